Source: an optimization exercise on an open RTL-to-GDS flow (aim: a short achievable clock period and few clock cycles). Production flows keep margins and buffers that such runs may drop.
RTL that was checked went through simulation tests only; none was proved equivalent to the original.
The runs stand in the order in which they began. Some may have run side by side, so a run need not build on the results above it, and the first need not be the original design.
Not every run is shown, and edits may drop behaviour that the tests do not exercise.
For runs 2 and 3, only the layout was checked, not whether the RTL still works.
No activity file was given, so power comes from the tool's default toggle rates.

## flow/config.mk

```make
export PLATFORM = sky130hd
export DESIGN_NAME = Processador
export DESIGN_NICKNAME = Processador
export VERILOG_FILES = /design/flow/design.v
export SDC_FILE = /design/flow/constraint.sdc
export NUM_CORES = 4
export LEC_CHECK = 0
export CAP_MARGIN = 20
export CORE_MARGIN = 2
export CORE_UTILIZATION = 40
export SLEW_MARGIN = 20
```

## flow/constraint.sdc

```tcl
create_clock -name core_clock -period 10.5 [get_ports {clock}]
set_input_delay 2.1000 -clock core_clock [delete_from_list [all_inputs] [get_ports {clock}]]
set_output_delay 2.1000 -clock core_clock [all_outputs]
set_load 0.01 [all_outputs]
```

## flow/design.v

```verilog
module mux(
    input [31:0] valor1,
    input [31:0] valor2,
    input sinal_mux,
    output [31:0] endereco_saida
);
    assign endereco_saida = (sinal_mux == 0) ? valor1 : valor2;
endmodule
module PC(
    input clock,
    input reset,
    input wire [31:0] endereco_pc,  
    output reg [31:0] endereco_saida  
);
always @(posedge clock) begin
    if (reset) begin
        endereco_saida <= 32'b0;
    end
    else begin
        endereco_saida <= endereco_pc;
    end
end
endmodule
module BRegistradores(
    input clock,                   
    input reg_escrita,              
    input [4:0] endereco_regd,      
    input [4:0] endereco_reg1,      
    input [4:0] endereco_reg2,      
    input [31:0] dado_escrita,      
    output reg [31:0] valor_reg1,   
    output reg [31:0] valor_reg2    
);
    reg [31:0] registradores[1:31];  
    always @(posedge clock) begin
        if (reg_escrita && endereco_regd != 0) begin  
            registradores[endereco_regd] <= dado_escrita;
        end
    end
    always @(*) begin
        if (endereco_reg1 == 5'd0) valor_reg1 = 32'b0;
        else valor_reg1 = registradores[endereco_reg1];
    end
    always @(*) begin
        if (endereco_reg2 == 5'd0) valor_reg2 = 32'b0;
        else valor_reg2 = registradores[endereco_reg2];
    end
endmodule
module ImmGen (
    input [31:0] instrucao, 
    input [6:0] opcode,
    output reg [31:0] imm_estendido
);
    always @(*) begin
        case(opcode)
            7'b0010011:  
                imm_estendido = {{20{instrucao[31]}}, instrucao[31:20]}; 
            7'b0000011:   
                imm_estendido = {{20{instrucao[31]}}, instrucao[31:20]}; 
            7'b0100011:   
                imm_estendido = {{20{instrucao[31]}}, instrucao[31:25], instrucao[11:7]}; 
            7'b1100011:   
                imm_estendido = {{19{instrucao[31]}}, instrucao[31], instrucao[7], instrucao[30:25], instrucao[11:8], 1'b0}; 
            default:     imm_estendido = 32'b0;  
        endcase
    end
endmodule
module ALU (
    input wire [3:0] resultado_alu_control,
    input wire [31:0] valor1,
    input wire [31:0] valor2,
    output reg [31:0] resultado_alu,
    output reg resultado_desvio  
);
    always @(*) begin
        resultado_desvio = 1'b0;
        case(resultado_alu_control)
            4'b0000: resultado_alu = valor1 & valor2;  
            4'b0001: resultado_alu = valor1 | valor2;  
            4'b0010: resultado_alu = valor1 + valor2;  
            4'b0011: resultado_alu = valor1 << valor2[4:0];  
            4'b0110: begin
                resultado_alu = valor1 - valor2;  
                resultado_desvio = (resultado_alu != 32'b0);  
            end
            default: resultado_alu = 32'b0;
        endcase
    end
endmodule
module ALUControl (
    input wire [1:0] ALUop,  
    input wire [2:0] funct3,  
    output reg [3:0] operacao_selecionada  
);
always @(*) begin 
    case (ALUop)
        2'b00: operacao_selecionada = 4'b0010;  
        2'b01: operacao_selecionada = 4'b0110;  
        2'b10: begin
            case(funct3)
                3'b110:operacao_selecionada = 4'b0001;  
                3'b000:operacao_selecionada = 4'b0010;  
                3'b001:operacao_selecionada = 4'b0011;  
                default:operacao_selecionada = 4'b1111;  
            endcase
        end
        2'b11: operacao_selecionada = 4'b0000;  
        default: operacao_selecionada = 4'b1111;  
    endcase
end
endmodule
module Controle (
    input wire [6:0] opcode,         
    input wire [6:0] funct7,          
    input wire [2:0] funct3,          
    output reg [1:0] ALUop,            
    output reg sinal_leitura,          
    output reg sinal_escrita,          
    output reg reg_escrita,            
    output reg ALUSrc,                 
    output reg branch,                 
    output reg MemToReg                
);
    always @(*) begin
        case (opcode)
            7'b0000011: begin  
                ALUop = 2'b00;    
                sinal_leitura = 1;
                sinal_escrita = 0;
                reg_escrita = 1;
                ALUSrc = 1;
                branch = 0;
                MemToReg = 1;
            end
            7'b0100011: begin  
                ALUop = 2'b00;    
                sinal_leitura = 0;
                sinal_escrita = 1;
                reg_escrita = 0;
                ALUSrc = 1;
                branch = 0;
                MemToReg = 0;
            end
            7'b0110011: begin  
                ALUop = 2'b10;    
                sinal_leitura = 0;
                sinal_escrita = 0;
                reg_escrita = 1;
                ALUSrc = 0;
                branch = 0;
                MemToReg = 0;
            end
            7'b0010011: begin  
                ALUop = 2'b11;  
                sinal_leitura = 0;
                sinal_escrita = 0;
                reg_escrita = 1;
                ALUSrc = 1;
                branch = 0;
                MemToReg = 0;
            end
            7'b1100011: begin  
                ALUop = 2'b01;    
                sinal_leitura = 0;
                sinal_escrita = 0;
                reg_escrita = 0;
                ALUSrc = 0;
                branch = 1;
                MemToReg = 0;
            end
            default: begin  
                ALUop = 2'b00;
                sinal_leitura = 0;
                sinal_escrita = 0;
                reg_escrita = 0;
                ALUSrc = 0;
                branch = 0;
                MemToReg = 0;
            end
        endcase
    end
endmodule
module Processador(
    input clock,
    input reset,
    output [31:0] imem_endereco,
    input  [31:0] imem_instrucao,
    output [31:0] dmem_endereco,
    output [15:0] dmem_dado_escrita,
    output        dmem_escrita,
    input  [15:0] dmem_dado_leitura
);
    wire [31:0] endereco_pc;
    wire [31:0] endereco_soma4;
    wire [31:0] endereco_desvio;
    wire [31:0] valor_reg1;
    wire [31:0] valor_reg2;
    wire [31:0] valor2;
    wire [31:0] resultado_alu;
    wire [31:0] dado_saida;
    wire [31:0] imm_estendido;
    wire [31:0] dado_escrita;
    wire [31:0] endereco_saida;
    wire [31:0] instrucao_saida;
    wire [3:0] operacao_selecionada;
    wire [4:0] endereco_reg1;
    wire [4:0] endereco_reg2;
    wire [4:0] endereco_regd;
    wire [6:0] opcode;
    wire [2:0] funct3;
    wire [6:0] funct7;
    wire [1:0] ALUop;
    wire sinal_leitura;
    wire branch;
    wire sinal_escrita;
    wire reg_escrita;
    wire ALUSrc;
    wire resultado_desvio;
    wire MemToReg;
    wire sinal_mux;
    assign instrucao_saida = imem_instrucao;
    assign opcode        = instrucao_saida[6:0];
    assign funct3        = instrucao_saida[14:12];
    assign funct7        = instrucao_saida[31:25];
    assign endereco_reg1 = instrucao_saida[19:15];
    assign endereco_reg2 = instrucao_saida[24:20];
    assign endereco_regd = instrucao_saida[11:7];
    assign imem_endereco = endereco_saida;
    assign dmem_endereco     = resultado_alu;
    assign dmem_dado_escrita = valor_reg2[15:0];
    assign dmem_escrita      = sinal_escrita & ~reset;
    assign dado_saida        = {{16{dmem_dado_leitura[15]}}, dmem_dado_leitura};
    assign sinal_mux = resultado_desvio & branch;
    assign endereco_desvio = endereco_saida + imm_estendido;
    assign endereco_soma4 = endereco_saida + 32'h4;
    PC pc_inst (
        .clock(clock),
        .reset(reset),
        .endereco_pc(endereco_pc),
        .endereco_saida(endereco_saida)
    );
    BRegistradores reg_inst (
        .clock(clock),
        .reg_escrita(reg_escrita & ~reset),
        .endereco_regd(endereco_regd),
        .endereco_reg1(endereco_reg1),
        .endereco_reg2(endereco_reg2),
        .dado_escrita(dado_escrita),
        .valor_reg1(valor_reg1),
        .valor_reg2(valor_reg2)
    );
    ImmGen immgen_inst (
        .instrucao(instrucao_saida),
        .opcode(opcode),
        .imm_estendido(imm_estendido)
    );
    ALU alu_inst (
        .resultado_alu_control(operacao_selecionada),
        .valor1(valor_reg1),
        .valor2(valor2),
        .resultado_alu(resultado_alu),
        .resultado_desvio(resultado_desvio)
    );
    ALUControl alucontrol_inst (
        .ALUop(ALUop),
        .funct3(funct3),
        .operacao_selecionada(operacao_selecionada)
    );
    Controle controle_inst (
        .opcode(opcode),
        .funct7(funct7),
        .funct3(funct3),
        .ALUop(ALUop),
        .sinal_leitura(sinal_leitura),
        .sinal_escrita(sinal_escrita),
        .reg_escrita(reg_escrita),
        .ALUSrc(ALUSrc),
        .branch(branch),
        .MemToReg(MemToReg)
    );
    mux muxpc_inst (
        .valor1(endereco_soma4),
        .valor2(endereco_desvio),
        .sinal_mux(sinal_mux),
        .endereco_saida(endereco_pc)
    );
    mux muxalu_inst (
        .valor1(valor_reg2),
        .valor2(imm_estendido),
        .sinal_mux(ALUSrc),
        .endereco_saida(valor2)
    );
    mux muxmemreg_inst (
        .valor1(resultado_alu),
        .valor2(dado_saida),
        .sinal_mux(MemToReg),
        .endereco_saida(dado_escrita)
    );
endmodule
```

## flow/run.sh

```bash
#!/bin/bash
# synth_recipe.tcl (not shown) runs the flow's synth.tcl, then flattens the netlist and writes it again
# the make line also repeats each setting of config.mk as NAME=value (left out here)
make -C /OpenROAD-flow-scripts/flow DESIGN_CONFIG=/design/flow/config.mk WORK_HOME=/design/flow/orfs CLKGATE_MAP_FILE= SYNTH_SCRIPT=/design/flow/synth_recipe.tcl finish
```

==> run notes, run 1 <==
The run finished with no timing, DRC or antenna violations. The final hold violation count came out at 0. The via density per instance came out at approximately 6.5. The number of enable flip-flop cells after synthesis is 992. The worst path uses 97.8% of the clock period. For this design the ratio of total power to cell area is 177 mW/mm2. The number of CTS-inserted buffers came out at 107. The number of different library cells used by synthesis comes to 96. Prior to clock tree synthesis, the placed netlist has a worst setup slack of -218 ps. After synthesis, the mean cell area works out to 14.0 um2. The critical path capture point type is a primary output. The area taken by flip-flops and latches came out at a little over 0.03 mm2.

The later pin in the worst-skew pair is clocked with a latency of 730 ps. The overall die width came out at 382 um. Synthesis handed over a netlist of 4088 instances. The number of design rule violations left after detail routing is 0. Internal power comes to 0.00826 W. The number of nets in the layout came out at 4604.

The total length of routed wires came out at 208 mm. Derived from the worst setup path, the maximum achievable clock frequency is 0.0974 GHz. The floorplan core area came out at 0.142 mm2.

The final antenna-violating net count is 0. For this design, the CTS-stage hold fixing added 0 buffers. Input and output buffers added on the ports amount to 130. The final setup violation count is 0. The area added between synthesis and finish came out at 16.8%. The number of max-cap violations is 0.

The max-slew violation count is 0. The cell that appears most often on the critical path is sky130_fd_sc_hd__buf_4. Setup repair after global routing left no endpoint under its margin. The arrival time at the worst endpoint came out at 8170 ps. The worst-case headroom to the max-slew limit came out at 19.8%. The maximum single-stage delay on the critical path came out at between 500 and 600 ps. The worst setup path is launched from a primary input. The signal on the critical path passes through buf_12, buf_4, mux4_2, a22o_1, a31oi_1, a31oi_1, nor2_1, ha_1, or4_1, nand3_1, a41oi_1, buf_4, o41ai_1, buf_4, a21boi_0, o21bai_1, xnor2_1, a211oi_1, o21ai_0, clkdlybuf4s50_1. The placer's final routability congestion estimate came out at 0.992. The met3 track utilization from global routing came out at under 10%.

The routed length per placed instance is 32.4 um. The H-tree was split into 3 levels. The number of synthesized register bits is 1024. The initial antenna violation count is 7. The leakage power figure came out at 23.1 nW. The portion of total power attributed to combinational logic is 24.8%. The total overflow left after global routing is 0. Of the total power, registers draw 42.6%. The number of warning messages in the yosys log is 6. For this run, global-route usage on met1 was measured as 36.1%.

The initial core utilization is between 40 and 50%. For this block, the via count after detailed routing is 41400. The filler cell count is 12500.

The die covers 0.146 mm2. The worst vdd rail ir drop came out at 0.123 mV. The slack of the critical path is 233 ps. The combined area of all synthesized cells came out at about 0.057 mm2. The number of nets in the synthesized netlist came out at approximately 4300. Entering global routing, the biggest net connects 65 pins.

In this run switching power makes up 30.1% of total power. Pin placement for this block handled 131 I/O pins. The most used flip-flop cell after synthesis is sky130_fd_sc_hd__edfxtp_1.

The power spent charging and discharging nets came out at between 0.003 and 0.004 W. The global-route wire length before repair came out at 293 mm. The total global routing track utilization is 27.9%.

The number of clock sinks seen by CTS came out at 1024. The slowest stage of the critical path is the sky130_fd_sc_hd__or4_1 cell. The largest driver fanout on the critical path came out at 51.

Broken down by cell family, the worst path's largest delay share belongs to compound AO/OA/AOI/OAI gates. For the pin with the worst max-slew slack, the measured transition is 1200 ps. The proportion of layout cells with a drive suffix above 1 came out at 25.6%. The count of buffering cells on the critical path with inverters included is 5.

The sequential cell area fraction in the yosys report came out at 53.3%. The total iterations of the first detailed-routing run came out at 6. Counting along the longest clock path gives a buffer depth of 3.

The final critical delay including setup and external delays is between 10000 and 15000 ps. The via count of the first global-routing pass came to 40100. Power comes to ~0.012 W. The vertical die dimension is 382 um. The initialized floorplan defines roughly 140 standard-cell rows. The layer flagged by global routing as most heavily used is met2. The worst clock skew came out at between 40 and 50 ps.

The root buffer cell chosen for the clock tree is sky130_fd_sc_hd__clkbuf_16. The final HPWL from detailed placement is 138 mm. The worst setup path is of the in -> out kind.

The proportion of power drawn by the clock network is 32.6%. Of all flip-flops after synthesis, the portion carrying an async set or reset was 0%. The area of the multi-input gates is ~0.025 mm2. The count of routing violations after the opening detailed-route iteration is 5502. The worst endpoint required time came out at 8400 ps. The worst hold path belongs to the class reg -> reg. The post-CTS clock slew at the launch and capture registers of the worst setup and hold paths is 50 ps.

The TritonCTS clock tree is built. The global routing usage on met2 is 46.3%.
[worst min-delay path, cell delays in order (launching register included)]
cell and delay [ps]:
sky130_fd_sc_hd__dfxtp_1 320, sky130_fd_sc_hd__nand4b_1 90, sky130_fd_sc_hd__nand2_1 50
[metal layers]
| layer | vias up | share of wire (%) |
|---|---|---|
| li1 | 17200 | - |
| met4 | 2 | 4.5 |
| met2 | 2385 | 48 |
| met3 | 442 | 9.3 |
| met1 | 21400 | 38 |
| met5 | - | 0.0038 |
[final cells by class]
cell class | count | share of cell area, %
timing repair buffer | 535 | 6.91
multi-input combinational | 2666 | 38.0
antenna | 1 | 0.00375
tap | 1890 | 3.55
inverter | 108 | 0.608
clock inverter | 75 | 1.04
clock buffer | 125 | 4.27
sequential | 1024 | 45.6
[kinds of logic after synthesis]
family	count (synthesis)	share of synthesized area (%)
flops	1024	53.3
simple gates	855	7.33
compound gates	850	10.1
mux	799	23.0
buf+inv	398	3.03
fa+ha+maj	112	2.49
xor+xnor	50	0.767
[path summary, 6_finish.rpt]
kind | startpoint | end | slack (ps) | depth (start not counted)
min reg2reg | pc_inst.endereco_saida[31]$_SDFF_PP0_ | pc_inst.endereco_saida[31]$_SDFF_PP0_ | 510 | 2
min | pc_inst.endereco_saida[31]$_SDFF_PP0_ | pc_inst.endereco_saida[31]$_SDFF_PP0_ | 510 | 2
max | imem_instrucao[20] | dmem_endereco[23] | 230 | 20
max reg2reg | reg_inst.registradores[10][14]$_DFFE_PP_ | pc_inst.endereco_saida[28]$_SDFF_PP0_ | 3610 | 22
[synth_stat cells, drive strengths merged (82+ instances only)]
cell type  count  area (um2)
ha           109        1360
clkbuf       144         541
mux4         404        9100
buf          146         783
o21ai        165         826
a211oi        82         621
a21oi        177         890
edfxtp       992       29800
nor2         309        1180
inv          107         402
mux2i        323        3230
nand2        164         618
[cell usage in the layout, fill, tap and decap left out, types with 105 or more instances in the layout]
| cell type | count |
|---|---|
| sky130_fd_sc_hd__clkdlybuf4s50_1 | 119 |
| sky130_fd_sc_hd__mux4_2 | 404 |
| sky130_fd_sc_hd__nand2_1 | 163 |
| sky130_fd_sc_hd__mux2i_1 | 322 |
| sky130_fd_sc_hd__o21ai_0 | 163 |
| sky130_fd_sc_hd__clkbuf_16 | 112 |
| sky130_fd_sc_hd__inv_1 | 105 |
| sky130_fd_sc_hd__nor2_1 | 270 |
| sky130_fd_sc_hd__edfxtp_1 | 992 |
| sky130_fd_sc_hd__ha_1 | 109 |
| sky130_fd_sc_hd__a21oi_1 | 176 |
| sky130_fd_sc_hd__buf_4 | 385 |
[power groups by stage]
stage / Clock, W / Sequential (W) / Combinational, W
final: 0.00385 / 0.00503 / 0.00293
after global routing: 0.00405 / 0.00503 / 0.00310
after CTS: 0.00389 / 0.00504 / 0.00287
after detailed placement: 0 / 0.00512 / 0.00286
after global placement: 0 / 0.00512 / 0.00284
after floorplan: 0 / 0.00512 / 0.00153
[sequential cells by signal, summed over array words and instances (netlist names)]
signal and cells:
reg_inst.registradores 992, pc_inst.endereco_saida 32
[what timing repair did]
action,in CTS,in global routing
resized for setup,2,10
setup buffers,0,0
setup endpoints to repair,3,7
pin swaps,0,0
[per-stage QoR]
| stage | cells | instance area [um2] | utilization, % | setup TNS (ps) | hold WS [ps] |
|---|---|---|---|---|---|
| 2_1_floorplan | 4088 | 57100 | - | 0 | 496 |
| 4_1_cts | 6423 | 66600 | 47.1 | 0 | 512 |
| 5_1_grt | 6424 | 66700 | 47.1 | 0 | 542 |
| 3_3_place_gp | 6221 | 63100 | 44.5 | -295 | 480 |
| 3_5_place_dp | 6223 | 63100 | 44.6 | -376 | 503 |
| 6_report | 6424 | 66700 | 47.1 | 0 | 508 |
Testbench counts, summed over its fixed seeds: cycles 14,273.
==> run 2, diff against run 1 <==
--- a/flow/design.v
+++ b/flow/design.v
@@ -192,108 +192,126 @@
 );
-    wire [31:0] endereco_pc;
-    wire [31:0] endereco_soma4;
-    wire [31:0] endereco_desvio;
-    wire [31:0] valor_reg1;
-    wire [31:0] valor_reg2;
-    wire [31:0] valor2;
-    wire [31:0] resultado_alu;
-    wire [31:0] dado_saida;
-    wire [31:0] imm_estendido;
-    wire [31:0] dado_escrita;
-    wire [31:0] endereco_saida;
-    wire [31:0] instrucao_saida;
-    wire [3:0] operacao_selecionada;
-    wire [4:0] endereco_reg1;
-    wire [4:0] endereco_reg2;
-    wire [4:0] endereco_regd;
-    wire [6:0] opcode;
-    wire [2:0] funct3;
-    wire [6:0] funct7;
-    wire [1:0] ALUop;
-    wire sinal_leitura;
-    wire branch;
-    wire sinal_escrita;
-    wire reg_escrita;
-    wire ALUSrc;
-    wire resultado_desvio;
-    wire MemToReg;
-    wire sinal_mux;
-    assign instrucao_saida = imem_instrucao;
-    assign opcode        = instrucao_saida[6:0];
-    assign funct3        = instrucao_saida[14:12];
-    assign funct7        = instrucao_saida[31:25];
-    assign endereco_reg1 = instrucao_saida[19:15];
-    assign endereco_reg2 = instrucao_saida[24:20];
-    assign endereco_regd = instrucao_saida[11:7];
-    assign imem_endereco = endereco_saida;
-    assign dmem_endereco     = resultado_alu;
-    assign dmem_dado_escrita = valor_reg2[15:0];
-    assign dmem_escrita      = sinal_escrita & ~reset;
-    assign dado_saida        = {{16{dmem_dado_leitura[15]}}, dmem_dado_leitura};
-    assign sinal_mux = resultado_desvio & branch;
-    assign endereco_desvio = endereco_saida + imm_estendido;
-    assign endereco_soma4 = endereco_saida + 32'h4;
-    PC pc_inst (
-        .clock(clock),
-        .reset(reset),
-        .endereco_pc(endereco_pc),
-        .endereco_saida(endereco_saida)
-    );
-    BRegistradores reg_inst (
-        .clock(clock),
-        .reg_escrita(reg_escrita & ~reset),
-        .endereco_regd(endereco_regd),
-        .endereco_reg1(endereco_reg1),
-        .endereco_reg2(endereco_reg2),
-        .dado_escrita(dado_escrita),
-        .valor_reg1(valor_reg1),
-        .valor_reg2(valor_reg2)
-    );
-    ImmGen immgen_inst (
-        .instrucao(instrucao_saida),
-        .opcode(opcode),
-        .imm_estendido(imm_estendido)
-    );
-    ALU alu_inst (
-        .resultado_alu_control(operacao_selecionada),
-        .valor1(valor_reg1),
-        .valor2(valor2),
-        .resultado_alu(resultado_alu),
-        .resultado_desvio(resultado_desvio)
-    );
-    ALUControl alucontrol_inst (
-        .ALUop(ALUop),
-        .funct3(funct3),
-        .operacao_selecionada(operacao_selecionada)
-    );
-    Controle controle_inst (
-        .opcode(opcode),
-        .funct7(funct7),
-        .funct3(funct3),
-        .ALUop(ALUop),
-        .sinal_leitura(sinal_leitura),
-        .sinal_escrita(sinal_escrita),
-        .reg_escrita(reg_escrita),
-        .ALUSrc(ALUSrc),
-        .branch(branch),
-        .MemToReg(MemToReg)
-    );
-    mux muxpc_inst (
-        .valor1(endereco_soma4),
-        .valor2(endereco_desvio),
-        .sinal_mux(sinal_mux),
-        .endereco_saida(endereco_pc)
-    );
-    mux muxalu_inst (
-        .valor1(valor_reg2),
-        .valor2(imm_estendido),
-        .sinal_mux(ALUSrc),
-        .endereco_saida(valor2)
-    );
-    mux muxmemreg_inst (
-        .valor1(resultado_alu),
-        .valor2(dado_saida),
-        .sinal_mux(MemToReg),
-        .endereco_saida(dado_escrita)
-    );
+    reg [31:0] pc_f;
+    reg        id_valid;
+    reg [31:0] id_pc;
+    reg [31:0] id_ir;
+    reg        ex_valid;
+    reg [31:0] ex_fall;       
+    reg [4:0]  ex_rd;
+    reg        ex_wr;         
+    reg        ex_load;
+    reg        ex_store;
+    reg        ex_branch;
+    reg        ex_use_imm;
+    reg        ex_op_add, ex_op_or, ex_op_and, ex_op_sll;
+    reg [31:0] ex_a, ex_b, ex_imm;
+    reg        ex_fa_mem, ex_fa_wb, ex_fb_mem, ex_fb_wb;
+    reg [31:0] mem_res;       
+    reg [15:0] mem_sd;
+    reg        mem_we;
+    reg        mem_load;
+    reg        mem_wr;
+    reg [4:0]  mem_rd;
+    reg [31:0] wb_val;
+    reg        wb_wr;
+    reg [4:0]  wb_rd;
+    reg [31:0] regs [1:31];
+    assign imem_endereco     = pc_f;
+    assign dmem_endereco     = mem_res;
+    assign dmem_dado_escrita = mem_sd;
+    assign dmem_escrita      = mem_we;
+    wire [6:0] opc = id_ir[6:0];
+    wire [4:0] rs1 = id_ir[19:15];
+    wire [4:0] rs2 = id_ir[24:20];
+    wire [4:0] rd  = id_ir[11:7];
+    wire [2:0] f3  = id_ir[14:12];
+    wire d_r      = (opc == 7'b0110011);
+    wire d_andi   = (opc == 7'b0010011);
+    wire d_load   = (opc == 7'b0000011);
+    wire d_store  = (opc == 7'b0100011);
+    wire d_branch = (opc == 7'b1100011);
+    wire d_use2   = d_r | d_store | d_branch;
+    wire d_wr     = (d_r | d_andi | d_load) & (rd != 5'd0);
+    wire [31:0] imm_i = {{20{id_ir[31]}}, id_ir[31:20]};
+    wire [31:0] imm_s = {{20{id_ir[31]}}, id_ir[31:25], id_ir[11:7]};
+    wire [31:0] imm_b = {{19{id_ir[31]}}, id_ir[31], id_ir[7], id_ir[30:25], id_ir[11:8], 1'b0};
+    wire [31:0] rf1 = (rs1 == 5'd0) ? 32'd0 : (wb_wr && wb_rd == rs1) ? wb_val : regs[rs1];
+    wire [31:0] rf2 = (rs2 == 5'd0) ? 32'd0 : (wb_wr && wb_rd == rs2) ? wb_val : regs[rs2];
+    wire ex_wr_v  = ex_valid & ex_wr;
+    wire fa_mem   = ex_wr_v && ex_rd == rs1;
+    wire fb_mem   = ex_wr_v && ex_rd == rs2;
+    wire fa_wb    = mem_wr && mem_rd == rs1;
+    wire fb_wb    = mem_wr && mem_rd == rs2;
+    wire stall = id_valid & ex_valid & ex_load & ex_wr &
+                 ((ex_rd == rs1) | (d_use2 & (ex_rd == rs2)));
+    wire id_go    = id_valid & ~stall;
+    wire id_redir = id_go & d_branch;
+    wire [31:0] id_target = id_pc + imm_b;
+    wire [31:0] a  = ex_fa_mem ? mem_res : ex_fa_wb ? wb_val : ex_a;
+    wire [31:0] b  = ex_fb_mem ? mem_res : ex_fb_wb ? wb_val : ex_b;
+    wire [31:0] b2 = ex_use_imm ? ex_imm : b;
+    wire [31:0] sum = a + b2;
+    wire [31:0] res = ex_op_add ? sum :
+                      ex_op_or  ? (a | b2) :
+                      ex_op_and ? (a & b2) :
+                                  (a << b2[4:0]);
+    wire ex_mispred = ex_valid & ex_branch & (a == b);
+    always @(posedge clock) begin
+        if (reset) begin
+            pc_f     <= 32'd0;
+            id_valid <= 1'b0;
+            ex_valid <= 1'b0;
+            mem_we   <= 1'b0;
+            mem_wr   <= 1'b0;
+            mem_load <= 1'b0;
+            wb_wr    <= 1'b0;
+        end else begin
+            if (ex_mispred) begin
+                pc_f     <= ex_fall;
+                id_valid <= 1'b0;
+            end else if (id_redir) begin
+                pc_f     <= id_target;
+                id_valid <= 1'b0;
+            end else if (!stall) begin
+                pc_f     <= pc_f + 32'd4;
+                id_valid <= 1'b1;
+            end
+            ex_valid <= id_go & ~ex_mispred;
+            mem_we   <= ex_valid & ex_store;
+            mem_wr   <= ex_valid & ex_wr;
+            mem_load <= ex_load;
+            wb_wr    <= mem_wr;
+        end
+    end
+    always @(posedge clock) begin
+        if (!stall && !ex_mispred) begin
+            id_pc <= pc_f;
+            id_ir <= imem_instrucao;
+        end
+        if (!stall) begin
+            ex_fall    <= id_pc + 32'd4;
+            ex_rd      <= rd;
+            ex_wr      <= d_wr;
+            ex_load    <= d_load;
+            ex_store   <= d_store;
+            ex_branch  <= d_branch;
+            ex_use_imm <= d_andi | d_load | d_store;
+            ex_op_add  <= d_load | d_store | (d_r & f3 == 3'b000);
+            ex_op_or   <= d_r & f3 == 3'b110;
+            ex_op_and  <= d_andi;
+            ex_op_sll  <= d_r & f3 == 3'b001;
+            ex_a       <= rf1;
+            ex_b       <= rf2;
+            ex_imm     <= d_store ? imm_s : imm_i;
+            ex_fa_mem  <= fa_mem;
+            ex_fa_wb   <= fa_wb;
+            ex_fb_mem  <= fb_mem;
+            ex_fb_wb   <= fb_wb;
+        end
+        mem_res <= res;
+        mem_sd  <= b[15:0];
+        mem_rd  <= ex_rd;
+        wb_val  <= mem_load ? {{16{dmem_dado_leitura[15]}}, dmem_dado_leitura} : mem_res;
+        wb_rd   <= mem_rd;
+        if (wb_wr) regs[wb_rd] <= wb_val;
+    end
 endmodule
==> run 2 against run 1 <==
- cell count grew 7.3%
- register-to-register slack better by 1400 ps
- worst setup slack better by 4800 ps
- critical endpoint is now mem_res[28]$_DFF_P_
- area after synthesis up 15%
- via count rose by 4.9%
- non-clock buffer count is 284 lower
- total power grew 9.1%
- core utilization down 1.5 points
- clock skew is 5.7 ps lower
- critical path depth down 7
==> run notes, run 2 <==
The depth of the most critical reg-to-reg path came to 13 (was 22). The number of rows created at floorplan is 148 (was 138). The total length of routed wires came to 213 mm (was 208 mm). The final HPWL from detailed placement was 124 mm (was 138 mm). The proportion of register bits with asynchronous set or reset after synthesis was 0% (unchanged).

The number of clock sinks seen by CTS came out at 1309 (was 1024). The total global routing track utilization came out at 25.0% (was 27.9%). Biggest area contributors in the synthesized netlist: sky130_fd_sc_hd__edfxtp_1, sky130_fd_sc_hd__mux4_2, sky130_fd_sc_hd__mux2i_1, sky130_fd_sc_hd__dfxtp_1, sky130_fd_sc_hd__a21oi_1 (was sky130_fd_sc_hd__edfxtp_1, sky130_fd_sc_hd__mux4_2, sky130_fd_sc_hd__mux2i_1, sky130_fd_sc_hd__ha_1, sky130_fd_sc_hd__nor2_1). The post-CTS clock slew at the launch and capture registers of the worst setup and hold paths is 60 ps (was 50 ps). The portion of synthesized cell area occupied by the leading cell type is 53.8% (was 52.1%). The number of flip-flops under the largest register name is 992 (unchanged). The arrival time at the worst endpoint was 6130 ps (was 8170 ps). The post-CTS setup buffer count came out at 0 (unchanged). The combined area of all synthesized cells is 0.0659 mm2 (was 0.0571 mm2).

The H-tree depth came out at 4 (was 3). Leading cell types in the layout, fill and taps excluded: sky130_fd_sc_hd__edfxtp_1, sky130_fd_sc_hd__mux4_2, sky130_fd_sc_hd__mux2i_1, sky130_fd_sc_hd__a21oi_1, sky130_fd_sc_hd__nor2_1 (was sky130_fd_sc_hd__edfxtp_1, sky130_fd_sc_hd__mux4_2, sky130_fd_sc_hd__buf_4). The total iterations of the first detailed-routing run is 5 (was 6). The routed length per placed instance was 31.0 um (was 32.4 um).

The count of routing violations after the opening detailed-route iteration came out at 5666 (was 5502). The most frequent standard cell in the layout excluding fill and tap cells is sky130_fd_sc_hd__edfxtp_1 (unchanged). The clock latency on the worst-skew pair is 780 ps (was 730 ps). The number of non-filler instances in the completed layout is 6891 (was 6424). The power per standard cell area came out at 173 mW/mm2 (was 177 mW/mm2). The placer's final routability congestion estimate is 0.902 (was 0.992). The TritonCTS clock tree is built (unchanged). The register ranked first by flip-flop count was regs (was reg_inst.registradores). The top-level port count came out at 131 (unchanged). The number of synthesized register bits came to 1309 (was 1024). The number of nets in the synthesized netlist is 4676 (was 4250). The proportion of layout cells with a drive suffix above 1 is 20.3% (was 25.6%). The number of placed instances, taps included came out at 6634 (was 6223).

The max-slew violation count was 0 (unchanged). The worst endpoint required time came out at 11140 ps (was 8400 ps). The post-cts hold buffer count was 0 (unchanged).

The via count of the first global-routing pass is 43400 (was 40100). The number of max-cap violations came out at 0 (unchanged). The count of cell types in the netlist is 90 (was 96). The transition time at the pin with the least slew margin was 1110 ps (was 1200 ps). The launching element of the worst setup path is wb_val[0]$_DFF_P_ (was imem_instrucao[20]).

The final critical delay including setup and external delays is 5490 ps (was 10270 ps). The largest driver fanout on the critical path was 35 (was 51). The maximum clock path buffer count is 3 (unchanged).

The critical path capture point type is a flip-flop (was primary output). The number of nets in the layout is 4748 (was 4604). The initial core utilization is 40.4% (was 40.3%).

The die area is 0.168 mm2 (was 0.146 mm2). The leakage power figure came to 25.2 nW (was 23.1 nW). The most numerous cell in the Yosys netlist was sky130_fd_sc_hd__edfxtp_1 (unchanged).

The number of warning messages in the yosys log is 1 (was 6). The per-instance average area after synthesis is 14.5 um2 (was 14.0 um2). The startpoint type of the worst setup path is a flip-flop (was primary input).

The number of antenna cells inserted is 0 (was 1). The largest net degree at the start of global routing is 97 (was 65). The overall die width is 410 um (was 382 um). The floorplan core area is 0.163 mm2 (was 0.142 mm2). The worst-case headroom to the max-slew limit is 25.7% (was 19.8%). The vertical die dimension was 410 um (was 382 um).

The global-route wire length before repair came out at 306 mm (was 293 mm). The count of cells along the worst hold path is 0 (was 2). The final hold violation count is 0 (unchanged). The number of instances in the synthesized netlist is 4531 (was 4088).

The worst clock skew came out at 36.4 ps (was 42.0 ps). The final setup violation count came out at 0 (unchanged). The number of buffers inserted by port buffering came out at 130 (unchanged). The number of gates resized after CTS is 0 (was 2). The number of enable flip-flop cells after synthesis came out at 1181 (was 992). The total via count after detailed routing came out at 43500 (was 41400). The endpoint of the worst setup timing path was mem_res[28]$_DFF_P_ (was dmem_endereco[23]). The register-to-register setup slack came to 5010 ps (was 3610 ps). The buffer cell driving the clock tree root is sky130_fd_sc_hd__clkbuf_16 (unchanged). The leading register cell type out of synthesis is sky130_fd_sc_hd__edfxtp_1 (unchanged). The via density per instance is 6.31 (was 6.45).

The beginning of the worst register-to-register path is wb_val[0]$_DFF_P_ (was reg_inst.registradores[10][14]$_DFFE_PP_). The initial antenna violation count is 2 (was 7). Setup repair after global routing missed its margin: no (unchanged). Result of the run: no timing/DRC/antenna violations (unchanged). The area added between synthesis and finish came out at 12.8% (was 16.8%).

The worst vdd rail ir drop came out at 0.153 mV (was 0.123 mV). The total congestion overflow after global routing is 0 (unchanged). The type of the worst setup path is reg -> reg (was in -> out). The path type of the worst min-delay path is reg -> reg (unchanged).

Commonest cells in the netlist: sky130_fd_sc_hd__edfxtp_1, sky130_fd_sc_hd__mux4_2, sky130_fd_sc_hd__a21oi_1, sky130_fd_sc_hd__mux2i_1, sky130_fd_sc_hd__nor2_1 (was sky130_fd_sc_hd__edfxtp_1, sky130_fd_sc_hd__mux4_2, sky130_fd_sc_hd__mux2i_1, sky130_fd_sc_hd__nor2_1, sky130_fd_sc_hd__a21oi_1). The share of the clock period used by the worst path came to 52.3% (was 97.8%). The end of the worst register-to-register path is mem_res[28]$_DFF_P_ (was pc_inst.endereco_saida[28]$_SDFF_PP0_). The highest attainable clock frequency is 0.182 GHz (was 0.0974 GHz). The final antenna-violating net count is 0 (unchanged). The number of design rule violations left after detail routing came to 0 (unchanged). The number of CTS-inserted buffers is 142 (was 107). The sequential cell area fraction in the yosys report is 57.7% (was 53.3%).

The biggest area consumer among synthesized cells is sky130_fd_sc_hd__edfxtp_1 (unchanged). The setup TNS was 0 ps (unchanged).
run 2: changes by cell type in the layout (fill, tap and decap cells not counted), moves of 61 or more:
cell / delta
sky130_fd_sc_hd__a21oi_1: +130
sky130_fd_sc_hd__mux2_2: +61
sky130_fd_sc_hd__a211oi_1: -62
sky130_fd_sc_hd__buf_4: -272
sky130_fd_sc_hd__a221oi_1: +69
sky130_fd_sc_hd__edfxtp_1: +189
sky130_fd_sc_hd__dfxtp_1: +81
run 2: critical path, stage by stage, from the launching register on:
cell and delay [ps]:
sky130_fd_sc_hd__dfxtp_1 1050, sky130_fd_sc_hd__mux2i_1 230, sky130_fd_sc_hd__a221o_1 720, sky130_fd_sc_hd__inv_2 610
sky130_fd_sc_hd__ha_1 310, sky130_fd_sc_hd__inv_1 80, sky130_fd_sc_hd__fa_1 490, sky130_fd_sc_hd__maj3_1 420
sky130_fd_sc_hd__a2111oi_2 410, sky130_fd_sc_hd__nand4b_1 200, sky130_fd_sc_hd__a31oi_1 120, sky130_fd_sc_hd__o21ai_2 210
sky130_fd_sc_hd__a41oi_1 180, sky130_fd_sc_hd__o311a_1 320
run 2: layer usage:
metal | vias up | wire length, um | global-route usage [%]
li1 | 18200 | - | -
met1 | 22500 | 85800 | 34.0
met2 | 2307 | 101000 | 39.9
met3 | 438 | 18300 | 4.29
met4 | 0 | 8840 | 9.97
met5 | - | 0 | 0
run 2: final cells by class:
cell class,count,area [um2]
clock buffers,185,3760
multi-input cells,2775,26400
flip-flops and latches,1309,38000
well taps,2175,2720
clock inverters,72,671
fillers,14300,88800
repair buffers,251,2310
inverters,124,473
run 2: how the worst min path moves through the flow:
stage | from | to | slack [ps]
after CTS | mem_rd[3]$_DFF_P_ | wb_rd[3]$_DFF_P_ | 400
final | mem_rd[4]$_DFF_P_ | wb_rd[4]$_DFF_P_ | 400
after floorplan | mem_rd[0]$_DFF_P_ | wb_rd[0]$_DFF_P_ | 370
after detailed placement | mem_rd[3]$_DFF_P_ | wb_rd[3]$_DFF_P_ | 390
after global routing | mem_rd[4]$_DFF_P_ | wb_rd[4]$_DFF_P_ | 410
after global placement | mem_rd[3]$_DFF_P_ | wb_rd[3]$_DFF_P_ | 390
run 2: cells by family after synthesis:
group | share of synthesized area [%]
and+or+nand+nor | 5.36
buffers and inverters | 2.75
muxes | 21.7
adders and majority gates | 1.86
AOI/OAI and AO/OA | 8.79
xor gates and xnor gates | 1.81
DFF | 57.7
run 2: power by group:
part,total (W),internal (W),switching [W]
Combinational,0.00177,0.000677,0.00110
Sequential,0.00630,0.00604,0.000262
Clock,0.00483,0.00270,0.00213
run 2: per-stage QoR:
step                      total power [W]  setup WS (ps)  util, %  instance area (um2)  hold slack, ps
after floorplan                   0.00738           4740        -                65900             373
after global placement            0.00815           5170     42.9                69900             394
after detailed placement          0.00815           5090     42.9                69900             391
after CTS                          0.0129           5070     45.6                74400             403
after global routing               0.0133           4640     45.6                74400             412
final                              0.0129           5010     45.6                74400             401
==> run 3, diff against run 2 <==
--- a/flow/design.v
+++ b/flow/design.v
@@ -196,2 +196,3 @@
     reg [31:0] id_ir;
+    reg        stall_r;       
     reg        ex_valid;
@@ -203,6 +204,5 @@
     reg        ex_branch;
-    reg        ex_use_imm;
-    reg        ex_op_add, ex_op_or, ex_op_and, ex_op_sll;
-    reg [31:0] ex_a, ex_b, ex_imm;
-    reg        ex_fa_mem, ex_fa_wb, ex_fb_mem, ex_fb_wb;
+    reg        ex_op_add, ex_op_or, ex_op_and;
+    reg [31:0] ex_a, ex_b, ex_b2;    
+    reg        ex_fa_mem, ex_fa_wb, ex_fb_mem, ex_fb_wb, ex_fc_mem, ex_fc_wb;
     reg [31:0] mem_res;       
@@ -231,3 +231,3 @@
     wire d_branch = (opc == 7'b1100011);
-    wire d_use2   = d_r | d_store | d_branch;
+    wire d_imm    = d_andi | d_load | d_store;
     wire d_wr     = (d_r | d_andi | d_load) & (rd != 5'd0);
@@ -235,3 +235,2 @@
     wire [31:0] imm_s = {{20{id_ir[31]}}, id_ir[31:25], id_ir[11:7]};
-    wire [31:0] imm_b = {{19{id_ir[31]}}, id_ir[31], id_ir[7], id_ir[30:25], id_ir[11:8], 1'b0};
     wire [31:0] rf1 = (rs1 == 5'd0) ? 32'd0 : (wb_wr && wb_rd == rs1) ? wb_val : regs[rs1];
@@ -243,15 +242,18 @@
     wire fb_wb    = mem_wr && mem_rd == rs2;
-    wire stall = id_valid & ex_valid & ex_load & ex_wr &
-                 ((ex_rd == rs1) | (d_use2 & (ex_rd == rs2)));
+    wire stall    = stall_r & id_valid;
     wire id_go    = id_valid & ~stall;
-    wire id_redir = id_go & d_branch;
-    wire [31:0] id_target = id_pc + imm_b;
+    wire [31:0] fi    = imem_instrucao;
+    wire        f_bne = (fi[6:0] == 7'b1100011);
+    wire [31:0] f_immb = {{19{fi[31]}}, fi[31], fi[7], fi[30:25], fi[11:8], 1'b0};
+    wire [31:0] f_target = pc_f + f_immb;
+    wire        f_use2 = (fi[6:0] == 7'b0110011) | (fi[6:0] == 7'b0100011) | f_bne;
+    wire        f_dep  = (fi[19:15] == rd) | (f_use2 & (fi[24:20] == rd));
     wire [31:0] a  = ex_fa_mem ? mem_res : ex_fa_wb ? wb_val : ex_a;
     wire [31:0] b  = ex_fb_mem ? mem_res : ex_fb_wb ? wb_val : ex_b;
-    wire [31:0] b2 = ex_use_imm ? ex_imm : b;
+    wire [31:0] b2 = ex_fc_mem ? mem_res : ex_fc_wb ? wb_val : ex_b2;
     wire [31:0] sum = a + b2;
     wire [31:0] res = ex_op_add ? sum :
-                      ex_op_or  ? (a | b2) :
-                      ex_op_and ? (a & b2) :
-                                  (a << b2[4:0]);
+                      ex_op_or  ? (a | b) :
+                      ex_op_and ? (a & ex_b2) :
+                                  (a << b[4:0]);
     wire ex_mispred = ex_valid & ex_branch & (a == b);
@@ -260,2 +262,3 @@
             pc_f     <= 32'd0;
+            stall_r  <= 1'b0;
             id_valid <= 1'b0;
@@ -270,9 +273,7 @@
                 id_valid <= 1'b0;
-            end else if (id_redir) begin
-                pc_f     <= id_target;
-                id_valid <= 1'b0;
             end else if (!stall) begin
-                pc_f     <= pc_f + 32'd4;
+                pc_f     <= f_bne ? f_target : pc_f + 32'd4;
                 id_valid <= 1'b1;
             end
+            stall_r  <= id_go & d_load & d_wr & f_dep;
             ex_valid <= id_go & ~ex_mispred;
@@ -285,7 +286,5 @@
     always @(posedge clock) begin
-        if (!stall && !ex_mispred) begin
+        if (!stall) begin
             id_pc <= pc_f;
             id_ir <= imem_instrucao;
-        end
-        if (!stall) begin
             ex_fall    <= id_pc + 32'd4;
@@ -296,3 +295,2 @@
             ex_branch  <= d_branch;
-            ex_use_imm <= d_andi | d_load | d_store;
             ex_op_add  <= d_load | d_store | (d_r & f3 == 3'b000);
@@ -300,6 +298,5 @@
             ex_op_and  <= d_andi;
-            ex_op_sll  <= d_r & f3 == 3'b001;
             ex_a       <= rf1;
             ex_b       <= rf2;
-            ex_imm     <= d_store ? imm_s : imm_i;
+            ex_b2      <= d_imm ? (d_store ? imm_s : imm_i) : rf2;
             ex_fa_mem  <= fa_mem;
@@ -308,2 +305,4 @@
             ex_fb_wb   <= fb_wb;
+            ex_fc_mem  <= fb_mem & ~d_imm;
+            ex_fc_wb   <= fb_wb & ~d_imm;
         end
==> flow/flow/run.sh (new file) <==
#!/bin/bash
set -euo pipefail
bash standard.sh SETUP_SLACK_MARGIN=${MARGIN:-8} finish > standard_flow.log 2>&1
==> flow/standard.sh (new file) <==
#!/bin/bash
# synth_recipe.tcl (not shown) runs the flow's synth.tcl, then flattens the netlist and writes it again
# the make line also repeats each setting of config.mk as NAME=value (left out here)
make -C /OpenROAD-flow-scripts/flow DESIGN_CONFIG=/design/flow/config.mk WORK_HOME=/design/flow/orfs CLKGATE_MAP_FILE= SYNTH_SCRIPT=/design/flow/synth_recipe.tcl "${@:-finish}"
removed: flow/run.sh
==> run 3 against run 2 <==
- clock power increased by 4%
- largest power group unchanged
- sequential share of layout area decreased by 6.7 points
- flip-flop and latch count increased by 27
- global-route usage increased by 2.9 points
- first-iteration DRC count increased by 27%
- clock-buffer cell count decreased by 2
- die area increased by 2.0%
- combinational power increased by 57%
- area after synthesis increased by 2.0%
- core utilization increased by 7.1 points
- worst setup slack improved by 1800 ps
- still clean on timing, DRC and antenna
==> run notes, run 3 <==
The highest attainable clock frequency is 0.270 GHz (was 0.182 GHz). The sequential cell area fraction in the yosys report came out at 57.6% (was 57.7%). The worst vdd rail ir drop came to 0.146 mV (was 0.153 mV). The most frequent standard cell in the layout excluding fill and tap cells is sky130_fd_sc_hd__edfxtp_1 (unchanged). The register-to-register setup slack is 6940 ps (was 5010 ps).

The worst endpoint required time came out at 11180 ps (was 11140 ps). The total via count after detailed routing is 48200 (was 43500). The register ranked first by flip-flop count is regs (unchanged). The number of flip-flops under the largest register name came out at 992 (unchanged). The number of enable flip-flop cells after synthesis is 1202 (was 1181). The TritonCTS clock tree is built (unchanged). The initial antenna violation count was 5 (was 2). The total global routing track utilization is 27.9% (was 25.0%).

The largest driver fanout on the critical path is 3 (was 35). The number of buffers inserted by port buffering came out at 130 (unchanged). The total iterations of the first detailed-routing run is 6 (was 5). The number of synthesized register bits came out at 1336 (was 1309). The share of the clock period used by the worst path is 35.3% (was 52.3%).

The area taken by flip-flops and latches came out at 0.0391 mm2 (was 0.0380 mm2). The arrival time at the worst endpoint is 4380 ps (was 6130 ps). The final critical delay including setup and external delays is 3700 ps (was 5490 ps). The clock latency on the worst-skew pair came to 800 ps (was 780 ps). The area added between synthesis and finish came out at 30.8% (was 12.8%). The leading register cell type out of synthesis is sky130_fd_sc_hd__edfxtp_1 (unchanged). The count of cell types in the netlist is 87 (was 90). The per-instance average area after synthesis came out at 14.7 um2 (was 14.5 um2). The floorplan core area is 0.167 mm2 (was 0.163 mm2).

The global routing usage on met2 came to 42.7% (was 39.9%). The path type of the worst min-delay path was reg -> reg (unchanged). The max-slew violation count came out at 0 (unchanged). The type of the worst setup path was in -> reg (was reg -> reg). The number of rows created at floorplan was 150 (was 148). The most numerous cell in the Yosys netlist is sky130_fd_sc_hd__edfxtp_1 (unchanged).

The number of design rule violations left after detail routing came out at 0 (unchanged). The final setup violation count came out at 0 (unchanged). The number of clock sinks seen by CTS was 1336 (was 1309).

The most heavily used metal layer in global routing is met2 (unchanged). The transition time at the pin with the least slew margin came out at 1130 ps (was 1110 ps). The overall die width is 414 um (was 410 um). The portion of synthesized cell area occupied by the leading cell type came out at 53.7% (was 53.8%).

The number of antenna cells inserted is 0 (unchanged). The area of the multi-input gates is 0.0309 mm2 (was 0.0264 mm2). The maximum clock path buffer count is 3 (unchanged). Leading cell types in the layout, fill and taps excluded: sky130_fd_sc_hd__edfxtp_1, sky130_fd_sc_hd__mux4_2, sky130_fd_sc_hd__buf_4 (was sky130_fd_sc_hd__edfxtp_1, sky130_fd_sc_hd__mux4_2, sky130_fd_sc_hd__mux2i_1, sky130_fd_sc_hd__a21oi_1, sky130_fd_sc_hd__nor2_1). The proportion of register bits with asynchronous set or reset after synthesis is 0% (unchanged).

The global-route wire length before repair is 345 mm (was 306 mm). The proportion of layout cells with a drive suffix above 1 is 42.3% (was 20.3%). The startpoint type of the worst setup path is a primary input (was flip-flop). The largest net degree at the start of global routing came out at 97 (unchanged). The post-route core utilization was 52.7% (was 45.6%). The top-level port count came to 131 (unchanged). The leakage power figure is 30.8 nW (was 25.2 nW). The sum of internal, switching and leakage power is 0.0141 W (was 0.0129 W). The final hold violation count is 0 (unchanged). The power per standard cell area came out at 160 mW/mm2 (was 173 mW/mm2). The final antenna-violating net count was 0 (unchanged). The vertical die dimension was 414 um (was 410 um). The biggest area consumer among synthesized cells is sky130_fd_sc_hd__edfxtp_1 (unchanged). The worst slack after detailed placement came out at 5010 ps (was 5090 ps). The count of routing violations after the opening detailed-route iteration is 7194 (was 5666).

Setup repair after global routing missed its margin: yes (was no). The final HPWL from detailed placement is 130 mm (was 124 mm). The H-tree depth came out at 4 (unchanged). The routed length per placed instance came out at 33.0 um (was 31.0 um).

The setup TNS came out at 0 ps (unchanged). The total congestion overflow after global routing came to 0 (unchanged). The post-cts hold buffer count came out at 0 (unchanged).

The die area is 0.171 mm2 (was 0.168 mm2). The critical path capture point type is a flip-flop (unchanged). The initial core utilization is 40.3% (was 40.4%). The worst hold slack is 388 ps (was 401 ps).

Commonest cells in the netlist: sky130_fd_sc_hd__edfxtp_1, sky130_fd_sc_hd__mux4_2, sky130_fd_sc_hd__nand2_1, sky130_fd_sc_hd__mux2i_1, sky130_fd_sc_hd__a21oi_1 (was sky130_fd_sc_hd__edfxtp_1, sky130_fd_sc_hd__mux4_2, sky130_fd_sc_hd__a21oi_1, sky130_fd_sc_hd__mux2i_1, sky130_fd_sc_hd__nor2_1). The worst-case headroom to the max-slew limit came to 24.7% (was 25.7%). The met3 track utilization from global routing was 5.99% (was 4.29%). The met1 track demand over resource in global routing was 38.9% (was 34.0%). The worst clock skew is 32.8 ps (was 36.4 ps). Biggest area contributors in the synthesized netlist: sky130_fd_sc_hd__edfxtp_1, sky130_fd_sc_hd__mux4_2, sky130_fd_sc_hd__mux2i_1, sky130_fd_sc_hd__dfxtp_1, sky130_fd_sc_hd__a21oi_1 (unchanged). The total length of routed wires came out at 248 mm (was 213 mm). The number of warning messages in the yosys log is 1 (unchanged). The buffer cell driving the clock tree root is sky130_fd_sc_hd__clkbuf_16 (unchanged). The number of nets in the synthesized netlist is 4710 (was 4676). Result of the run: no timing/DRC/antenna violations (unchanged). The combined area of all synthesized cells is 0.0673 mm2 (was 0.0659 mm2). The filler cell count is 13500 (was 14300).

The number of max-cap violations came to 0 (unchanged). The number of instances in the synthesized netlist came to 4562 (was 4531). The placer's final routability congestion estimate came to 0.946 (was 0.902). The number of nets in the layout is 5345 (was 4748). The via density per instance came out at 6.41 (was 6.31).

The post-CTS clock slew at the launch and capture registers of the worst setup and hold paths came to 60 ps (about the same). The via count of the first global-routing pass came to 47100 (was 43400). The slack of the critical path came out at 6800 ps (was 5010 ps).

The number of CTS-inserted buffers came out at 141 (was 142).
## run 3: changes by cell type after synthesis, moves of 36 or more
cell                       before  now
sky130_fd_sc_hd__a21oi_1      306  260
sky130_fd_sc_hd__mux4_2       433  505
sky130_fd_sc_hd__nor3_1        96   60
sky130_fd_sc_hd__mux2_2       130   80
sky130_fd_sc_hd__a221oi_1     105   65
sky130_fd_sc_hd__nand2_1      194  296
## run 3: kinds of logic (layout without fill, tap and decap cells)
logic type | count (synthesis) | count (layout) | share of synthesized area [%]
simple gates | 844 | 845 | 5.70
fa+ha+maj | 98 | 98 | 1.85
compound gates | 846 | 846 | 7.91
buf+inv | 439 | 1189 | 2.67
flops | 1336 | 1336 | 57.6
mux | 884 | 884 | 22.7
xor+xnor | 115 | 115 | 1.50
## run 3: power breakdown
part / switching [W] / leakage (nW) / internal, W
Sequential: 0.000145 / 12.6 / 0.00619
Combinational: 0.00159 / 16.0 / 0.00119
Clock: 0.00220 / 2.21 / 0.00281
## run 3: timing repair
item | CTS | global route
cloned | 59 | 15
gates resized for setup | 1370 | 373
setup buffers | 354 | 135
pin swaps | 166 | 166
endpoints found under the setup margin | 1027 | 565
## run 3: cell type report
class                           count  share of cell area, %
Clock buffer                      183                   4.35
Clock inverter                     76                  0.795
Inverter                          112                  0.519
Multi-Input combinational cell   2788                   35.2
Sequential cell                  1336                   44.4
Tap cell                         2204                   3.13
Timing Repair Buffer              818                   11.6
## run 3: final timing paths
path | start | end | cells past startpoint
max | imem_instrucao[8] | pc_f[31]$_SDFFE_PP0P_ | 12
min | mem_rd[2]$_DFF_P_ | wb_rd[2]$_DFF_P_ | 0
max reg2reg | ex_fa_wb$_DFFE_PN_ | mem_res[30]$_DFF_P_ | 14
min reg2reg | mem_rd[2]$_DFF_P_ | wb_rd[2]$_DFF_P_ | 0
## run 3: metrics by stage
stage	instances	cell area, um2
after floorplan	4562	68000
after global placement	6695	71700
after detailed placement	6695	71700
after CTS	7367	84800
after global routing	7517	88000
final	7517	88000
## run 3: worst max-delay path, cell delays in order
cell	delay, ps
sky130_fd_sc_hd__buf_8	80
sky130_fd_sc_hd__ha_4	150
sky130_fd_sc_hd__inv_2	40
sky130_fd_sc_hd__fa_2	330
sky130_fd_sc_hd__nand2b_4	150
sky130_fd_sc_hd__a21o_1	180
sky130_fd_sc_hd__a211o_1	360
sky130_fd_sc_hd__a31oi_4	240
sky130_fd_sc_hd__a31oi_4	140
sky130_fd_sc_hd__o31a_1	280
sky130_fd_sc_hd__a31o_1	190
sky130_fd_sc_hd__o2111a_1	120
## run 3: routing by layer
layer | routed length, um | up-vias
met5 | 52 | -
met4 | 11400 | 8
met3 | 29300 | 553
met2 | 112000 | 3134
met1 | 95800 | 24900
li1 | - | 19700
==> run 4, diff against run 3 <==
--- a/flow/design.v
+++ b/flow/design.v
@@ -67,23 +67,26 @@
 endmodule
-module ALU (
-    input wire [3:0] resultado_alu_control,
-    input wire [31:0] valor1,
-    input wire [31:0] valor2,
-    output reg [31:0] resultado_alu,
-    output reg resultado_desvio  
+module ALU #(parameter W = 32, parameter L = 5) (
+    input  [W-1:0] a,
+    input  [W-1:0] b,
+    output [W-1:0] s
 );
-    always @(*) begin
-        resultado_desvio = 1'b0;
-        case(resultado_alu_control)
-            4'b0000: resultado_alu = valor1 & valor2;  
-            4'b0001: resultado_alu = valor1 | valor2;  
-            4'b0010: resultado_alu = valor1 + valor2;  
-            4'b0011: resultado_alu = valor1 << valor2[4:0];  
-            4'b0110: begin
-                resultado_alu = valor1 - valor2;  
-                resultado_desvio = (resultado_alu != 32'b0);  
+    wire [W-1:0] g [0:L];
+    wire [W-1:0] p [0:L];
+    assign g[0] = a & b;
+    assign p[0] = a ^ b;
+    genvar k, i;
+    generate
+        for (k = 0; k < L; k = k + 1) begin : lvl
+            for (i = 0; i < W; i = i + 1) begin : bit_
+                if (i >= (1 << k)) begin : comb
+                    assign g[k+1][i] = g[k][i] | (p[k][i] & g[k][i-(1<<k)]);
+                    assign p[k+1][i] = p[k][i] & p[k][i-(1<<k)];
+                end else begin : pass
+                    assign g[k+1][i] = g[k][i];
+                    assign p[k+1][i] = p[k][i];
+                end
             end
-            default: resultado_alu = 32'b0;
-        endcase
-    end
+        end
+    endgenerate
+    assign s = p[0] ^ {g[L][W-2:0], 1'b0};
 endmodule
@@ -203,6 +206,5 @@
     reg        ex_store;
-    reg        ex_branch;
+    reg        ex_branch;     
     reg        ex_op_add, ex_op_or, ex_op_and;
     reg [31:0] ex_a, ex_b, ex_b2;    
-    reg        ex_fa_mem, ex_fa_wb, ex_fb_mem, ex_fb_wb, ex_fc_mem, ex_fc_wb;
     reg [31:0] mem_res;       
@@ -238,6 +240,7 @@
     wire ex_wr_v  = ex_valid & ex_wr;
-    wire fa_mem   = ex_wr_v && ex_rd == rs1;
-    wire fb_mem   = ex_wr_v && ex_rd == rs2;
-    wire fa_wb    = mem_wr && mem_rd == rs1;
-    wire fb_wb    = mem_wr && mem_rd == rs2;
+    wire fa_ex    = ex_wr_v && ex_rd == rs1;
+    wire fb_ex    = ex_wr_v && ex_rd == rs2;
+    wire fa_mem   = mem_wr && mem_rd == rs1;
+    wire fb_mem   = mem_wr && mem_rd == rs2;
+    wire [31:0] mem_val = mem_load ? {{16{dmem_dado_leitura[15]}}, dmem_dado_leitura} : mem_res;
     wire stall    = stall_r & id_valid;
@@ -246,10 +249,19 @@
     wire        f_bne = (fi[6:0] == 7'b1100011);
+    wire        f_jmp = f_bne & (fi[19:15] != fi[24:20]);
     wire [31:0] f_immb = {{19{fi[31]}}, fi[31], fi[7], fi[30:25], fi[11:8], 1'b0};
-    wire [31:0] f_target = pc_f + f_immb;
+    wire [12:0] f_lo;
+    wire        f_c13;
+    ALU #(.W(14), .L(4)) add_tgt (.a({1'b0, pc_f[12:0]}), .b({1'b0, f_immb[12:0]}), .s({f_c13, f_lo}));
+    wire [18:0] pc_hi   = pc_f[31:13];
+    wire [18:0] pc_hi_p = pc_hi + 19'd1;
+    wire [18:0] pc_hi_m = pc_hi - 19'd1;
+    wire [18:0] f_hi    = (fi[31] == f_c13) ? pc_hi : fi[31] ? pc_hi_m : pc_hi_p;
+    wire [31:0] f_target = {f_hi, f_lo};
     wire        f_use2 = (fi[6:0] == 7'b0110011) | (fi[6:0] == 7'b0100011) | f_bne;
     wire        f_dep  = (fi[19:15] == rd) | (f_use2 & (fi[24:20] == rd));
-    wire [31:0] a  = ex_fa_mem ? mem_res : ex_fa_wb ? wb_val : ex_a;
-    wire [31:0] b  = ex_fb_mem ? mem_res : ex_fb_wb ? wb_val : ex_b;
-    wire [31:0] b2 = ex_fc_mem ? mem_res : ex_fc_wb ? wb_val : ex_b2;
-    wire [31:0] sum = a + b2;
+    wire [31:0] a  = ex_a;
+    wire [31:0] b  = ex_b;
+    wire [31:0] b2 = ex_b2;
+    wire [31:0] sum;
+    ALU add_ex (.a(a), .b(b2), .s(sum));
     wire [31:0] res = ex_op_add ? sum :
@@ -259,2 +271,4 @@
     wire ex_mispred = ex_valid & ex_branch & (a == b);
+    wire [31:0] op1 = fa_ex ? res : fa_mem ? mem_val : rf1;
+    wire [31:0] op2 = fb_ex ? res : fb_mem ? mem_val : rf2;
     always @(posedge clock) begin
@@ -274,3 +288,3 @@
             end else if (!stall) begin
-                pc_f     <= f_bne ? f_target : pc_f + 32'd4;
+                pc_f     <= f_jmp ? f_target : pc_f + 32'd4;
                 id_valid <= 1'b1;
@@ -294,3 +308,3 @@
             ex_store   <= d_store;
-            ex_branch  <= d_branch;
+            ex_branch  <= d_branch & (rs1 != rs2);
             ex_op_add  <= d_load | d_store | (d_r & f3 == 3'b000);
@@ -298,11 +312,5 @@
             ex_op_and  <= d_andi;
-            ex_a       <= rf1;
-            ex_b       <= rf2;
-            ex_b2      <= d_imm ? (d_store ? imm_s : imm_i) : rf2;
-            ex_fa_mem  <= fa_mem;
-            ex_fa_wb   <= fa_wb;
-            ex_fb_mem  <= fb_mem;
-            ex_fb_wb   <= fb_wb;
-            ex_fc_mem  <= fb_mem & ~d_imm;
-            ex_fc_wb   <= fb_wb & ~d_imm;
+            ex_a       <= op1;
+            ex_b       <= op2;
+            ex_b2      <= d_imm ? (d_store ? imm_s : imm_i) : op2;
         end
@@ -311,3 +319,3 @@
         mem_rd  <= ex_rd;
-        wb_val  <= mem_load ? {{16{dmem_dado_leitura[15]}}, dmem_dado_leitura} : mem_res;
+        wb_val  <= mem_val;
         wb_rd   <= mem_rd;
==> run 4 against run 3 <==
- still clean on timing, DRC and antenna
- via count down 0.65%
- total power up 0.28%
- sequential share of layout area up 0.20 points
- critical path type unchanged
- highest routed layer unchanged
==> run notes, run 4 <==
The final HPWL from detailed placement came out at 131 mm (was 130 mm). The worst vdd rail ir drop was 0.186 mV (was 0.146 mV). The combined area of all synthesized cells is 0.0668 mm2 (was 0.0673 mm2). The worst slack after detailed placement came to 4900 ps (was 5010 ps). The worst-case headroom to the max-slew limit is 23.4% (was 24.7%).

The via count of the first global-routing pass came out at 46800 (was 47100). Result of the run: no timing/DRC/antenna violations (unchanged). The depth of the most critical reg-to-reg path came to 12 (was 14).

The leakage power figure came out at 30.8 nW (about the same). The top-level port count is 131 (unchanged). The start point of the worst min-delay path was ex_b[8]$_DFFE_PN_ (was mem_rd[2]$_DFF_P_).

The initial antenna violation count is 3 (was 5). The count of routing violations after the opening detailed-route iteration is 7450 (was 7194). The number of max-cap violations came to 0 (unchanged).

The startpoint type of the worst setup path is a primary input (unchanged). The total via count after detailed routing is 47900 (was 48200). The power per standard cell area is 162 mW/mm2 (was 160 mW/mm2). The number of CTS-inserted buffers is 142 (was 141). The via density per instance is 6.53 (was 6.41).

The number of nets in the layout is 5184 (was 5345). The final antenna-violating net count came out at 0 (unchanged). The global-route wire length before repair is 347 mm (was 345 mm). Commonest cells in the netlist: sky130_fd_sc_hd__edfxtp_1, sky130_fd_sc_hd__mux4_2, sky130_fd_sc_hd__nor2_1, sky130_fd_sc_hd__a21oi_1, sky130_fd_sc_hd__nand2_1 (was sky130_fd_sc_hd__edfxtp_1, sky130_fd_sc_hd__mux4_2, sky130_fd_sc_hd__nand2_1, sky130_fd_sc_hd__mux2i_1, sky130_fd_sc_hd__a21oi_1). The maximum clock path buffer count came out at 3 (unchanged). The clock latency on the worst-skew pair came to 810 ps (was 800 ps). The total global routing track utilization was 28.7% (was 27.9%). The path type of the worst min-delay path is reg -> reg (unchanged). The number of instances in the synthesized netlist is 4358 (was 4562). The overall die width came out at 413 um (was 414 um). The number of flip-flops under the largest register name came out at 992 (unchanged).

The worst endpoint required time came out at 11130 ps (was 11180 ps). The routed length per placed instance came out at 33.8 um (was 33.0 um). The post-cts hold buffer count is 0 (unchanged).

Biggest area contributors in the synthesized netlist: sky130_fd_sc_hd__edfxtp_1, sky130_fd_sc_hd__mux4_2, sky130_fd_sc_hd__dfxtp_1, sky130_fd_sc_hd__mux2i_1, sky130_fd_sc_hd__a211oi_1 (was sky130_fd_sc_hd__edfxtp_1, sky130_fd_sc_hd__mux4_2, sky130_fd_sc_hd__mux2i_1, sky130_fd_sc_hd__dfxtp_1, sky130_fd_sc_hd__a21oi_1). The largest net degree at the start of global routing is 106 (was 97). The worst clock skew is 35.3 ps (was 32.8 ps). The highest attainable clock frequency came out at 0.260 GHz (was 0.270 GHz).

The final setup violation count is 0 (unchanged). The biggest area consumer among synthesized cells is sky130_fd_sc_hd__edfxtp_1 (unchanged). The die area is 0.170 mm2 (was 0.171 mm2). The H-tree depth came out at 4 (unchanged). The share of the clock period used by the worst path came out at 36.6% (was 35.3%). The total length of routed wires is 248 mm (about the same).

The type of the worst setup path is in -> reg (unchanged). The floorplan core area is 0.165 mm2 (was 0.167 mm2). The number of design rule violations left after detail routing is 0 (unchanged). The final hold violation count came out at 0 (unchanged). The leading register cell type out of synthesis is sky130_fd_sc_hd__edfxtp_1 (unchanged). Setup repair after global routing missed its margin: yes (unchanged). The register-to-register setup slack is 7140 ps (was 6940 ps). The arrival time at the worst endpoint came out at 4480 ps (was 4380 ps).

The setup TNS came out at 0 ps (unchanged). The number of nets in the synthesized netlist came out at 4507 (was 4710). The per-instance average area after synthesis was 15.3 um2 (was 14.7 um2). The post-CTS clock slew at the launch and capture registers of the worst setup and hold paths is 60 ps (about the same). The total iterations of the first detailed-routing run is 9 (was 6). The proportion of register bits with asynchronous set or reset after synthesis is 0% (unchanged). The most numerous cell in the Yosys netlist is sky130_fd_sc_hd__edfxtp_1 (unchanged). The transition time at the pin with the least slew margin is 1150 ps (was 1130 ps). The most frequent standard cell in the layout excluding fill and tap cells is sky130_fd_sc_hd__edfxtp_1 (unchanged). The largest driver fanout on the critical path came to 5 (was 3).

The number of rows created at floorplan came out at 149 (was 150). The count of cells along the worst hold path is 0 (unchanged). The proportion of layout cells with a drive suffix above 1 is 44.5% (was 42.3%).

The number of enable flip-flop cells after synthesis is 1196 (was 1202). The register ranked first by flip-flop count is regs (unchanged). The number of warning messages in the yosys log came to 3 (was 1). The max-slew violation count is 0 (unchanged). The total congestion overflow after global routing came out at 0 (unchanged). Leading cell types in the layout, fill and taps excluded: sky130_fd_sc_hd__edfxtp_1, sky130_fd_sc_hd__mux4_2, sky130_fd_sc_hd__buf_4 (unchanged). The number of buffers inserted by port buffering is 130 (unchanged).

The buffer cell driving the clock tree root is sky130_fd_sc_hd__clkbuf_16 (unchanged). The initial core utilization came out at 40.4% (was 40.3%). The final critical delay including setup and external delays is 3850 ps (was 3700 ps). The critical path capture point type is a flip-flop (unchanged). The TritonCTS clock tree is built (unchanged). The vertical die dimension is 413 um (was 414 um). The count of cell types in the netlist came to 86 (was 87). The portion of synthesized cell area occupied by the leading cell type is 53.8% (was 53.7%).

The capture endpoint of the worst hold path is mem_sd[8]$_DFF_P_ (was wb_rd[2]$_DFF_P_). The number of antenna cells inserted came to 0 (unchanged). The end of the worst register-to-register path is ex_b2[6]$_DFFE_PN_ (was mem_res[30]$_DFF_P_). The placer's final routability congestion estimate is 0.936 (was 0.946). The sequential cell area fraction in the yosys report is 58.0% (was 57.6%). The slack of the critical path came out at 6650 ps (was 6800 ps). The number of synthesized register bits is 1335 (was 1336). The area added between synthesis and finish is 30.9% (was 30.8%). The number of clock sinks seen by CTS is 1335 (was 1336).
run 4: cell count changes after synthesis, moves of 23 or more:
| cell | change |
|---|---|
| sky130_fd_sc_hd__o21ai_0 | -130 |
| sky130_fd_sc_hd__mux2i_1 | -124 |
| sky130_fd_sc_hd__a211oi_1 | +121 |
| sky130_fd_sc_hd__nand2_1 | -82 |
| sky130_fd_sc_hd__mux2_2 | -54 |
| sky130_fd_sc_hd__mux4_2 | +54 |
| sky130_fd_sc_hd__nor2_1 | +45 |
| sky130_fd_sc_hd__clkbuf_1 | -40 |
| sky130_fd_sc_hd__a221oi_1 | -35 |
| sky130_fd_sc_hd__nor3_1 | -25 |
| sky130_fd_sc_hd__a21oi_1 | -23 |
run 4: power breakdown:
group	internal [W]	total (W)	leakage (nW)	switching [W]
registers	0.00617	0.00654	12.5	0.000366
clock network	0.00287	0.00507	2.22	0.00220
logic	0.00123	0.00255	16.1	0.00133
run 4: worst max-delay path by stage:
stage                            from               endpoint  slack, ps
floorplan           imem_instrucao[8]  pc_f[28]$_SDFFE_PP0P_       6190
global placement    imem_instrucao[8]  pc_f[31]$_SDFFE_PP0P_       5010
detailed placement  imem_instrucao[8]  pc_f[28]$_SDFFE_PP0P_       4900
CTS                 imem_instrucao[8]  pc_f[31]$_SDFFE_PP0P_       6630
global route        imem_instrucao[8]  pc_f[31]$_SDFFE_PP0P_       6610
finish              imem_instrucao[8]  pc_f[13]$_SDFFE_PP0P_       6650
run 4: critical path, cell delays in order:
cell and delay [ps]:
sky130_fd_sc_hd__buf_8 100, sky130_fd_sc_hd__ha_4 150, sky130_fd_sc_hd__fa_2 370, sky130_fd_sc_hd__a211oi_4 270
sky130_fd_sc_hd__o21a_1 160, sky130_fd_sc_hd__o211ai_1 140, sky130_fd_sc_hd__nor4bb_1 170, sky130_fd_sc_hd__or3_4 430
sky130_fd_sc_hd__buf_6 160, sky130_fd_sc_hd__buf_6 120, sky130_fd_sc_hd__a21oi_4 110, sky130_fd_sc_hd__xnor2_1 120
sky130_fd_sc_hd__a211oi_1 80
run 4: layer usage:
| metal | GRT usage (%) | routed length (um) | up-vias |
|---|---|---|---|
| li1 | - | - | 19200 |
| met1 | 38.8 | 92600 | 24800 |
| met2 | 43.8 | 113000 | 3333 |
| met3 | 7.39 | 29600 | 635 |
| met4 | 12.4 | 12600 | 6 |
| met5 | 0 | 34 | - |
run 4: layout make-up:
cell class	instances	area, um2
Clock buffer	177	3800
Multi-Input combinational cell	2607	30400
Clock inverter	79	785
Timing Repair Buffer	832	10200
Inverter	117	517
Fill cell	13100	78000
Sequential cell	1335	39000
Tap cell	2189	2740
run 4: cell families (layout without fill, tap and decap cells):
group | Yosys count | in the layout | share of synthesized area (%)
AOI/OAI and AO/OA | 837 | 837 | 8.49
and+or+nand+nor | 777 | 785 | 5.28
DFF | 1335 | 1335 | 58.0
muxes | 755 | 755 | 21.9
adders and majority gates | 99 | 99 | 1.89
xor gates and xnor gates | 131 | 131 | 1.72
buffers and inverters | 424 | 1205 | 2.82
run 4: repair_timing:
item	CTS	global route
cloned	69	9
endpoints found under the setup margin	934	410
pin swaps	212	186
resized for setup	1348	306
buffers inserted	379	156
run 4: stage by stage:
stage,utilization [%],area [um2],power [W],hold WS [ps],instances
2_1_floorplan,-,67400,0.00755,343,4358
3_3_place_gp,42.9,70900,0.00826,356,6465
3_5_place_dp,42.9,70900,0.00827,353,6467
4_1_cts,51.0,84300,0.0139,374,7171
5_1_grt,52.9,87400,0.0145,382,7336
6_report,52.9,87400,0.0142,374,7336
Testbench counts for the RTL of run 4, summed over its fixed seeds: cycles 15,042.
==> run 5, diff against run 4 <==
--- a/flow/design.v
+++ b/flow/design.v
@@ -247,2 +247,3 @@
     wire id_go    = id_valid & ~stall;
+    wire [31:0] id_fall = id_pc + 32'd4;
     wire [31:0] fi    = imem_instrucao;
@@ -271,2 +272,6 @@
     wire ex_mispred = ex_valid & ex_branch & (a == b);
+    wire ex_sum_zero = ((a ^ b2) == {a[30:0] | b2[30:0], 1'b0});
+    wire id_bpt      = d_branch & (rs1 != rs2);
+    wire id_nt       = id_go & id_bpt & ex_op_add & ex_sum_zero &
+                       ((fa_ex & (rs2 == 5'd0)) | (fb_ex & (rs1 == 5'd0)));
     wire [31:0] op1 = fa_ex ? res : fa_mem ? mem_val : rf1;
@@ -287,2 +292,5 @@
                 id_valid <= 1'b0;
+            end else if (id_nt) begin
+                pc_f     <= id_fall;
+                id_valid <= 1'b0;
             end else if (!stall) begin
@@ -303,3 +311,5 @@
             id_ir <= imem_instrucao;
-            ex_fall    <= id_pc + 32'd4;
+        end
+        begin
+            ex_fall    <= id_fall;
             ex_rd      <= rd;
@@ -308,3 +318,3 @@
             ex_store   <= d_store;
-            ex_branch  <= d_branch & (rs1 != rs2);
+            ex_branch  <= id_bpt & ~id_nt;
             ex_op_add  <= d_load | d_store | (d_r & f3 == 3'b000);
==> run 5 against run 4 <==
- flip-flop and latch count unchanged
- via count is 0.26% lower
- still clean
- worst setup slack better by 69 ps
- clock-buffer cell count is 15 higher
==> run notes, run 5 <==
The global-route wire length before repair is 346 mm (was 347 mm). The switching fraction of total power came to 28.0% (was 27.5%). The overall die width is 413 um (about the same). The total global routing track utilization came out at 28.6% (was 28.7%). The transition time at the pin with the least slew margin came out at 1320 ps (was 1150 ps). The post-CTS clock slew at the launch and capture registers of the worst setup and hold paths is 60 ps (about the same). The number of synthesized register bits is 1335 (unchanged).

The count of cell types in the netlist came out at 94 (was 86). The arrival time at the worst endpoint came out at 4490 ps (was 4480 ps). The highest attainable clock frequency is 0.265 GHz (was 0.260 GHz).

Biggest area contributors in the synthesized netlist: sky130_fd_sc_hd__edfxtp_1, sky130_fd_sc_hd__mux4_2, sky130_fd_sc_hd__dfxtp_1, sky130_fd_sc_hd__mux2i_1, sky130_fd_sc_hd__ha_1 (was sky130_fd_sc_hd__edfxtp_1, sky130_fd_sc_hd__mux4_2, sky130_fd_sc_hd__dfxtp_1, sky130_fd_sc_hd__mux2i_1, sky130_fd_sc_hd__a211oi_1). The number of instances in the synthesized netlist is 4540 (was 4358). The worst-case headroom to the max-slew limit is 11.8% (was 23.4%).

The portion of total power attributed to combinational logic came out at 18.5% (was 18.0%). The area taken by flip-flops and latches came to 0.0377 mm2 (was 0.0390 mm2). The combined area of all synthesized cells is 0.0669 mm2 (was 0.0668 mm2). The number of max-cap violations came to 0 (unchanged).

The placer's final routability congestion estimate came out at 0.990 (was 0.936). The register-to-register setup slack came out at 7010 ps (was 7140 ps). The final setup violation count is 0 (unchanged). The worst vdd rail ir drop was 0.195 mV (was 0.186 mV). The max-slew violation count came out at 0 (unchanged). The largest driver fanout on the critical path is 7 (was 5). Leading cell types in the layout, fill and taps excluded: sky130_fd_sc_hd__edfxtp_1, sky130_fd_sc_hd__mux4_2, sky130_fd_sc_hd__buf_4 (unchanged). The master of the slowest instance on the critical path is sky130_fd_sc_hd__a2111o_1 (was sky130_fd_sc_hd__or3_4). The initial antenna violation count is 2 (was 3). Result of the run: no timing/DRC/antenna violations (unchanged). The number of design rule violations left after detail routing came out at 0 (unchanged). The worst endpoint required time came to 11210 ps (was 11130 ps). The vertical die dimension came out at 413 um (about the same). The most numerous cell in the Yosys netlist is sky130_fd_sc_hd__edfxtp_1 (unchanged). The via count of the first global-routing pass came out at 47300 (was 46800). The TritonCTS clock tree is built (unchanged). The path type of the worst min-delay path was reg -> reg (unchanged).

The largest net degree at the start of global routing is 72 (was 106). The power spent charging and discharging nets is 0.00399 W (was 0.00389 W). The clock latency on the worst-skew pair came out at 810 ps (about the same). The maximum clock path buffer count came out at 3 (unchanged). The worst clock skew is 31.3 ps (was 35.3 ps). The per-instance average area after synthesis came out at 14.7 um2 (was 15.3 um2).

The buffer cell driving the clock tree root is sky130_fd_sc_hd__clkbuf_16 (unchanged). The total length of routed wires was 248 mm (about the same). The proportion of layout cells with a drive suffix above 1 was 43.6% (was 44.5%). The final critical delay including setup and external delays was 3780 ps (was 3850 ps). The count of buffering cells on the critical path with inverters included is 3 (unchanged). The number of clock sinks seen by CTS came out at 1335 (unchanged). The proportion of register bits with asynchronous set or reset after synthesis is 0% (unchanged). The power per standard cell area was 164 mW/mm2 (was 162 mW/mm2). The area added between synthesis and finish came to 29.9% (was 30.9%). The most frequent standard cell in the layout excluding fill and tap cells is sky130_fd_sc_hd__edfxtp_1 (unchanged). The area of the multi-input gates came out at 0.0317 mm2 (was 0.0304 mm2). The via density per instance came out at 6.42 (was 6.53).

The number of nets in the layout is 5298 (was 5184). The startpoint type of the worst setup path is a primary input (unchanged). The biggest area consumer among synthesized cells is sky130_fd_sc_hd__edfxtp_1 (unchanged). The total via count after detailed routing came out at 47800 (was 47900). The critical path capture point type is a flip-flop (unchanged).

The top-level port count came out at 131 (unchanged). The number of rows created at floorplan is 150 (was 149). The fraction of power consumed by sequential logic came out at 45.8% (was 46.2%). Commonest cells in the netlist: sky130_fd_sc_hd__edfxtp_1, sky130_fd_sc_hd__mux4_2, sky130_fd_sc_hd__dfxtp_1, sky130_fd_sc_hd__nor2_1, sky130_fd_sc_hd__a21oi_1 (was sky130_fd_sc_hd__edfxtp_1, sky130_fd_sc_hd__mux4_2, sky130_fd_sc_hd__nor2_1, sky130_fd_sc_hd__a21oi_1, sky130_fd_sc_hd__nand2_1). The type of the worst setup path is in -> reg (unchanged). Setup repair after global routing missed its margin: yes (unchanged). The total iterations of the first detailed-routing run is 6 (was 9).

The floorplan core area was 0.167 mm2 (was 0.165 mm2). The proportion of power drawn by the clock network came out at 35.6% (was 35.8%). The number of buffers inserted by port buffering is 130 (unchanged). The sequential cell area fraction in the yosys report is 55.8% (was 58.0%). The final antenna-violating net count came out at 0 (unchanged).

The portion of synthesized cell area occupied by the leading cell type is 47.4% (was 53.8%). The initial core utilization came to 40.1% (was 40.4%). The final HPWL from detailed placement is 132 mm (was 131 mm). Cell Chain, Critical Path: buf_8, ha_4, fa_2, a211oi_4, o21a_1, o21ai_2, a2111o_1, and3_4, nor2_4, buf_12, buf_16, a211oi_2, nor3_1 (was buf_8, ha_4, fa_2, a211oi_4, o21a_1, o211ai_1, nor4bb_1, or3_4, buf_6, buf_6, a21oi_4, xnor2_1, a211oi_1). The share of the clock period used by the worst path came to 36.0% (was 36.6%).

The number of nets in the synthesized netlist is 4720 (was 4507). The routed length per placed instance is 33.3 um (was 33.8 um). The number of flip-flops under the largest register name came to 992 (unchanged). The number of CTS-inserted buffers came out at 143 (was 142). The H-tree depth came to 4 (unchanged).

The register ranked first by flip-flop count is regs (unchanged). The setup TNS is 0 ps (unchanged). The leakage power figure came to 30.6 nW (was 30.8 nW). The number of enable flip-flop cells after synthesis came out at 1056 (was 1196). The count of routing violations after the opening detailed-route iteration came to 6725 (was 7450).

The total congestion overflow after global routing is 0 (unchanged). The final hold violation count was 0 (unchanged). The maximum single-stage delay on the critical path is 390 ps (was 430 ps). The worst hold slack came out at 349 ps (was 374 ps). The number of warning messages in the yosys log came to 3 (unchanged).

The die area is 0.170 mm2 (about the same). The leading register cell type out of synthesis is sky130_fd_sc_hd__edfxtp_1 (unchanged). The internal cell power is 0.0103 W (about the same). The largest delay contributor family on the critical path is compound AO/OA/AOI/OAI gates (unchanged). The filler cell count is 13400 (was 13100).
==> run 5: power groups by stage <==
stage               sequential, W  clock (W)  combinational (W)
global route              0.00656    0.00531            0.00275
finish                    0.00653    0.00507            0.00264
global placement          0.00664          0            0.00173
CTS                       0.00652    0.00511            0.00238
floorplan                 0.00642          0            0.00119
detailed placement        0.00665          0            0.00173
==> run 5: kinds of logic (layout without fill, tap and decap cells) <==
family / Yosys count / count (layout) / share of synthesized area [%]
DFF: 1335 / 1335 / 55.8
AOI/OAI and AO/OA: 847 / 848 / 8.31
and+or+nand+nor: 800 / 800 / 5.69
muxes: 773 / 773 / 22.2
buffers and inverters: 483 / 1177 / 3.25
xor gates and xnor gates: 172 / 172 / 2.25
adders and majority gates: 130 / 130 / 2.47
other: 0 / 1 / 0
==> run 5: layer usage <==
| metal | up-vias | track usage [%] | wire, um |
|---|---|---|---|
| met5 | - | 0 | 0 |
| met4 | 0 | 15.4 | 15200 |
| met3 | 677 | 6.03 | 26900 |
| met2 | 3081 | 43.8 | 113000 |
| met1 | 24700 | 38.1 | 93300 |
| li1 | 19400 | - | - |
==> run 5: area by class of cell <==
class,count,area share [%]
antenna,1,0.00288
clock inverter,70,0.813
inverter,154,0.705
tap,2204,3.18
multi-input combinational,2723,36.4
timing repair buffer,760,10.9
sequential,1335,43.4
clock buffer,192,4.49
timing repair inverter,1,0.00576
==> run 5: worst register-to-register path: stages (launching register included) <==
cell and delay [ps]:
sky130_fd_sc_hd__dfxtp_4 350, sky130_fd_sc_hd__buf_6 110, sky130_fd_sc_hd__buf_6 100, sky130_fd_sc_hd__buf_6 110, sky130_fd_sc_hd__buf_6 110, sky130_fd_sc_hd__buf_12 120
sky130_fd_sc_hd__buf_12 140, sky130_fd_sc_hd__buf_12 130, sky130_fd_sc_hd__buf_16 140, sky130_fd_sc_hd__buf_12 150, sky130_fd_sc_hd__mux4_2 420, sky130_fd_sc_hd__mux4_2 520
sky130_fd_sc_hd__mux2_4 330, sky130_fd_sc_hd__o221ai_4 160, sky130_fd_sc_hd__o21ai_2 100, sky130_fd_sc_hd__o21ai_2 120, sky130_fd_sc_hd__a21o_1 150, sky130_fd_sc_hd__a221oi_1 70
==> run 5: what timing repair did <==
| action | in CTS | in global routing |
|---|---|---|
| gates cloned | 61 | 6 |
| setup buffers | 345 | 120 |
| gates resized for setup | 1381 | 341 |
| pin swaps | 203 | 200 |
| hold buffers | 0 | 0 |
| endpoints found under the setup margin | 786 | 485 |
==> run 5: worst paths after layout <==
| path | from | cells past startpoint | end |
|---|---|---|---|
| hold / removal | ex_b[9]$_DFF_P_ | 0 | mem_sd[9]$_DFF_P_ |
| setup / recovery | imem_instrucao[8] | 13 | pc_f[29]$_SDFFE_PP0P_ |
| setup reg to reg | flip-flop | 17 | ex_b2[2]$_DFF_P_ |
| hold reg to reg | ex_b[9]$_DFF_P_ | 0 | mem_sd[9]$_DFF_P_ |
==> run 5: through the flow <==
| stage | utilization, % | total power (W) | std cells | area (um2) | setup WS (ps) |
|---|---|---|---|---|---|
| 3_5_place_dp | 42.6 | 0.00838 | 6645 | 71000 | 5060 |
| 4_1_cts | 50.5 | 0.0140 | 7313 | 84100 | 6830 |
| 5_1_grt | 52.1 | 0.0146 | 7439 | 86800 | 6610 |
| 6_report | 52.1 | 0.0142 | 7440 | 86800 | 6720 |
| 2_1_floorplan | - | 0.00760 | 4540 | 67700 | 6260 |
| 3_3_place_gp | 42.6 | 0.00837 | 6645 | 71000 | 5140 |
Testbench counts for the RTL of run 5, summed over its fixed seeds: cycles 14,875.
==> run 6, diff against run 5 <==
--- a/flow/design.v
+++ b/flow/design.v
@@ -248,2 +248,5 @@
     wire [31:0] id_fall = id_pc + 32'd4;
+    wire [31:0] imm_b   = {{19{id_ir[31]}}, id_ir[31], id_ir[7], id_ir[30:25], id_ir[11:8], 1'b0};
+    wire [31:0] id_target = id_pc + imm_b;
+    wire id_far   = id_target[31:13] != id_pc[31:13];
     wire [31:0] fi    = imem_instrucao;
@@ -253,9 +256,4 @@
     wire [12:0] f_lo;
-    wire        f_c13;
-    ALU #(.W(14), .L(4)) add_tgt (.a({1'b0, pc_f[12:0]}), .b({1'b0, f_immb[12:0]}), .s({f_c13, f_lo}));
-    wire [18:0] pc_hi   = pc_f[31:13];
-    wire [18:0] pc_hi_p = pc_hi + 19'd1;
-    wire [18:0] pc_hi_m = pc_hi - 19'd1;
-    wire [18:0] f_hi    = (fi[31] == f_c13) ? pc_hi : fi[31] ? pc_hi_m : pc_hi_p;
-    wire [31:0] f_target = {f_hi, f_lo};
+    ALU #(.W(13), .L(4)) add_tgt (.a(pc_f[12:0]), .b(f_immb[12:0]), .s(f_lo));
+    wire [31:0] f_target = {pc_f[31:13], f_lo};
     wire        f_use2 = (fi[6:0] == 7'b0110011) | (fi[6:0] == 7'b0100011) | f_bne;
@@ -295,2 +293,5 @@
                 id_valid <= 1'b0;
+            end else if (id_go && id_bpt && id_far) begin
+                pc_f     <= id_target;
+                id_valid <= 1'b0;
             end else if (!stall) begin
==> run 6 against run 5 <==
- still clean on timing, DRC and antenna
- non-clock buffer count is the same
- total power is 0.23% lower
- clock power is 0.8% lower
- clock-buffer cell count decreased by 1
- sequential power hardly changed
- flip-flop and latch count unchanged
- synthesized cell count is 4.5% higher
- core utilization grew 0.59 points
- register-to-register slack worse by 780 ps
- hold slack worse by 5.6 ps
- area after synthesis increased by 1.1%
- critical path type is now reg -> reg
- critical endpoint is now pc_f[16]$_SDFFE_PP0P_
- largest power group unchanged
==> run notes, run 6 <==
The final critical delay including setup and external delays came to 4270 ps (was 3780 ps). The depth of the most critical reg-to-reg path came out at 13 (was 17). The portion of synthesized cell area occupied by the leading cell type was 46.9% (was 47.4%).

The number of clock sinks seen by CTS came to 1335 (unchanged). The internal cell power came out at 0.0102 W (was 0.0103 W). The initial antenna violation count came out at 4 (was 2). The total via count after detailed routing came to 49200 (was 47800). The final hold violation count was 0 (unchanged). The TritonCTS clock tree was built (unchanged). The transition time at the pin with the least slew margin came out at 1200 ps (was 1320 ps). The via count of the first global-routing pass is 48000 (was 47300). The via density per instance came out at 6.44 (was 6.42).

Commonest cells in the netlist: sky130_fd_sc_hd__edfxtp_1, sky130_fd_sc_hd__mux4_2, sky130_fd_sc_hd__nor2_1, sky130_fd_sc_hd__dfxtp_1, sky130_fd_sc_hd__a21oi_1 (was sky130_fd_sc_hd__edfxtp_1, sky130_fd_sc_hd__mux4_2, sky130_fd_sc_hd__dfxtp_1, sky130_fd_sc_hd__nor2_1, sky130_fd_sc_hd__a21oi_1). The total congestion overflow after global routing came out at 0 (unchanged). The biggest area consumer among synthesized cells was sky130_fd_sc_hd__edfxtp_1 (unchanged). The startpoint type of the worst setup path is a flip-flop (was primary input).

The combined area of all synthesized cells came out at 0.0676 mm2 (was 0.0669 mm2). The proportion of power drawn by the clock network came to 35.4% (was 35.6%). The arrival time at the worst endpoint is 4920 ps (was 4490 ps).

The worst slack after detailed placement came out at 5280 ps (was 5060 ps). The area added between synthesis and finish came to 30.6% (was 29.9%). The largest driver fanout on the critical path is 16 (was 7). The number of buffers inserted by port buffering is 130 (unchanged). The area taken by flip-flops and latches came out at 0.0377 mm2 (about the same).

The number of flip-flops under the largest register name is 992 (unchanged). The worst-case headroom to the max-slew limit came to 19.7% (was 11.8%). The H-tree depth came out at 4 (unchanged). The type of the worst setup path was reg -> reg (was in -> reg).

The critical path capture point type is a flip-flop (unchanged). The proportion of layout cells with a drive suffix above 1 is 42.6% (was 43.6%). The initial core utilization was 40.3% (was 40.1%). The share of the clock period used by the worst path is 40.6% (was 36.0%). The worst vdd rail ir drop is 0.160 mV (was 0.195 mV). The most frequent standard cell in the layout excluding fill and tap cells was sky130_fd_sc_hd__edfxtp_1 (unchanged). The final setup violation count came out at 0 (unchanged). The top-level port count is 131 (unchanged). The post-CTS clock slew at the launch and capture registers of the worst setup and hold paths came to 70 ps (was 60 ps). The number of nets in the synthesized netlist came to 4935 (was 4720).

The placer's final routability congestion estimate is 0.942 (was 0.990). The worst endpoint required time came out at 11160 ps (was 11210 ps). The leading register cell type out of synthesis was sky130_fd_sc_hd__edfxtp_1 (unchanged). The proportion of register bits with asynchronous set or reset after synthesis is 0% (unchanged). The worst hold slack is 344 ps (was 349 ps). The number of warning messages in the yosys log is 3 (unchanged). The leakage power figure came out at 31.4 nW (was 30.6 nW).

The sum of internal, switching and leakage power came out at 0.0142 W (about the same). The total iterations of the first detailed-routing run came out at 8 (was 6). The filler cell count came out at 13300 (was 13400). The portion of total power attributed to combinational logic came out at 18.8% (was 18.5%). Result of the run: no timing/DRC/antenna violations (unchanged).

The global-route wire length before repair came out at 351 mm (was 346 mm). Setup repair after global routing missed its margin: yes (unchanged). The slack of the critical path came to 6230 ps (was 6720 ps). The path type of the worst min-delay path is reg -> reg (unchanged). The total global routing track utilization came out at 28.3% (was 28.6%).

The maximum clock path buffer count is 3 (unchanged). The vertical die dimension was 415 um (was 413 um). The highest attainable clock frequency is 0.234 GHz (was 0.265 GHz). The number of synthesized register bits came out at 1335 (unchanged). The final HPWL from detailed placement came out at 130 mm (was 132 mm). The worst clock skew is 41.0 ps (was 31.3 ps).

The count of cells along the worst hold path was 0 (unchanged). The final antenna-violating net count came out at 0 (unchanged). The power spent charging and discharging nets came out at 0.00401 W (was 0.00399 W).

Biggest area contributors in the synthesized netlist: sky130_fd_sc_hd__edfxtp_1, sky130_fd_sc_hd__mux4_2, sky130_fd_sc_hd__dfxtp_1, sky130_fd_sc_hd__mux2i_1, sky130_fd_sc_hd__ha_1 (unchanged). The max-slew violation count came to 0 (unchanged). The post-cts hold buffer count came out at 0 (unchanged). The number of design rule violations left after detail routing is 0 (unchanged). The area of the multi-input gates is 0.0327 mm2 (was 0.0317 mm2). The overall die width is 415 um (was 413 um). The largest net degree at the start of global routing is 81 (was 72).

The buffer cell driving the clock tree root is sky130_fd_sc_hd__clkbuf_16 (unchanged). The setup TNS came out at 0 ps (unchanged). The die area came to 0.172 mm2 (was 0.170 mm2).

The number of max-cap violations is 0 (unchanged). The number of nets in the layout came out at 5508 (was 5298). The routed length per placed instance is 33.0 um (was 33.3 um).

The most numerous cell in the Yosys netlist was sky130_fd_sc_hd__edfxtp_1 (unchanged). The clock latency on the worst-skew pair is 810 ps (about the same). The fraction of power consumed by sequential logic is 45.8% (about the same). The floorplan core area is 0.168 mm2 (was 0.167 mm2). The number of rows created at floorplan is 150 (unchanged). The count of routing violations after the opening detailed-route iteration is 7251 (was 6725). The number of instances in the synthesized netlist is 4743 (was 4540). The switching fraction of total power is 28.2% (was 28.0%). The register ranked first by flip-flop count was regs (unchanged). The total length of routed wires came to 252 mm (was 248 mm). The number of enable flip-flop cells after synthesis is 1056 (unchanged). Leading cell types in the layout, fill and taps excluded: sky130_fd_sc_hd__edfxtp_1, sky130_fd_sc_hd__mux4_2, sky130_fd_sc_hd__buf_4 (unchanged). The per-instance average area after synthesis came out at 14.3 um2 (was 14.7 um2). The sequential cell area fraction in the yosys report came out at 55.2% (was 55.8%).

The number of CTS-inserted buffers is 142 (was 143). The count of cell types in the netlist is 89 (was 94). The power per standard cell area came out at 161 mW/mm2 (was 164 mW/mm2).
==> run 6: layout make-up <==
cell class	instances	share of cell area (%)
Antenna cell	1	0.00283
Timing Repair Buffer	760	11.2
Tap cell	2204	3.12
Clock inverter	69	0.681
Inverter	194	0.840
Multi-Input combinational cell	2883	37.0
Clock buffer	191	4.51
Sequential cell	1335	42.6
==> run 6: power by group through the flow <==
stage | clock, W | sequential [W] | combinational [W]
5_1_grt | 0.00527 | 0.00653 | 0.00278
6_report | 0.00503 | 0.00651 | 0.00267
3_3_place_gp | 0 | 0.00661 | 0.00174
2_1_floorplan | 0 | 0.00642 | 0.00117
3_5_place_dp | 0 | 0.00662 | 0.00174
4_1_cts | 0.00505 | 0.00650 | 0.00241
==> run 6: logic make-up (layout without fill, tap and decap cells) <==
family,count (synthesis),in the layout,share of synthesized area (%)
AND/OR/NAND/NOR,888,898,5.96
flip-flops,1335,1335,55.2
buffers and inverters,535,1214,3.11
adder cells (fa/ha/maj),142,142,2.66
XOR/XNOR,206,206,2.75
multiplexers,778,778,22.1
other,0,1,0
AO/OA/AOI/OAI,859,859,8.25
==> run 6: what timing repair did <==
item	in CTS	in global routing
endpoints found under the setup margin	973	747
setup buffers	327	128
cloned	81	13
resized for setup	1344	332
pin swaps	192	194
==> run 6: layer usage <==
layer  vias to the layer above  global-route usage [%]  share of wire [%]
li1                      20000                       -                  -
met1                     25300                    37.6                 37
met2                      3162                    43.6                 46
met3                       688                    6.65                 11
met4                         8                    14.4                5.9
met5                         -                       0              0.021
==> run 6: worst paths after layout <==
check,from,end,slack [ps]
worst max register to register,id_ir[31]$_DFFE_PN_,pc_f[16]$_SDFFE_PP0P_,6230
worst min-delay path,ex_b[14]$_DFF_P_,mem_sd[14]$_DFF_P_,340
worst max-delay path,id_ir[31]$_DFFE_PN_,pc_f[16]$_SDFFE_PP0P_,6230
worst min register to register,ex_b[14]$_DFF_P_,mem_sd[14]$_DFF_P_,340
==> run 6: stage by stage <==
step	instance area, um2	utilization [%]	cells
floorplan	68600	-	4743
global placement	72100	43.0	6827
detailed placement	72100	43.0	6827
CTS	85500	51.0	7495
global route	88300	52.7	7636
finish	88300	52.7	7637
==> run 6: critical path, stage by stage, from the launching register on <==
cell                        delay [ps]
sky130_fd_sc_hd__edfxtp_1          420
sky130_fd_sc_hd__buf_6             180
sky130_fd_sc_hd__bufbuf_16         310
sky130_fd_sc_hd__ha_2              420
sky130_fd_sc_hd__inv_1             110
sky130_fd_sc_hd__or4_4             560
sky130_fd_sc_hd__o21bai_1          200
sky130_fd_sc_hd__a311oi_1          320
sky130_fd_sc_hd__nand4_1           210
sky130_fd_sc_hd__nor4_4            330
sky130_fd_sc_hd__and4_4            350
sky130_fd_sc_hd__o221ai_4          170
sky130_fd_sc_hd__buf_4             220
sky130_fd_sc_hd__a311oi_1          300
Testbench counts for the RTL of run 6, summed over its fixed seeds: cycles 14,875.
==> run 7, diff against run 6 <==
--- a/flow/design.v
+++ b/flow/design.v
@@ -199,2 +199,3 @@
     reg [31:0] id_ir;
+    reg [31:1] id_s1, id_s2;  
     reg        stall_r;       
@@ -209,2 +210,3 @@
     reg [31:0] ex_a, ex_b, ex_b2;    
+    reg        ex_la, ex_lb;         
     reg [31:0] mem_res;       
@@ -237,4 +239,14 @@
     wire [31:0] imm_s = {{20{id_ir[31]}}, id_ir[31:25], id_ir[11:7]};
-    wire [31:0] rf1 = (rs1 == 5'd0) ? 32'd0 : (wb_wr && wb_rd == rs1) ? wb_val : regs[rs1];
-    wire [31:0] rf2 = (rs2 == 5'd0) ? 32'd0 : (wb_wr && wb_rd == rs2) ? wb_val : regs[rs2];
+    reg  [31:0] rd1, rd2;
+    integer j;
+    always @(*) begin
+        rd1 = 32'd0;
+        rd2 = 32'd0;
+        for (j = 1; j < 32; j = j + 1) begin
+            rd1 = rd1 | ({32{id_s1[j]}} & regs[j]);
+            rd2 = rd2 | ({32{id_s2[j]}} & regs[j]);
+        end
+    end
+    wire [31:0] rf1 = (wb_wr && wb_rd == rs1 && rs1 != 5'd0) ? wb_val : rd1;
+    wire [31:0] rf2 = (wb_wr && wb_rd == rs2 && rs2 != 5'd0) ? wb_val : rd2;
     wire ex_wr_v  = ex_valid & ex_wr;
@@ -250,3 +262,6 @@
     wire [31:0] id_target = id_pc + imm_b;
-    wire id_far   = id_target[31:13] != id_pc[31:13];
+    wire [12:0] id_lo;
+    wire        id_c13;
+    ALU #(.W(14), .L(4)) add_far (.a({1'b0, id_pc[12:0]}), .b({1'b0, imm_b[12:0]}), .s({id_c13, id_lo}));
+    wire id_far   = id_c13 ^ id_ir[31];
     wire [31:0] fi    = imem_instrucao;
@@ -258,4 +273,5 @@
     wire [31:0] f_target = {pc_f[31:13], f_lo};
-    wire        f_use2 = (fi[6:0] == 7'b0110011) | (fi[6:0] == 7'b0100011) | f_bne;
-    wire        f_dep  = (fi[19:15] == rd) | (f_use2 & (fi[24:20] == rd));
+    wire        f_arith = ((fi[6:0] == 7'b0110011) & (fi[14:12] != 3'b110)) | f_bne;
+    wire        f_need1 = f_arith | (fi[6:0] == 7'b0000011) | (fi[6:0] == 7'b0100011);
+    wire        f_dep  = (f_need1 & (fi[19:15] == rd)) | (f_arith & (fi[24:20] == rd));
     wire [31:0] a  = ex_a;
@@ -263,2 +279,5 @@
     wire [31:0] b2 = ex_b2;
+    wire [31:0] ld = {{16{dmem_dado_leitura[15]}}, dmem_dado_leitura};
+    wire [31:0] al = ex_la ? ld : ex_a;      
+    wire [31:0] bl = ex_lb ? ld : ex_b;
     wire [31:0] sum;
@@ -266,4 +285,4 @@
     wire [31:0] res = ex_op_add ? sum :
-                      ex_op_or  ? (a | b) :
-                      ex_op_and ? (a & ex_b2) :
+                      ex_op_or  ? (al | bl) :
+                      ex_op_and ? (al & ex_b2) :
                                   (a << b[4:0]);
@@ -272,3 +291,3 @@
     wire id_bpt      = d_branch & (rs1 != rs2);
-    wire id_nt       = id_go & id_bpt & ex_op_add & ex_sum_zero &
+    wire id_nt       = id_go & id_bpt & ex_op_add & ~ex_load & ex_sum_zero &
                        ((fa_ex & (rs2 == 5'd0)) | (fb_ex & (rs1 == 5'd0)));
@@ -312,2 +331,6 @@
             id_ir <= imem_instrucao;
+            for (j = 1; j < 32; j = j + 1) begin
+                id_s1[j] <= (imem_instrucao[19:15] == j);
+                id_s2[j] <= (imem_instrucao[24:20] == j);
+            end
         end
@@ -326,5 +349,7 @@
             ex_b2      <= d_imm ? (d_store ? imm_s : imm_i) : op2;
+            ex_la      <= fa_ex & ex_load;
+            ex_lb      <= fb_ex & ex_load;
         end
         mem_res <= res;
-        mem_sd  <= b[15:0];
+        mem_sd  <= bl[15:0];
         mem_rd  <= ex_rd;
==> run 7 against run 6 <==
- flip-flop and latch count up 54
- cell area decreased by 7.7%
- area after synthesis decreased by 5.1%
- fmax grew 24%
- worst setup slack gained 820 ps
- sequential share of layout area increased by 5.7 points
- critical path depth is 12 lower
- largest cell class unchanged
==> run notes, run 7 <==
The leading register cell type out of synthesis was sky130_fd_sc_hd__edfxtp_1 (unchanged). The share of the clock period used by the worst path came out at 32.8% (was 40.6%). The number of placed instances, taps included came to 7102 (was 6827). The die area came out at 0.164 mm2 (was 0.172 mm2).

The proportion of layout cells with a drive suffix above 1 is 29.8% (was 42.6%). The total iterations of the first detailed-routing run came out at 13 (was 8). The worst endpoint required time came out at 8400 ps (was 11160 ps). The largest driver fanout on the critical path is 2 (was 16). The number of synthesized register bits came out at 1389 (was 1335). The maximum clock path buffer count is 3 (unchanged). Biggest area contributors in the synthesized netlist: sky130_fd_sc_hd__edfxtp_1, sky130_fd_sc_hd__dfxtp_1, sky130_fd_sc_hd__a221oi_1, sky130_fd_sc_hd__a22o_1, sky130_fd_sc_hd__a22oi_1 (was sky130_fd_sc_hd__edfxtp_1, sky130_fd_sc_hd__mux4_2, sky130_fd_sc_hd__dfxtp_1, sky130_fd_sc_hd__mux2i_1, sky130_fd_sc_hd__ha_1). The number of max-cap violations is 0 (unchanged). The buffer cell driving the clock tree root was sky130_fd_sc_hd__clkbuf_16 (unchanged). The total global routing track utilization came to 36.7% (was 28.3%). The count of routing violations after the opening detailed-route iteration is 13700 (was 7251). The final HPWL from detailed placement came out at 166 mm (was 130 mm). The largest net degree at the start of global routing is 74 (was 81). The clock latency on the worst-skew pair is 800 ps (was 810 ps). The max-slew violation count came to 0 (unchanged). The number of clock sinks seen by CTS is 1389 (was 1335).

The worst-case headroom to the max-slew limit is 14.9% (was 19.7%). The number of instances in the synthesized netlist came out at 5104 (was 4743). The worst vdd rail ir drop came out at 0.164 mV (was 0.160 mV).

The post-cts hold buffer count came out at 0 (unchanged). The via density per instance is 7.42 (was 6.44). The H-tree depth is 4 (unchanged). Setup repair after global routing missed its margin: yes (unchanged). The placer's final routability congestion estimate came out at 0.959 (was 0.942). The arrival time at the worst endpoint came out at 1350 ps (was 4920 ps).

The combined area of all synthesized cells came to 0.0642 mm2 (was 0.0676 mm2). The number of enable flip-flop cells after synthesis is 1118 (was 1056). The top-level port count came out at 131 (unchanged). The depth of the most critical reg-to-reg path came out at 12 (was 13).

The portion of synthesized cell area occupied by the leading cell type is 52.3% (was 46.9%). The worst hold slack is 377 ps (was 344 ps). The number of nets in the layout came to 5682 (was 5508). The number of buffers inserted by port buffering is 130 (unchanged). The area taken by flip-flops and latches is 0.0394 mm2 (was 0.0377 mm2). The synthesized-area fraction occupied by and/or/nand/nor cells came out at 8.43% (was 5.96%). The post-synthesis compound-gate area fraction is 19.9% (was 8.25%). The transition time at the pin with the least slew margin is 1280 ps (was 1200 ps). The filler cell count came out at 13600 (was 13300).

The maximum single-stage delay on the critical path came out at 410 ps (was 560 ps). The number of cells on the critical path came out at 1 (was 13). The vertical die dimension came out at 405 um (was 415 um). The count of cell types in the netlist came out at 85 (was 89). The number of CTS-inserted buffers came to 144 (was 142). The total via count after detailed routing came out at 57500 (was 49200). The overall die width is 405 um (was 415 um).

The per-instance average area after synthesis came to 12.6 um2 (was 14.3 um2). The post-CTS clock slew at the launch and capture registers of the worst setup and hold paths is 70 ps (about the same). The final critical delay including setup and external delays is 3450 ps (was 4270 ps).

The master of the slowest instance on the critical path is sky130_fd_sc_hd__dfxtp_4 (was sky130_fd_sc_hd__or4_4). The initial antenna violation count came out at 10 (was 4). The multiplexer fraction of the synthesized cell area was 2.81% (was 22.1%). The dominant combinational cell family by area after synthesis is compound AO/OA/AOI/OAI gates (was multiplexers).

The register ranked first by flip-flop count was regs (unchanged). The type of the worst setup path is reg -> out (was reg -> reg). The highest attainable clock frequency is 0.290 GHz (was 0.234 GHz). The routed length per placed instance is 40.4 um (was 33.0 um). The TritonCTS clock tree is built (unchanged). The proportion of register bits with asynchronous set or reset after synthesis is 0% (unchanged). The number of non-filler instances in the completed layout is 7744 (was 7637). The final hold violation count came out at 0 (unchanged). The floorplan core area is 0.160 mm2 (was 0.168 mm2). The biggest area consumer among synthesized cells is sky130_fd_sc_hd__edfxtp_1 (unchanged). The post-synthesis xor/xnor area fraction came out at 2.91% (was 2.75%). Commonest cells in the netlist: sky130_fd_sc_hd__edfxtp_1, sky130_fd_sc_hd__a221oi_1, sky130_fd_sc_hd__a22o_1, sky130_fd_sc_hd__clkbuf_1, sky130_fd_sc_hd__a22oi_1 (was sky130_fd_sc_hd__edfxtp_1, sky130_fd_sc_hd__mux4_2, sky130_fd_sc_hd__nor2_1, sky130_fd_sc_hd__dfxtp_1, sky130_fd_sc_hd__a21oi_1).

The area of the multi-input gates came to 0.0277 mm2 (was 0.0327 mm2). The most numerous cell in the Yosys netlist was sky130_fd_sc_hd__edfxtp_1 (unchanged). The count of buffering cells on the critical path with inverters included was 1 (was 4). The sequential cell area fraction in the yosys report came to 60.8% (was 55.2%). The power per standard cell area is 185 mW/mm2 (was 161 mW/mm2). The initial core utilization is 40.1% (was 40.3%). The most frequent standard cell in the layout excluding fill and tap cells is sky130_fd_sc_hd__edfxtp_1 (unchanged).

The setup TNS came out at 0 ps (unchanged). The startpoint type of the worst setup path is a flip-flop (unchanged). The number of warning messages in the yosys log came out at 4 (was 3).

The largest delay contributor family on the critical path is flip-flops (was simple AND/OR/NAND/NOR gates). The number of nets in the synthesized netlist is 5263 (was 4935). The count of cells along the worst hold path is 0 (unchanged).

The area added between synthesis and finish was 27.0% (was 30.6%). The final setup violation count came out at 0 (unchanged). The global-route wire length before repair was 421 mm (was 351 mm). The via count of the first global-routing pass came to 53400 (was 48000). The total length of routed wires came out at 313 mm (was 252 mm). The path type of the worst min-delay path was reg -> reg (unchanged).

The number of rows created at floorplan is 147 (was 150). Leading cell types in the layout, fill and taps excluded: sky130_fd_sc_hd__edfxtp_1, sky130_fd_sc_hd__buf_4, sky130_fd_sc_hd__a221oi_1 (was sky130_fd_sc_hd__edfxtp_1, sky130_fd_sc_hd__mux4_2, sky130_fd_sc_hd__buf_4). The final antenna-violating net count is 0 (unchanged).

The area share of fa/ha/maj cells after synthesis is 2.16% (was 2.66%). The worst clock skew is 29.2 ps (was 41.0 ps). The leakage power figure is 28.4 nW (was 31.4 nW). Cell Chain, Critical Path: buf_6 (was buf_6, bufbuf_16, ha_2, inv_1, or4_4, o21bai_1, a311oi_1, nand4_1, nor4_4, and4_4, o221ai_4, buf_4, a311oi_1).

The number of flip-flops under the largest register name is 992 (unchanged). The critical path capture point type is a primary output (was flip-flop). The total congestion overflow after global routing was 0 (unchanged). The number of design rule violations left after detail routing came out at 0 (unchanged).

Result of the run: no timing/DRC/antenna violations (unchanged).
==> run 7: cell types whose count changed after synthesis, moves of 54 or more <==
cell and delta:
sky130_fd_sc_hd__edfxtp_1 +62, sky130_fd_sc_hd__mux4_2 -550, sky130_fd_sc_hd__mux2i_1 -116, sky130_fd_sc_hd__clkbuf_1 +64, sky130_fd_sc_hd__a22o_1 +320, sky130_fd_sc_hd__nand4_1 +127
sky130_fd_sc_hd__a211oi_1 -75, sky130_fd_sc_hd__a221oi_1 +324, sky130_fd_sc_hd__nand3_1 +56, sky130_fd_sc_hd__a22oi_1 +270, sky130_fd_sc_hd__nor2_1 -100, sky130_fd_sc_hd__a21oi_1 -99
sky130_fd_sc_hd__a222oi_1 +64, sky130_fd_sc_hd__nor3_1 +54
==> run 7: cell families (layout without fill, tap and decap cells) <==
kind of cell	Yosys count	in the layout
mux	141	141
compound gates	1672	1673
simple gates	1070	1074
xor+xnor	213	213
flops	1389	1389
fa+ha+maj	109	109
buf+inv	510	1044
other cells	0	15
==> run 7: area by class of cell <==
cell class | count | share of cell area (%)
clock buffers | 189 | 4.87
flip-flops and latches | 1389 | 48.3
well taps | 2086 | 3.20
diodes | 15 | 0.0460
inverters | 148 | 0.738
clock inverters | 77 | 0.953
multi-input cells | 3210 | 33.9
repair buffers | 630 | 7.98
==> run 7: final timing paths <==
check / start / end / slack, ps
setup reg to reg: ex_b2[20]$_DFF_P_ / pc_f[2]$_SDFFE_PP0P_ / 7250
hold reg to reg: mem_rd[0]$_DFF_P_ / wb_rd[0]$_DFF_P_ / 380
hold / removal: mem_rd[0]$_DFF_P_ / wb_rd[0]$_DFF_P_ / 380
setup / recovery: mem_res[12]$_DFF_P_ / dmem_endereco[12] / 7050
==> run 7: where the power goes <==
group          switching [W]  total (W)  internal, W
clock                0.00230    0.00528      0.00298
sequential          0.000547    0.00704      0.00650
combinational        0.00156    0.00273      0.00116
total                0.00440     0.0150       0.0106
==> run 7: routing by layer <==
metal / vias to the layer above / track usage, % / wire (um)
met5: - / 0.446 / 190
met4: 12 / 20.9 / 24100
met3: 1534 / 16.3 / 55600
met2: 6206 / 50.1 / 123000
met1: 28200 / 48.1 / 110000
li1: 21500 / - / -
==> run 7: what timing repair did <==
item	in CTS	in global routing
endpoints found under the setup margin	1095	516
cloned	15	8
gates resized for setup	1342	328
buffers inserted	236	101
pin swaps	213	172
==> run 7: through the flow <==
stage / util [%] / cell area [um2] / total power, W / setup WS (ps)
after CTS: 49.5 / 79200 / 0.0146 / 7040
after detailed placement: 43.1 / 69000 / 0.00898 / 4630
final: 51.0 / 81600 / 0.0150 / 7050
after global routing: 50.9 / 81500 / 0.0153 / 7010
after global placement: 43.1 / 69000 / 0.00896 / 4710
after floorplan: - / 65800 / 0.00802 / 6560
Testbench counts for the RTL of run 7, summed over its fixed seeds: cycles 14,798.

## what the ideal ports hide
In the flow no input, the clock included, has a driving cell. The finished layouts below were timed again as built, in two steps.
Step 1: set_driving_cell puts a clkbuf_16 on clock and a buf_2 on each other input, an assumption about the parent block.
Step 2, shift: input delay + t, output delay - t, t = (earliest + latest rising clock arrival at the registers) / 2. This alone moves slack from input paths to output paths.
Three values: ideal, step 1, step 2; two values: the first two.
| run | t (ns) | slack for setup (ns) | worst setup path at the end |
|---|---|---|---|
| run 1 | 0.791 | 0.233 / 0.170 / 0.170 | input to output |
| run 2 | 0.837 | 5.007 / 5.007 / 5.007 | register to register |
| run 3 | 0.860 | 6.796 / 6.816 / 5.956 | input to register |
| run 4 | 0.879 | 6.654 / 6.700 / 5.820 | input to register |
| run 5 | 0.881 | 6.723 / 6.772 / 5.890 | input to register |
| run 6 | 0.875 | 6.234 / 6.234 / 5.591 | input to register |
| run 7 | 0.882 | 7.053 / 6.962 / 6.249 | input to register |
After both steps setup and hold are still met in every run listed. For run 3, which loses most, drivers alone change the setup slack by +0.020 ns; drivers and shift together by -0.840 ns.
